From an optimization exercise on the open Yosys and OpenROAD flow, aimed at small area; shortcuts taken in it are not production practice.
In this exercise RTL edits were held to simulation tests only and were not proved equivalent to the original.
Order is by start time. A run may have started before the one above it ended, and the first run may already hold edits.
The series may have gaps, and a smaller design here may also do less where the tests do not look.
No driver is modelled on the clock port, so clock power and skew are understated where the tree is cut down; a real chip needs a root buffer or a tree.
Power is estimated from default activity; no workload was simulated.

`flow/run.sh`:
```
#!/bin/bash
# synth_recipe.tcl (not shown) runs the flow's synth.tcl, then flattens the netlist and writes it again
# the make line also repeats each setting of config.mk as NAME=value (left out here)
make -C /OpenROAD-flow-scripts/flow DESIGN_CONFIG=/design/flow/config.mk WORK_HOME=/design/flow/orfs CLKGATE_MAP_FILE= SYNTH_SCRIPT=/design/flow/synth_recipe.tcl finish
```
`flow/config.mk`:
```
export PLATFORM = sky130hd
export DESIGN_NAME = stopWatch
export DESIGN_NICKNAME = stopWatch
export VERILOG_FILES = /design/flow/design.v
export SDC_FILE = /design/flow/constraint.sdc
export NUM_CORES = 4
export LEC_CHECK = 0
export CAP_MARGIN = 20
export CORE_MARGIN = 2
export CORE_UTILIZATION = 40
export SLEW_MARGIN = 20
```
`flow/constraint.sdc`:
```
create_clock -name core_clock -period 10.0 [get_ports {clk}]
set_input_delay 2.0000 -clock core_clock [delete_from_list [all_inputs] [get_ports {clk}]]
set_output_delay 2.0000 -clock core_clock [all_outputs]
set_load 0.01 [all_outputs]
```
`flow/design.v`:
```
`timescale 1ns / 1ps
module SetClk(
    sys_clk, rst,
    onehz_clk, twohz_clk, fast_clk, blink_clk,
    onehz_rise, twohz_rise, fast_rise
    );
input sys_clk;
input rst;
output wire onehz_clk;
reg onehz_clk_temp;
output wire twohz_clk;
reg twohz_clk_temp;
output wire fast_clk;
reg fast_clk_temp;
output wire blink_clk;
reg blink_clk_temp;
reg [31:0] onehz_count;
reg [31:0] twohz_count;
reg [31:0] fasthz_count;
reg [31:0] blinkhz_count;
    always @ (posedge sys_clk or posedge rst) begin
        if (rst == 1'b1) begin
            onehz_count <= 32'b0;
            onehz_clk_temp <= 1'b0;
        end
        else if (onehz_count == 32'd4000 - 32'b1) begin
            onehz_count <= 32'b0;
            onehz_clk_temp <= ~onehz_clk;
        end
        else begin
            onehz_count <= onehz_count + 32'b1;
            onehz_clk_temp <= onehz_clk;
        end
    end
    always @ (posedge sys_clk or posedge rst) begin
        if (rst == 1'b1) begin
            twohz_count <= 32'b0;
            twohz_clk_temp <= 1'b0;
        end
        else if (twohz_count == 32'd2000 - 32'b1) begin
            twohz_count <= 32'b0;
            twohz_clk_temp <= ~twohz_clk;
        end
        else begin
            twohz_count <= twohz_count + 32'b1;
            twohz_clk_temp <= twohz_clk;
        end
    end
    always @ (posedge sys_clk or posedge rst) begin
        if (rst == 1'b1) begin
            fasthz_count <= 32'b0;
            fast_clk_temp <= 1'b0;
        end
        else if (fasthz_count == 32'd10 - 32'b1) begin
            fasthz_count <= 32'b0;
            fast_clk_temp <= ~fast_clk;
        end
        else begin
            fasthz_count <= fasthz_count + 32'b1;
            fast_clk_temp <= fast_clk;
        end
    end
    always @ (posedge sys_clk or posedge rst) begin
        if (rst == 1'b1) begin
            blinkhz_count <= 32'b0;
            blink_clk_temp <= 1'b0;
        end
        else if (blinkhz_count == 32'd1000 - 32'b1) begin
            blinkhz_count <= 32'b0;
            blink_clk_temp <= ~blink_clk;
        end
        else begin
            blinkhz_count <= blinkhz_count + 32'b1;
            blink_clk_temp <= blink_clk;
        end
    end
	 assign onehz_clk = onehz_clk_temp;
	 assign twohz_clk = twohz_clk_temp;
	 assign fast_clk = fast_clk_temp;
	 assign blink_clk = blink_clk_temp;
output wire onehz_rise;
output wire twohz_rise;
output wire fast_rise;
	 assign onehz_rise = (onehz_count == 32'd4000 - 32'b1) && !onehz_clk_temp;
	 assign twohz_rise = (twohz_count == 32'd2000 - 32'b1) && !twohz_clk_temp;
	 assign fast_rise = (fasthz_count == 32'd10 - 32'b1) && !fast_clk_temp;
endmodule
`timescale 1ns / 1ps
module chose_clk(
onehz_clk,
twohz_clk,
adj,
sel_clk
    );
input onehz_clk;
input twohz_clk;
input adj;
output sel_clk;
reg clk_temp;
always @ (*) begin
    if (adj)
        clk_temp = twohz_clk;
    else
        clk_temp = onehz_clk;
end
assign sel_clk = clk_temp;
endmodule
`timescale 1ns / 1ps
module counter(
clk,
onehz_clk,
twohz_clk,
rst,
pause,
adj,
sel,
seconds,
minutes 
    );
input clk;
input onehz_clk;
input twohz_clk;
input adj;
input rst;
input sel;
input pause;
output [5:0] seconds;
output [5:0] minutes;
reg [5:0] minutes_temp;
reg [5:0] seconds_temp;
wire used_en;
chose_clk choose(.onehz_clk(onehz_clk), .twohz_clk(twohz_clk), .adj(adj), .sel_clk(used_en));
always @ (posedge clk or posedge rst) begin
    if (rst) begin
        minutes_temp <= 5'b0;
        seconds_temp <= 5'b0;
    end
    else begin
        if (used_en && !pause) begin
            minutes_temp <= minutes;
            seconds_temp <= seconds;
            if (adj) begin
                if (sel) begin
                    if (seconds_temp == 59) begin
                        seconds_temp <= 5'b0;
                    end
                    else begin
                        seconds_temp <= seconds_temp + 5'b1;
                    end
                end
                else begin
                    if (minutes_temp == 59) begin
                        minutes_temp <= 5'b0;
                    end
                    else begin
                        minutes_temp <= minutes_temp + 5'b1;
                    end
                end
            end
            else begin
                if (minutes_temp == 59 && seconds_temp == 59) begin
                    minutes_temp <= 5'b0;
                    seconds_temp <= 5'b0;
                end
                else if (seconds_temp == 59) begin
                    minutes_temp <= minutes_temp + 5'b1;
                    seconds_temp <= 5'b0;
                end
                else begin
                    seconds_temp <= seconds_temp + 5'b1;
                end
            end
        end
    end
end
	assign minutes = minutes_temp;
	assign seconds = seconds_temp;
endmodule
`timescale 1ns / 1ps
module seperate_digit(
left, middle_left, middle_right, right,
minute, second
    );
    input [5:0] minute;
    input [5:0] second;
    output [3:0] left;
    output [3:0] middle_left;
    output [3:0] middle_right;
    output [3:0] right;
    assign left = minute/10;
    assign middle_left = minute - (10*left);
    assign middle_right = second/10;
    assign right = second- 10*middle_right;
endmodule
`timescale 1ns / 1ps
module digit_to_segment(
num,
segment
    );
    input [3:0] num;
    output [6:0] segment;
    reg [6:0] segment_temp;
    always @ (num) begin
        case (num) 
            0: segment_temp = 7'b1000000; 
            1: segment_temp = 7'b1111001; 
            2: segment_temp = 7'b0100100; 
            3: segment_temp = 7'b0110000; 
            4: segment_temp = 7'b0011001; 
            5: segment_temp = 7'b0010010; 
            6: segment_temp = 7'b0000010; 
            7: segment_temp = 7'b1111000; 
            8: segment_temp = 7'b0000000; 
            9: segment_temp = 7'b0010000; 
            default: segment_temp = 7'b1111111;
        endcase
    end
    assign segment = segment_temp;
endmodule
`timescale 1ns / 1ps
module seven_segment(
seg, an,
clk, rst, display_clk, blink_clk, sel, adj, left, middle_left, middle_right, right);
    output [6:0] seg;
    output [3:0] an;
    input clk;
    input rst;
    input display_clk;
    input blink_clk;
    input sel;
    input adj;
    input [6:0] left;
    input [6:0] middle_left;
    input [6:0] middle_right;
    input [6:0] right;
    reg [1:0] cur_seg;
    reg [3:0] an_temp;
    reg [6:0] seg_temp;
    always @ (posedge clk or posedge rst) begin
        if (rst) begin
            cur_seg <= 2'b0;
            an_temp <= 4'b1111;
            seg_temp <= 7'b1111111;
        end
        else if (!display_clk) begin
        end
        else if (cur_seg == 0)begin
            cur_seg <= cur_seg+1;
            an_temp <= 4'b0111;
            if (adj && !sel)begin
                if (blink_clk)
                    seg_temp <= left;
                else
                    seg_temp <= 7'b1111111;
            end
            else
                seg_temp <= left;
        end
        else if (cur_seg == 1)begin
            cur_seg <= cur_seg+1;
            an_temp <= 4'b1011;
            if (adj && !sel)begin
                if (blink_clk)
                    seg_temp <= middle_left;
                else
                    seg_temp <= 7'b1111111;
            end
            else
                seg_temp <= middle_left;
        end
        else if (cur_seg == 2)begin
            cur_seg <= cur_seg+1;
            an_temp <= 4'b1101;
            if (adj && sel)begin
                if (blink_clk)
                    seg_temp <= middle_right;
                else
                    seg_temp <= 7'b1111111;
            end
            else
                seg_temp <= middle_right;
        end
        else if (cur_seg == 3)begin
            cur_seg <= 0;
            an_temp <= 4'b1110;
            if (adj && sel)begin
                if (blink_clk)
                    seg_temp <= right;
                else
                    seg_temp <= 7'b1111111;
            end
            else
                seg_temp <= right;
        end
    end  
    assign seg = seg_temp;
    assign an = an_temp;
endmodule
`timescale 1ns / 1ps
module stopWatch(
seg, an,
sel, adj, rst, pause, clk
    );
    input sel;
    input adj;
    input rst;
    input pause;
    input clk;
    output [6:0] seg;
    output [3:0] an;
    wire onehz_clk;
    wire tick_clk;
    wire blink_clk;
    wire display_clk;
    wire onehz_rise;
    wire tick_rise;
    wire display_rise;
    SetClk setClk(.sys_clk(clk), .rst(rst), .onehz_clk(onehz_clk), .twohz_clk(tick_clk), .blink_clk(blink_clk), .fast_clk(display_clk), .onehz_rise(onehz_rise), .twohz_rise(tick_rise), .fast_rise(display_rise));
    wire [5:0] second;
    wire [5:0] minute;
    counter counter(.clk(clk), .onehz_clk(onehz_rise), .twohz_clk(tick_rise), .rst(rst), .pause(pause), .adj(adj), .sel(sel), .seconds(second), .minutes(minute));
    wire [3:0] minute_10;
    wire [3:0] minute_1;
    wire [3:0] second_10;
    wire [3:0] second_1;
    seperate_digit digits(.minute(minute), .second(second), .left(minute_10), .middle_left(minute_1), .middle_right(second_10), .right(second_1));
    wire [6:0] left_num;
    wire [6:0] middle_left_num;
    wire [6:0] middle_right_num;
    wire [6:0] right_num;
    digit_to_segment tens_minute(.num(minute_10), .segment(left_num));
    digit_to_segment ones_minute(.num(minute_1), .segment(middle_left_num));
    digit_to_segment tens_second(.num(second_10), .segment(middle_right_num));
    digit_to_segment ones_second(.num(second_1), .segment(right_num));
    seven_segment display(.seg(seg), .an(an), .clk(clk), .rst(rst), .display_clk(display_rise), .blink_clk(blink_clk), .sel(sel), .adj(adj), .left(left_num), .middle_left(middle_left_num), .middle_right(middle_right_num), .right(right_num));
endmodule
```
==> results of run 1 <==
-- how the worst max path moves through the flow --
stage                                              startpoint                             endpoint  slack [ns]  cells past startpoint
after floorplan                                           rst  counter.minutes_temp[0]$_DFFE_PP0P_        3.78                      1
after global placement    counter.minutes_temp[3]$_DFFE_PP0P_      display.seg_temp[4]$_DFFE_PP1P_        4.52                     21
after detailed placement  counter.minutes_temp[3]$_DFFE_PP0P_      display.seg_temp[4]$_DFFE_PP1P_        4.37                     21
after CTS                 counter.minutes_temp[3]$_DFFE_PP0P_      display.seg_temp[4]$_DFFE_PP1P_        4.35                     21
after global routing      counter.minutes_temp[3]$_DFFE_PP0P_      display.seg_temp[4]$_DFFE_PP1P_        3.82                     21
final                     counter.minutes_temp[3]$_DFFE_PP0P_      display.seg_temp[4]$_DFFE_PP1P_        4.33                     21
-- cell usage after synthesis, types with 3 or more instances --
library cell	number	area, µm²
buf_2	6	30.0
ha_1	47	588
o211ai_1	3	22.5
nand4_1	22	138
a21oi_1	19	95.1
mux2i_1	4	40.0
xor2_1	44	385
nand2_1	97	364
and2_1	9	56.3
nand3_1	53	265
nand2b_1	11	68.8
xnor2_1	78	683
mux2_2	4	45.0
nor4_1	25	156
a31oi_1	7	43.8
nor3_1	12	60.1
a21o_1	3	22.5
or2_2	3	18.8
nor4bb_1	4	40.0
inv_1	30	113
and4_1	10	87.6
o31ai_1	6	45.0
clkbuf_1	9	33.8
a311o_1	4	40.0
nor2b_1	10	62.6
or3_1	9	56.3
o21ai_0	42	210
buf_6	4	45.0
and3_1	23	144
or4_1	3	22.5
nor2_1	85	319
dfstp_2	11	289
a22o_1	3	26.3
nand3b_1	4	30.0
dfrtp_1	146	3650
-- state kept, by name (all words and copies together) (netlist names) --
| register | flops |
|---|---|
| counter.minutes_temp | 6 |
| counter.seconds_temp | 6 |
| display.an_temp | 4 |
| display.cur_seg | 2 |
| display.seg_temp | 7 |
| setClk.blink_clk_temp | 1 |
| setClk.blinkhz_count | 32 |
| setClk.fast_clk_temp | 1 |
| setClk.fasthz_count | 32 |
| setClk.onehz_clk_temp | 1 |
| setClk.onehz_count | 32 |
| setClk.twohz_clk_temp | 1 |
| setClk.twohz_count | 32 |
-- kinds of logic after synthesis --
family / count (synthesis) / share of synthesized area (%)
simple gates: 393 / 22.7
flops: 157 / 44.7
xor+xnor: 125 / 12.9
compound gates: 116 / 8.76
buf+inv: 52 / 2.91
fa+ha+maj: 49 / 7.12
mux: 8 / 0.964
-- routing by layer --
layer	share of wire [%]	routed length, µm	GRT usage, %	vias up
met3	2.6	432	3.38	20
met4	1.9	306	5.25	0
met2	43	7080	21.7	79
met1	53	8650	21.5	2961
li1	-	-	-	3175
met5	0	0	0	-
-- layout make-up --
cell class | instances | area (µm²)
fillers | 2043 | 11900
multi-input cells | 691 | 4630
flip-flops and latches | 157 | 3940
clock buffers | 17 | 425
well taps | 280 | 350
clock inverters | 15 | 193
repair buffers | 18 | 173
inverters | 30 | 118
-- power breakdown --
group | leakage (µW) | internal [µW] | switching (µW)
combinational | 0.00201 | 15.9 | 27.1
clock | 0.000295 | 362 | 308
sequential | 0.00210 | 641 | 2.88
total | 0.00440 | 1020 | 338
-- through the flow --
stage               util, %  area, µm²  worst slack, ns  std cells  power [µW]
floorplan                 -       8820             3.78        900         683
global placement       42.3       9210             4.52       1176         700
detailed placement     42.4       9210             4.37       1176         700
CTS                    45.2       9830             4.35       1208        1370
global route           45.2       9830             3.82       1208        1410
finish                 45.2       9830             4.33       1208        1360
-- worst reg2reg max path, delay by kind of cell (launching register included) --
kind                     cells  cell delay [ns]
AO/OA/AOI/OAI                5             1.34
XOR/XNOR                     2             0.59
adder cells (fa/ha/maj)      5             1.22
buffers and inverters        4             0.56
flip-flops                   1             0.59
AND/OR/NAND/NOR              5             1.29
==> metrics.cfg, run 1 <==
[run_status]
status = complete, no violations

[route]
drt_iter0_markers = 336
final_antenna_net_count = 0
via_count = 6235
drt_first_pass_iters = 4
drc_errors = 0
viasPerCell = 5.16
totalWireLength_um = 16500
wire_per_inst_um = 13.6

[place]
hpwl_um = 11300
place.gp.congestion = 0.783
port_buffers = 15

[die]
rows = 54
fp.dieH_um = 153
fp.dieW_um = 153
io_pins = 16
dieArea_mm2 = 0.0233
start_util_pct = 40.6
core_area_mm2 = 0.0218

[worst_setup_path]
worstRegToRegCells = 21
cp_max_fo = 13
r2r_start = counter.minutes_temp[3]$_DFFE_PP0P_
criticalPathCategory = reg2reg
crit_slowest_cell = a211oi_4
critPathBufInv = 4
path_cells = inv_1 -> ha_1 -> inv_1 -> ha_1 -> nand2b_1 -> or4_1 -> o21ai_0 -> a21oi_1 -> inv_1 -> ha_1 -> nor3b_1 -> nor2_1 -> a211oi_4 -> inv_1 -> ha_1 -> fa_1 -> xor2_2 -> xor2_4 -> and3b_2 -> a311o_1 -> a31oi_1
rrSetupSlack_ns = 4.33
crit_path_end_kind = flop
worst_r2r_endpoint = display.seg_temp[4]$_DFFE_PP1P_
startpoint_type = flop
cp.arrival_ns = 6.02
cp.required_ns = 10.35
crit_family = compound AO/OA/AOI/OAI gates
critPathMaxStageDelay_ns = 0.60

[sta]
setup_viol = 0
grt_setup_unrepaired = false
min_period_ns = 5.67
hold_violations = 0
fin_tns_setup_ns = 0
period_share_pct = 56.7
hold_ws_ns = 0.474
maxSlewHeadroom_pct = 39.3
fmax_mhz = 176
worstMarginPinSlew_ns = 0.911
maxSlewViolCount = 0
finClkSkew_ns = 0.0136

[global_routing]
overflow = 0
grt_pass1_wl_um = 28900
grt_pass1_vias = 5896
grt_start_max_net_pins = 86
track_usage_pct = 14.8
antenna_found_initial = 0

[synth]
ys.warnings.count = 5
syn_area_mm2 = 0.00882
synthFlopType = dfrtp_1
avgSynthCellArea_um2 = 9.81
async_flop_share_pct = 100
synth_nets = 954
ys_ff_latch = 157
synth_cell_types = 76
yosysSeqAreaShare_pct = 44.7
synth_edf_count = 0
synth_cells = 900

[final_layout]
nets = 969
diodes = 0
final_common_cell = dfrtp_1
layout_common_cells = dfrtp_1 (146), nand2_1 (97), nor2_1 (85), xnor2_1 (78), nand3_1 (53)
layout-drive-gt1-share_pct = 7.00
area_growth_syn_to_layout_pct = 11.4

[clock_network]
worstSkewPairLatency_ns = 0.43
htree_levels = 4
cts-resized-gates = 0
cts_made_buffers = 17
cts_tree = built
cts_root_buf = clkbuf_16
cts_sinks = 157
path_clk_slew_ns = 0.07
hold_buffers = 0
clock_path_buffers = 2
postCtsSetupBuffers = 0

[pwr]
p_leak_uw = 0.00440
power_density_mw_per_mm2 = 138
vdd_drop_max_mv = 0.128

[min_path]
min_path_cells = 1
holdPathEnd = setClk.twohz_count[31]$_DFF_PP0_
hold_class = reg2reg
hold_start = setClk.twohz_count[31]$_DFF_PP0_

[job]
max_cap_viol_count = 0

==> inputs of run 2 (changes only) <==
==> flow/design.v (replaced) <==
`timescale 1ns / 1ps
module stopWatch(
seg, an,
sel, adj, rst, pause, clk
    );
    input sel;
    input adj;
    input rst;
    input pause;
    input clk;
    output [6:0] seg;
    output [3:0] an;
    reg [4:0] r;
    reg [8:0] q;
    reg       started;
    reg       blank;
    reg       pend;
    reg [3:0] so;
    reg [2:0] st;
    reg [3:0] mo;
    reg [2:0] mt;
    wire scan   = (r == 5'd19);
    wire tick_r = (r == 5'd9);
    wire q199   = (q == 9'd199);
    wire qT     = q199 | (q == 9'd99) | (q == 9'd299);
    wire ev     = tick_r & qT & ~pause & (adj ? ~q199 : q199);
    wire sec_f  = ~adj | sel;
    wire so9    = (so == 4'd9);
    wire carry_s = ev & so9 & sec_f;
    wire min_inc = ev & (adj ? ~sel : (so9 & st == 3'd5));
    wire [1:0] npos = q[1:0] + 2'd1;
    wire blink = ((q >= 9'd49) && (q < 9'd99)) || ((q >= 9'd149) && (q < 9'd199)) ||
                 ((q >= 9'd249) && (q < 9'd299)) || ((q >= 9'd349) && (q < 9'd399));
    always @(posedge clk or posedge rst) begin
        if (rst) begin
            r <= 5'd10;
            q <= 9'd399;
            started <= 1'b0;
            blank <= 1'b1;
            pend <= 1'b0;
            so <= 4'd0;
            st <= 3'd0;
            mo <= 4'd0;
            mt <= 3'd0;
        end else begin
            r <= scan ? 5'd0 : r + 5'd1;
            if (scan) begin
                q <= (q == 9'd399) ? 9'd0 : q + 9'd1;
                started <= 1'b1;
                blank <= adj & (sel == npos[1]) & ~blink;
                if (pend)
                    so <= so9 ? 4'd0 : so + 4'd1;
            end
            if (tick_r)
                pend <= ev & sec_f;
            if (carry_s)
                st <= (st == 3'd5) ? 3'd0 : st + 3'd1;
            if (min_inc) begin
                mo <= (mo == 4'd9) ? 4'd0 : mo + 4'd1;
                if (mo == 4'd9)
                    mt <= (mt == 3'd5) ? 3'd0 : mt + 3'd1;
            end
        end
    end
    reg [3:0] digit;
    always @(*) begin
        case (q[1:0])
            2'd0: digit = {1'b0, mt};
            2'd1: digit = mo;
            2'd2: digit = {1'b0, st};
            default: digit = so;
        endcase
    end
    reg [6:0] dec;
    always @(*) begin
        case (digit)
            4'd0: dec = 7'b1000000;
            4'd1: dec = 7'b1111001;
            4'd2: dec = 7'b0100100;
            4'd3: dec = 7'b0110000;
            4'd4: dec = 7'b0011001;
            4'd5: dec = 7'b0010010;
            4'd6: dec = 7'b0000010;
            4'd7: dec = 7'b1111000;
            4'd8: dec = 7'b0000000;
            default: dec = 7'b0010000;
        endcase
    end
    assign seg = blank ? 7'b1111111 : dec;
    assign an = started ? ~(4'b1000 >> q[1:0]) : 4'b1111;
endmodule
==> run 2 against run 1 <==
Compared with the run above: synthesized cell count shrank 74%; still clean; sequential power is about 80% lower; utilization increased by 2.7 points; largest power group is now registers; power decreased by 82%; first-iteration DRC count shrank 56%; via count is 72% lower.
==> metrics.cfg, run 2 <==
[min_path]
hold_start = r[0]$_DFF_PP0_  ; was setClk.twohz_count[31]$_DFF_PP0_
min_path_cells = 1  ; unchanged
hold_class = reg2reg  ; unchanged
holdPathEnd = r[0]$_DFF_PP0_  ; was setClk.twohz_count[31]$_DFF_PP0_

[worst_setup_path]
path_cells = inv_1 -> ha_1 -> a222oi_1 -> nand2_1 -> o21ai_0 -> inv_1 -> ha_1 -> inv_1 -> nor3_1 -> a21oi_1 -> clkdlybuf4s50_1  ; was inv_1 -> ha_1 -> inv_1 -> ha_1 -> nand2b_1 -> or4_1 -> o21ai_0 -> a21oi_1 -> inv_1 -> ha_1 -> nor3b_1 -> nor2_1 -> a211oi_4 -> inv_1 -> ha_1 -> fa_1 -> xor2_2 -> xor2_4 -> and3b_2 -> a311o_1 -> a31oi_1
criticalPathCategory = reg2out  ; was reg2reg
worst_r2r_endpoint = mt[1]$_DFFE_PP0P_  ; was display.seg_temp[4]$_DFFE_PP1P_
critPathMaxStageDelay_ns = 0.60  ; about the same
cp.arrival_ns = 3.19  ; was 6.02 ns
crit_path_frequent_cell = inv_1
r2r_start = q[7]$_DFFE_PP1N_  ; was counter.minutes_temp[3]$_DFFE_PP0P_
startpoint_type = flop  ; unchanged
worstRegToRegCells = 5  ; was 21
cp.required_ns = 8.00  ; was 10.35 ns
crit_path_end_kind = primary output  ; was flop
cp_max_fo = 9  ; was 13
crit_slowest_cell = dfstp_2  ; was a211oi_4
rrSetupSlack_ns = 7.48  ; was 4.33 ns

[clock_network]
postCtsSetupBuffers = 0  ; unchanged
htree_levels = 2  ; was 4
hold_buffers = 0  ; unchanged
worstSkewPairLatency_ns = 0.28  ; was 0.43 ns
cts_root_buf = clkbuf_8  ; was clkbuf_16
cts_sinks = 31  ; was 157
cts_made_buffers = 5  ; was 17
path_clk_slew_ns = 0.07  ; about the same
clock_path_buffers = 2  ; unchanged
cts-resized-gates = 0  ; unchanged
cts_tree = built  ; unchanged

[global_routing]
grt_pass1_wl_um = 7580  ; was 28900 µm
overflow = 0  ; unchanged
antenna_found_initial = 0  ; unchanged
track_usage_pct = 15.9  ; was 14.8%
grt_start_max_net_pins = 32  ; was 86
grt_pass1_vias = 1581  ; was 5896

[sta]
worstMarginPinSlew_ns = 0.772  ; was 0.911 ns
period_share_pct = 51.9  ; was 56.7%
finClkSkew_ns = 0.00643  ; was 0.0136 ns
hold_violations = 0  ; unchanged
min_period_ns = 5.19  ; was 5.67 ns
fin_tns_setup_ns = 0  ; unchanged
fmax_mhz = 193  ; was 176 MHz
setup_viol = 0  ; unchanged
hold_ws_ns = 0.501  ; was 0.474 ns
maxSlewViolCount = 0  ; unchanged
grt_setup_unrepaired = false  ; unchanged
maxSlewHeadroom_pct = 47.1  ; was 39.3%

[synth]
async_flop_share_pct = 100  ; unchanged
avgSynthCellArea_um2 = 9.00  ; was 9.81 µm²
synth_nets = 255  ; was 954
synth_edf_count = 0  ; unchanged
synth.most_common_cell = nand2_1  ; was dfrtp_1
ys_ff_latch = 31  ; was 157
ys_top_cells_by_area = dfrtp_1 (26%), dfstp_2 (11%), ha_1 (7.0%)  ; was dfrtp_1 (41%), xnor2_1 (7.7%), ha_1 (6.7%)
synth_cells = 238  ; was 900
yosysSeqAreaShare_pct = 36.7  ; was 44.7%
ys_top_cells_by_count = nand2_1 (33), dfrtp_1 (22), nor2_1 (18), o21ai_0 (18), inv_1 (14)  ; was dfrtp_1 (146), nand2_1 (97), nor2_1 (85), xnor2_1 (78), nand3_1 (53)
syn_area_mm2 = 0.00214  ; was 0.00882 mm²
yosys.area.top_type = dfrtp_1  ; unchanged
synth_cell_types = 55  ; was 76
ys.warnings.count = 1  ; was 5
synth_top_cell_area_share_pct = 25.7  ; was 41.4%
synthFlopType = dfrtp_1  ; unchanged

[run_status]
status = complete, no violations  ; unchanged

[place]
port_buffers = 15  ; unchanged
hpwl_um = 3230  ; was 11300 µm
place.gp.congestion = 0.857  ; was 0.783

[final_layout]
diodes = 0  ; unchanged
largest_register_ffs = 9
top_regs = q (9), r (5)
multi_input_area_mm2 = 0.00127  ; was 0.00463 mm²
largest-register = q
layout_common_cells = nand2_1 (33), dfrtp_1 (22), nor2_1 (18), o21ai_0 (18), clkdlybuf4s50_1 (15)  ; was dfrtp_1 (146), nand2_1 (97), nor2_1 (85), xnor2_1 (78), nand3_1 (53)
fillers = 505  ; was 2043
nets = 269  ; was 969
final_common_cell = nand2_1  ; was dfrtp_1
area_growth_syn_to_layout_pct = 15.0  ; was 11.4%
layout-drive-gt1-share_pct = 11.9  ; was 7.00%
regArea_um2 = 787  ; was 0.00394 mm²

[die]
core_area_mm2 = 0.00514  ; was 0.0218 mm²
io_pins = 16  ; unchanged
dieArea_mm2 = 0.00596  ; was 0.0233 mm²
start_util_pct = 41.7  ; was 40.6%
fp.dieW_um = 77.2  ; was 153 µm
fp.dieH_um = 77.2  ; was 153 µm
rows = 26  ; was 54

[route]
via_count = 1731  ; was 6235
drt_iter0_markers = 148  ; was 336
final_antenna_net_count = 0  ; unchanged
drt_first_pass_iters = 4  ; unchanged
drc_errors = 0  ; unchanged
viasPerCell = 5.36  ; was 5.16
totalWireLength_um = 4470  ; was 16500 µm
wire_per_inst_um = 13.8  ; was 13.6 µm

[pwr]
p_leak_uw = 0.00102  ; was 0.00440 µW
vdd_drop_max_mv = 0.0559  ; was 0.128 mV
swShare_pct = 21.4  ; was 24.9%
power_density_mw_per_mm2 = 100  ; was 138 mW/mm²
comb_power_share_pct = 4.4  ; was 3.2%
power_uw = 247  ; was 1360 µW
power.switching_uw = 52.9  ; was 338 µW
pwr-share-clk_pct = 44.3  ; was 49.4%
p_int_uw = 194  ; was 1020 µW
seq_power_share_pct = 51.3  ; was 47.4%

[job]
max_cap_viol_count = 0  ; unchanged

[run 2: changes by cell type after synthesis, moves of 16 or more]
| cell | previous run | this run |
|---|---|---|
| o21ai_0 | 42 | 18 |
| nand2_1 | 97 | 33 |
| xnor2_1 | 78 | 8 |
| nand3_1 | 53 | 5 |
| and3_1 | 23 | 4 |
| xor2_1 | 44 | 3 |
| dfrtp_1 | 146 | 22 |
| nand4_1 | 22 | 2 |
| nor2_1 | 85 | 18 |
| ha_1 | 47 | 12 |
| nor4_1 | 25 | 1 |
| inv_1 | 30 | 14 |
[run 2: stage by stage]
step                      util (%)  instances  instance area (µm²)  setup slack, ns
after CTS                     47.9        323                 2460             4.80
after detailed placement      46.0        315                 2360             5.11
after floorplan                  -        238                 2140             5.86
after global placement        46.0        315                 2360             5.25
final                         47.9        323                 2460             4.81
after global routing          47.9        323                 2460             4.57
[run 2: kinds of logic after synthesis]
group / share of synthesized area [%]
AO/OA/AOI/OAI: 16.4
XOR/XNOR: 4.50
flip-flops: 36.7
AND/OR/NAND/NOR: 24.8
buffers and inverters: 4.26
multiplexers: 6.37
adder cells (fa/ha/maj): 7.01
[run 2: worst max-delay path by stage]
stage	startpoint	endpoint	slack, ns	cells after the start
after floorplan	q[1]$_DFFE_PP1N_	seg[3]	5.86	8
final	q[1]$_DFFE_PP1N_	seg[4]	4.81	11
after CTS	q[1]$_DFFE_PP1N_	seg[4]	4.80	11
after global routing	q[1]$_DFFE_PP1N_	seg[4]	4.57	11
after detailed placement	q[1]$_DFFE_PP1N_	seg[4]	5.11	11
after global placement	q[1]$_DFFE_PP1N_	seg[4]	5.25	11
[run 2: worst max-delay path, delay by kind of cell, from the launching register on]
family                   cells  cell delay, ns
AO/OA/AOI/OAI                3            0.83
adder cells (fa/ha/maj)      2            0.50
buffers and inverters        4            0.84
flip-flops                   1            0.60
AND/OR/NAND/NOR              2            0.14
[run 2: per-layer routing]
layer / routed length, µm / track usage [%] / vias to the layer above / part of all wire, %
met5: 0 / 0 / - / 0
met4: 58 / 5.36 / 0 / 1.3
met3: 188 / 3.53 / 5 / 4.2
met2: 1950 / 23.5 / 41 / 44
met1: 2270 / 23.1 / 807 / 51
li1: - / - / 878 / -
[run 2: power by group through the flow]
stage | clock network, µW | registers [µW] | logic (µW)
global placement | 0 | 129 | 11.2
global route | 118 | 126 | 12.0
CTS | 113 | 126 | 11.2
finish | 109 | 126 | 10.9
floorplan | 0 | 129 | 5.10
detailed placement | 0 | 129 | 11.2
[run 2: layout make-up]
cell class	instances	share of cell area (%)
timing repair buffer	17	6.71
clock buffer	8	4.07
inverter	14	2.13
sequential	31	32.0
multi-input combinational	183	51.6
tap	70	3.56
==> inputs of run 3 (changes only) <==
--- a/flow/design.v
+++ b/flow/design.v
@@ -10,8 +10,11 @@
     input clk;
     output [6:0] seg;
     output [3:0] an;
-    reg [4:0] r;
-    reg [8:0] q;
+    reg [1:0] a;    
+    reg [2:0] b;    
+    reg [1:0] p;
+    reg [4:0] g;
+    reg [1:0] H;
     reg       started;
     reg       blank;
     reg       pend;
@@ -19,22 +22,28 @@
     reg [2:0] st;
     reg [3:0] mo;
     reg [2:0] mt;
-    wire scan   = (r == 5'd19);
-    wire tick_r = (r == 5'd9);
-    wire q199   = (q == 9'd199);
-    wire qT     = q199 | (q == 9'd99) | (q == 9'd299);
+    wire b4     = b[2] & ~b[1];
+    wire scan   = a[1] & ~a[0] & b4;       
+    wire tick_r = ~a[1] & a[0] & b4;       
+    wire p3     = (p == 2'd3);
+    wire g24    = (g == 5'd24);
+    wire q99    = g24 & p3;                
+    wire qT     = q99 & (H != 2'd3);
+    wire q199   = (H == 2'd1);
     wire ev     = tick_r & qT & ~pause & (adj ? ~q199 : q199);
     wire sec_f  = ~adj | sel;
     wire so9    = (so == 4'd9);
     wire carry_s = ev & so9 & sec_f;
     wire min_inc = ev & (adj ? ~sel : (so9 & st == 3'd5));
-    wire [1:0] npos = q[1:0] + 2'd1;
-    wire blink = ((q >= 9'd49) && (q < 9'd99)) || ((q >= 9'd149) && (q < 9'd199)) ||
-                 ((q >= 9'd249) && (q < 9'd299)) || ((q >= 9'd349) && (q < 9'd399));
-    always @(posedge clk or posedge rst) begin
+    wire [1:0] npos = p + 2'd1;
+    wire blink = ((g > 5'd12) | (g == 5'd12 & p != 2'd0)) & ~q99;
+    always @(posedge clk) begin
         if (rst) begin
-            r <= 5'd10;
-            q <= 9'd399;
+            a <= 2'b11;
+            b <= 3'b000;
+            p <= 2'd3;
+            g <= 5'd24;
+            H <= 2'd3;
             started <= 1'b0;
             blank <= 1'b1;
             pend <= 1'b0;
@@ -43,9 +52,15 @@
             mo <= 4'd0;
             mt <= 3'd0;
         end else begin
-            r <= scan ? 5'd0 : r + 5'd1;
+            a <= {a[0], ~a[1]};
+            b <= {b[1:0], ~b[2] & ~b[1]};
             if (scan) begin
-                q <= (q == 9'd399) ? 9'd0 : q + 9'd1;
+                p <= npos;
+                if (p3) begin
+                    g <= g24 ? 5'd0 : g + 5'd1;
+                    if (g24)
+                        H <= H + 2'd1;
+                end
                 started <= 1'b1;
                 blank <= adj & (sel == npos[1]) & ~blink;
                 if (pend)
@@ -64,7 +79,7 @@
     end
     reg [3:0] digit;
     always @(*) begin
-        case (q[1:0])
+        case (p)
             2'd0: digit = {1'b0, mt};
             2'd1: digit = mo;
             2'd2: digit = {1'b0, st};
@@ -87,5 +102,5 @@
         endcase
     end
     assign seg = blank ? 7'b1111111 : dec;
-    assign an = started ? ~(4'b1000 >> q[1:0]) : 4'b1111;
+    assign an = started ? ~(4'b1000 >> p) : 4'b1111;
 endmodule
==> flow/flow/run.sh (new file) <==
#!/bin/bash
# Standard ORFS layout with area-oriented choices:
#  - synthesis: the standard flow's script unchanged except that ABC maps with an area
#    script (flow/area.abc) and Yosys's adder extraction is off;
#  - port buffers: the smallest buffer (buf_1);
#  - CTS: small clock buffers, no dummy loads.
set -euo pipefail
W=$PWD
sed "s#log_cmd abc {\*}\$abc_args#log_cmd abc -script $W/flow/area.abc {*}[lrange \$abc_args 2 end]#" \
    $FLOW_HOME/scripts/synth.tcl > $W/synth_area.tcl
grep -q "flow/area.abc" $W/synth_area.tcl
sed "s#\$::env(SCRIPTS_DIR)/synth.tcl#$W/synth_area.tcl#" synth_recipe.tcl > $W/synth_recipe_area.tcl
grep -q "synth_area.tcl" $W/synth_recipe_area.tcl
sed "s#SYNTH_SCRIPT=[^ ]*#SYNTH_SCRIPT=$W/synth_recipe_area.tcl#" standard.sh > $W/standard_area.sh
grep -q "synth_recipe_area.tcl" $W/standard_area.sh
bash $W/standard_area.sh ADDER_MAP_FILE= \
    "BUFFER_PORTS_ARGS=-buffer_cell sky130_fd_sc_hd__buf_1" \
    "CTS_ARGS=-sink_clustering_enable -repair_clock_nets -dont_use_dummy_load -buf_list sky130_fd_sc_hd__clkbuf_4 sky130_fd_sc_hd__clkbuf_8 -root_buf sky130_fd_sc_hd__clkbuf_8" \
    finish > $W/flow_make.log 2>&1
==> flow/flow/area.abc (new file) <==
strash
dch -f
amap
strash
dch -f
amap
==> flow/standard.sh (new file) <==
#!/bin/bash
# synth_recipe.tcl (not shown) runs the flow's synth.tcl, then flattens the netlist and writes it again
# the make line also repeats each setting of config.mk as NAME=value (left out here)
make -C /OpenROAD-flow-scripts/flow DESIGN_CONFIG=/design/flow/config.mk WORK_HOME=/design/flow/orfs CLKGATE_MAP_FILE= SYNTH_SCRIPT=/design/flow/synth_recipe.tcl "${@:-finish}"
removed: flow/run.sh
==> run 3 against run 2 <==
Compared with the run above: synthesized cell count decreased by 18%; the run now fails in clock tree synthesis (4_1_cts); synthesized area decreased by 33%.
==> metrics.cfg, run 3 <==
[synth]
syn_area_mm2 = 0.00143  ; was 0.00214 mm²
synth_cells = 195  ; was 238
synth_nets = 200  ; was 255
synth.most_common_cell = nor2_1  ; was nand2_1
yosys.area.top_type = dfxtp_1  ; was dfrtp_1
yosysSeqAreaShare_pct = 43.4  ; was 36.7%
ys.warnings.count = 1  ; unchanged
synth_top_cell_area_share_pct = 43.4  ; was 25.7%
ys_ff_latch = 31  ; unchanged
async_flop_share_pct = 0  ; was 100%
ys_top_cells_by_count = nor2_1 (38), dfxtp_1 (31), clkinv_1 (30), o21ai_0 (20), nand2_1 (18)  ; was nand2_1 (33), dfrtp_1 (22), nor2_1 (18), o21ai_0 (18), inv_1 (14)
synth_cell_types = 27  ; was 55
synth_edf_count = 0  ; unchanged
synthFlopType = dfxtp_1  ; was dfrtp_1
ys_top_cells_by_area = dfxtp_1 (43%), nor2_1 (10%), clkinv_1 (7.9%)  ; was dfrtp_1 (26%), dfstp_2 (11%), ha_1 (7.0%)
avgSynthCellArea_um2 = 7.33  ; was 9.00 µm²

[die]
io_pins = 16  ; unchanged
rows = 21  ; was 26
fp.dieW_um = 63.8  ; was 77.2 µm
start_util_pct = 42.2  ; was 41.7%
fp.dieH_um = 63.8  ; was 77.2 µm

[run_status]
status = aborted with a tool error  ; was complete, no violations
error = [ERROR STA-0564] clock_tree_synthesis positional arguments not supported.
haltStage = clock tree synthesis (4_1_cts)

[place]
dp_cells = 256  ; was 315
port_buffers = 15  ; unchanged
place.gp.congestion = 0.747  ; was 0.857
hpwl_um = 2480  ; was 3230 µm
place_area_mm2 = 0.00154  ; was 0.00236 mm²
dp_slack_ns = 5.97  ; was 5.11 ns

run 3: changes by cell type after synthesis, moves of 12 or more:
cell | before | now
clkinv_1 | 0 | 30
dfrtp_1 | 22 | 0
dfxtp_1 | 0 | 31
ha_1 | 12 | 0
inv_1 | 14 | 0
nand2_1 | 33 | 18
nor2_1 | 18 | 38
run 3: cells by family after synthesis:
family / count (synthesis) / synth area share (%)
buffers and inverters: 30 / 7.87
AO/OA/AOI/OAI: 52 / 23.4
flip-flops: 31 / 43.4
AND/OR/NAND/NOR: 82 / 25.3
run 3: how the worst max path moves through the flow:
stage / slack, ns / end / start / cells past startpoint
after floorplan: 6.23 / seg[0] / p[0]$_SDFFE_PP1P_ / 7
after detailed placement: 5.97 / seg[3] / p[0]$_SDFFE_PP1P_ / 8
after global placement: 6.14 / seg[0] / p[0]$_SDFFE_PP1P_ / 8
run 3: per-stage QoR:
stage | power (µW) | util, %
after floorplan | 136 | -
after detailed placement | 140 | 45.6
after global placement | 140 | 45.6
run 3: power by group through the flow:
stage / clock, µW / sequential, µW / combinational (µW)
floorplan: 0 / 130 / 6.40
global placement: 0 / 130 / 10.2
detailed placement: 0 / 130 / 10.3
==> inputs of run 4 (changes only) <==
--- a/flow/flow/run.sh
+++ b/flow/flow/run.sh
@@ -15,5 +15,5 @@
 grep -q "synth_recipe_area.tcl" $W/standard_area.sh
 bash $W/standard_area.sh ADDER_MAP_FILE= \
     "BUFFER_PORTS_ARGS=-buffer_cell sky130_fd_sc_hd__buf_1" \
-    "CTS_ARGS=-sink_clustering_enable -repair_clock_nets -dont_use_dummy_load -buf_list sky130_fd_sc_hd__clkbuf_4 sky130_fd_sc_hd__clkbuf_8 -root_buf sky130_fd_sc_hd__clkbuf_8" \
+    "CTS_ARGS=-sink_clustering_enable -repair_clock_nets -dont_use_dummy_load -buf_list sky130_fd_sc_hd__clkbuf_4 -root_buf sky130_fd_sc_hd__clkbuf_4" \
     finish > $W/flow_make.log 2>&1
==> run 4 against run 3 <==
Compared with the run above: now clean on timing, DRC and antenna; synthesized area did not move; synthesized cell count did not move.
==> metrics.cfg, run 4 <==
[route]
dr_wl_met2_um = 1510
routed.top_layer = met4
wire_per_inst_um = 12.7
viasPerCell = 5.36
drt_first_pass_iters = 4
drt_iter0_markers = 83
totalWireLength_um = 3310
via_count = 1399
drc_errors = 0
wl_met1_um = 1600
dr_wl_met3_um = 144
final_antenna_net_count = 0

[synth]
synthSimpleGateAreaFrac_pct = 25.3  ; unchanged
avgSynthCellArea_um2 = 7.33  ; unchanged
async_flop_share_pct = 0  ; unchanged
yosys.area.top_type = dfxtp_1  ; unchanged
synth_nets = 200  ; unchanged
synthAdderAreaFrac_pct = 0  ; unchanged
ys_top_cells_by_count = nor2_1 (38), dfxtp_1 (31), clkinv_1 (30), o21ai_0 (20), nand2_1 (18)  ; unchanged
synth_cells = 195  ; unchanged
yosysSeqAreaShare_pct = 43.4  ; unchanged
ys_ff_latch = 31  ; unchanged
ys.warnings.count = 1  ; unchanged
synthFlopType = dfxtp_1  ; unchanged
synth_xor_xnor_area_share_pct = 0  ; unchanged
synth_cell_types = 27  ; unchanged
synth_compound_area_share_pct = 23.4  ; unchanged
synth_edf_count = 0  ; unchanged
synth_top_family_by_area = simple AND/OR/NAND/NOR gates  ; unchanged
syn_area_mm2 = 0.00143  ; unchanged
synth.most_common_cell = nor2_1  ; unchanged
synth_top_cell_area_share_pct = 43.4  ; unchanged
synth.area.mux_share_pct = 0  ; unchanged
ys_top_cells_by_area = dfxtp_1 (43%), nor2_1 (10%), clkinv_1 (7.9%)  ; unchanged

[job]
max_cap_viol_count = 0

[final_layout]
regArea_um2 = 621
fillers = 345
diodes = 0
layout_common_cells = nor2_1 (38), dfxtp_1 (31), clkinv_1 (30), o21ai_0 (20), nand2_1 (18)
layout-drive-gt1-share_pct = 2.33
final_common_cell = nor2_1
area_growth_syn_to_layout_pct = 10.6
largest-register = g
postLayoutCellArea_mm2 = 0.00158
fin_cells = 261
multi_input_area_um2 = 697
nets = 222
largest_register_ffs = 5
top_regs = g (5), mo (4), so (4)

[clock_network]
clock_path_buffers = 2
path_clk_slew_ns = 0.09
cts_root_buf = clkbuf_4
cts-resized-gates = 0
cts_tree = built
cts_made_buffers = 5
hold_buffers = 0
htree_levels = 2
worstSkewPairLatency_ns = 0.34
cts_sinks = 31
postCtsSetupBuffers = 0

[global_routing]
track_usage_pct = 18.4
grt_pass1_vias = 1318
overflow = 0
grt_pass1_wl_um = 5840
antenna_found_initial = 0
grt_start_max_net_pins = 22

[die]
fp.dieH_um = 63.8  ; unchanged
core_area_mm2 = 0.00339
io_pins = 16  ; unchanged
start_util_pct = 42.2  ; unchanged
fp.dieW_um = 63.8  ; unchanged
dieArea_mm2 = 0.00407
rows = 21  ; unchanged

[worst_setup_path]
cp.arrival_ns = 2.41
cp_max_fo = 5
path_cells = clkinv_1 -> nand2_1 -> o22ai_1 -> a221oi_1 -> nor2_1 -> or3_1 -> o21ai_0 -> buf_1
startpoint_type = flop
criticalPathCategory = reg2out
crit_slowest_cell = a221oi_1
crit_path_end_kind = primary output
cp.required_ns = 8.00
critPathMaxStageDelay_ns = 0.44

[sta]
maxSlewViolCount = 0
fmax_mhz = 227
maxSlewHeadroom_pct = 36.9
min_period_ns = 4.41
timing.final.ws_setup_ns = 5.59
period_share_pct = 44.1
hold_ws_ns = 0.393
fin_tns_setup_ns = 0
setup_viol = 0
worstMarginPinSlew_ns = 0.946
hold_violations = 0
grt_setup_unrepaired = false
finClkSkew_ns = 0.0199

[min_path]
hold_class = reg2reg

[pwr]
power_density_mw_per_mm2 = 126
vdd_drop_max_mv = 0.0684
p_leak_uw = 0.000523

[place]
port_buffers = 15  ; unchanged
dp_cells = 256  ; unchanged
place_area_mm2 = 0.00154  ; unchanged
place.gp.congestion = 0.747  ; unchanged
dp_slack_ns = 5.97  ; unchanged
hpwl_um = 2480  ; unchanged

[run_status]
status = complete, no violations  ; was aborted with a tool error

==> run 4: layer usage <==
| layer | up-vias | global-route usage, % |
|---|---|---|
| li1 | 724 | - |
| met1 | 642 | 24.2 |
| met2 | 27 | 28.4 |
| met3 | 6 | 5.81 |
| met4 | 0 | 6.52 |
| met5 | - | 0 |
==> run 4: kinds of logic (layout without fill, tap and decap cells) <==
kind of cell	after synthesis	after routing
AND/OR/NAND/NOR	82	82
AO/OA/AOI/OAI	52	52
flip-flops	31	31
buffers and inverters	30	50
==> run 4: through the flow <==
stage	utilization, %	total power [µW]
floorplan	-	136
global placement	45.6	140
detailed placement	45.6	140
CTS	46.7	202
global route	46.7	211
finish	46.7	199
==> run 4: area by class of cell <==
class / count / area share (%)
tap: 46 / 3.64
inverter: 30 / 7.12
clock buffer: 5 / 2.37
timing repair buffer: 15 / 3.56
sequential: 31 / 39.2
multi-input combinational: 134 / 44.1
==> run 4: worst max-delay path: cells and delay by family, from the launching register on <==
kind                   cells  cell delay [ns]
AND/OR/NAND/NOR            3             0.67
AO/OA/AOI/OAI              3             0.69
buffers and inverters      2             0.31
flip-flops                 1             0.41
==> run 4: final timing paths <==
check | from | end | slack [ns] | cells past startpoint
worst max register to register | p[0]$_SDFFE_PP1P_ | mt[1]$_SDFFE_PP0P_ | 7.57 | 9
worst min register to register | a[1]$_SDFF_PP1_ | a[0]$_SDFF_PP1_ | 0.39 | 1
worst max-delay path | p[0]$_SDFFE_PP1P_ | seg[3] | 5.59 | 8
worst min-delay path | a[1]$_SDFF_PP1_ | a[0]$_SDFF_PP1_ | 0.39 | 1
==> run 4: where the power goes <==
group	internal, µW	switching, µW	leakage [µW]
combinational	3.17	7.29	0.000248
clock	23.4	38.0	0.0000230
sequential	126	1.35	0.000252
total	152	46.7	0.000523
==> inputs of run 5 (changes only) <==
==> flow/design.v (replaced) <==
`timescale 1ns / 1ps
module stopWatch(
seg, an,
sel, adj, rst, pause, clk
    );
    input sel;
    input adj;
    input rst;
    input pause;
    input clk;
    output [6:0] seg;
    output [3:0] an;
    reg [1:0] a;    
    reg [2:0] b;    
    reg [1:0] p;
    reg [4:0] g;
    reg [1:0] H;
    reg       blank;
    reg       pend;
    reg [3:0] so;
    reg [2:0] st;
    reg [3:0] mo;
    reg [2:0] mt;
    wire b4     = b[2] & ~b[1];
    wire scan   = a[1] & ~a[0] & b4;       
    wire tick_r = ~a[1] & a[0] & b4;       
    wire p3     = p[1] & p[0];
    wire g24    = g[4] & g[3];             
    wire ns     = g24 & g[0];              
    wire q99    = g24 & p3;                
    wire qT     = q99 & ~(H[1] & H[0]);
    wire q199   = ~H[1] & H[0];
    wire ev     = tick_r & qT & ~pause & (adj ? ~q199 : q199);
    wire sec_f  = ~adj | sel;
    wire so9    = so[3] & so[0];
    wire st5    = st[2] & st[0];
    wire mo9    = mo[3] & mo[0];
    wire e_so   = scan & pend;
    wire e_st   = ev & so9 & sec_f;
    wire e_mo   = ev & (adj ? ~sel : (so9 & st5));
    wire e_mt   = e_mo & mo9;
    wire [1:0] npos = {p[1] ^ p[0], ~p[0]};
    wire g_ge13 = g[4] | (g[3] & g[2] & (g[1] | g[0]));
    wire g12    = ~g[4] & g[3] & g[2] & ~g[1] & ~g[0];
    wire blink  = (g_ge13 | (g12 & (p[1] | p[0]))) & ~q99;
    always @(posedge clk) begin
        if (rst) begin
            a <= 2'b11;
            b <= 3'b000;
            p <= 2'd3;
            g <= 5'd31;
            H <= 2'd3;
            blank <= 1'b1;
            pend <= 1'b0;
            so <= 4'd0;
            st <= 3'd0;
            mo <= 4'd0;
            mt <= 3'd0;
        end else begin
            a <= {a[0], ~a[1]};
            b <= {b[1:0], ~b[2] & ~b[1]};
            if (scan) begin
                p <= npos;
                if (p3) begin
                    g[0] <= ~g24 & ~g[0];
                    g[1] <= ~g24 & (g[1] ^ g[0]);
                    g[2] <= ~g24 & (g[2] ^ (g[1] & g[0]));
                    g[3] <= ~g24 & (g[3] ^ (g[2] & g[1] & g[0]));
                    g[4] <= ~g24 & (g[4] | (g[3] & g[2] & g[1] & g[0]));
                    if (g24)
                        H <= {H[1] ^ H[0], ~H[0]};
                end
                blank <= adj & (sel == npos[1]) & ~blink;
            end
            if (tick_r)
                pend <= ev & sec_f;
            so[0] <= so[0] ^ e_so;
            so[1] <= so[1] ^ (e_so & so[0] & ~so[3]);
            so[2] <= so[2] ^ (e_so & so[0] & so[1]);
            so[3] <= (so[3] & ~(e_so & so[0])) | (e_so & so[0] & so[1] & so[2]);
            st[0] <= st[0] ^ e_st;
            st[1] <= st[1] ^ (e_st & st[0] & ~st[2]);
            st[2] <= st[2] ^ (e_st & st[0] & (st[1] | st[2]));
            mo[0] <= mo[0] ^ e_mo;
            mo[1] <= mo[1] ^ (e_mo & mo[0] & ~mo[3]);
            mo[2] <= mo[2] ^ (e_mo & mo[0] & mo[1]);
            mo[3] <= (mo[3] & ~(e_mo & mo[0])) | (e_mo & mo[0] & mo[1] & mo[2]);
            mt[0] <= mt[0] ^ e_mt;
            mt[1] <= mt[1] ^ (e_mt & mt[0] & ~mt[2]);
            mt[2] <= mt[2] ^ (e_mt & mt[0] & (mt[1] | mt[2]));
        end
    end
    wire s0 = ~p[1] & ~p[0];
    wire s1 = ~p[1] &  p[0];
    wire s2 =  p[1] & ~p[0];
    wire s3 =  p[1] &  p[0];
    wire d0 = (s0 & mt[0]) | (s1 & mo[0]) | (s2 & st[0]) | (s3 & so[0]);
    wire d1 = (s0 & mt[1]) | (s1 & mo[1]) | (s2 & st[1]) | (s3 & so[1]);
    wire d2 = (s0 & mt[2]) | (s1 & mo[2]) | (s2 & st[2]) | (s3 & so[2]);
    wire d3 = (s1 & mo[3]) | (s3 & so[3]);
    wire t1 = ~d3 & ~d2 & ~d1 & d0;        
    wire t4 = d2 & ~d1 & ~d0;              
    wire t7 = d2 & d1 & d0;                
    wire a_off = t1 | t4;                  
    wire b_off = d2 & (d1 ^ d0);           
    wire c_off = ~d2 & d1 & ~d0;           
    wire d_off = t1 | t4 | t7;             
    wire e_off = d0 | (d2 & ~d1);          
    wire f_off = (~d3 & ~d2 & (d1 | d0)) | (d1 & d0);   
    wire g_off = (~d3 & ~d2 & ~d1) | t7;   
    assign seg = {7{blank}} | {g_off, f_off, e_off, d_off, c_off, b_off, a_off};
    assign an = ~({s0, s1, s2, s3} & {4{~ns}});
endmodule
==> flow/flow/run.sh (replaced) <==
#!/bin/bash
# Layout flow: the standard ORFS flow (standard.sh) with area-oriented choices.
#  - Synthesis is the standard flow's synthesis script unchanged except for the ABC step: the
#    combinational logic is mapped with an area-oriented ABC script, and Yosys's
#    adder extraction (ADDER_MAP_FILE) is off. The registers come out of the
#    steps before ABC, so they are the standard synthesis's registers. Several
#    ABC scripts (flow/abc*.abc) are tried; the one giving the least cell area
#    is used for the layout.
#  - Port buffers use the smallest buffer (buf_1).
#  - CTS uses small clock buffers and no dummy loads.
# Each tool's output goes to a log file in this folder.
set -euo pipefail
W=$PWD

make_scripts() {  # $1 = tag, $2 = abc script, $3 = work home
  sed "s#log_cmd abc {\*}\$abc_args#log_cmd abc -script $2 {*}[lrange \$abc_args 2 end]#" \
      $FLOW_HOME/scripts/synth.tcl > $W/synth_$1.tcl
  grep -q "$2" $W/synth_$1.tcl
  sed "s#\$::env(SCRIPTS_DIR)/synth.tcl#$W/synth_$1.tcl#" $W/synth_recipe.tcl > $W/synth_recipe_$1.tcl
  grep -q "synth_$1.tcl" $W/synth_recipe_$1.tcl
  sed -e "s#SYNTH_SCRIPT=[^ ]*#SYNTH_SCRIPT=$W/synth_recipe_$1.tcl#" \
      -e "s#WORK_HOME=[^ ]*#WORK_HOME=$3#" $W/standard.sh > $W/standard_$1.sh
  grep -q "synth_recipe_$1.tcl" $W/standard_$1.sh
}

# 1. try the ABC scripts
tags=()
for f in $W/flow/abc*.abc; do
  t=$(basename $f .abc)
  tags+=($t)
  make_scripts $t $f $W/try_$t
  (bash $W/standard_$t.sh ADDER_MAP_FILE= synth > $W/synth_try_$t.log 2>&1 || true) &
done
wait
best=""; best_area=""
for t in "${tags[@]}"; do
  stat=$W/try_$t/reports/$FLOW_PLATFORM/stopWatch/base/synth_stat.txt
  net=$W/try_$t/results/$FLOW_PLATFORM/stopWatch/base/1_2_yosys.v
  [[ -f $stat && -f $net ]] || continue
  a=$(awk '/Chip area/ {print $NF}' $stat | tail -1)
  # every register must carry its RTL name (as the standard synthesis names it)
  anon=$(grep -o 'sky130_fd_sc_hd__df[a-z]*_[0-9]* [^ ]*' $net | grep -vc '\$_' || true)
  echo "abc script $t: area $a, unnamed registers $anon" | tee -a $W/choice.log
  [[ "$anon" == "0" ]] || continue
  if [[ -z "$best" ]] || awk "BEGIN{exit !($a < $best_area)}"; then best=$t; best_area=$a; fi
done
[[ -n "$best" ]]
echo "chosen: $best ($best_area)" | tee -a $W/choice.log

# 2. the layout, with the chosen script
make_scripts main $W/flow/$best.abc $W/orfs
bash $W/standard_main.sh ADDER_MAP_FILE= \
    "BUFFER_PORTS_ARGS=-buffer_cell sky130_fd_sc_hd__buf_1" \
    "CTS_ARGS=-sink_clustering_enable -repair_clock_nets -dont_use_dummy_load -buf_list sky130_fd_sc_hd__clkbuf_4 -root_buf sky130_fd_sc_hd__clkbuf_4" \
    finish > $W/flow_make.log 2>&1
rm -rf $W/try_*
==> flow/flow/abc1.abc (new file) <==
strash; dc2; amap
==> flow/flow/abc2.abc (new file) <==
strash; dc2; dch -f; amap -m
==> flow/flow/abc3.abc (new file) <==
strash; dc2; dch; amap
==> flow/flow/abc4.abc (new file) <==
strash; dch -f; amap
==> flow/flow/abc5.abc (new file) <==
strash; dch -f; amap; strash; dch -f; amap
==> flow/flow/abc6.abc (new file) <==
strash; &get -n; &st; &dch -f; &nf -a; &put; strash; dch -f; amap
removed: flow/flow/area.abc
==> run 5 against run 4 <==
Compared with the run above: still clean on timing, DRC and antenna; die area down 7.9%; synthesized cell count decreased by 12%; sequential share of layout area increased by 1.9 points; via count fell by 11%; fmax up 4.5%; cell count down 9.6%; synthesized area decreased by 8.4%; register-to-register slack hardly changed; sequential cell count decreased by 1; highest routed layer unchanged.
==> metrics.cfg, run 5 <==
[synth]
yosys.area.top_type = dfxtp_1  ; unchanged
yosysSeqAreaShare_pct = 45.8  ; was 43.4%
synth_top_cell_area_share_pct = 45.8  ; was 43.4%
syn_area_mm2 = 0.00131  ; was 0.00143 mm²
ys_top_cells_by_count = dfxtp_1 (30), o21ai_0 (27), nor2_1 (25), nand2_1 (24), clkinv_1 (18)  ; was nor2_1 (38), dfxtp_1 (31), clkinv_1 (30), o21ai_0 (20), nand2_1 (18)
synth_nets = 177  ; was 200
async_flop_share_pct = 0  ; unchanged
synth.most_common_cell = dfxtp_1  ; was nor2_1
ys_ff_latch = 30  ; was 31
synth_cells = 172  ; was 195
ys_top_cells_by_area = dfxtp_1 (46%), o21ai_0 (10%), nor2_1 (7.2%)  ; was dfxtp_1 (43%), nor2_1 (10%), clkinv_1 (7.9%)
synth_cell_types = 21  ; was 27
ys.warnings.count = 1  ; unchanged
avgSynthCellArea_um2 = 7.62  ; was 7.33 µm²
synthFlopType = dfxtp_1  ; unchanged
synth_edf_count = 0  ; unchanged

[sta]
fmax_mhz = 237  ; was 227 MHz
min_period_ns = 4.21  ; was 4.41 ns
maxSlewViolCount = 0  ; unchanged
fin_tns_setup_ns = 0  ; unchanged
hold_violations = 0  ; unchanged
maxSlewHeadroom_pct = 49.2  ; was 36.9%
worstMarginPinSlew_ns = 0.755  ; was 0.946 ns
setup_viol = 0  ; unchanged
grt_setup_unrepaired = false  ; unchanged
period_share_pct = 42.1  ; was 44.1%
finClkSkew_ns = 0.0138  ; was 0.0199 ns
timing.final.ws_setup_ns = 5.79  ; was 5.59 ns

[global_routing]
grt_use_met1_pct = 23.7  ; was 24.2%
grt_pass1_vias = 1121  ; was 1318
grtUsageMet2_pct = 26.7  ; was 28.4%
overflow = 0  ; unchanged
busiest_layer = met2  ; unchanged
grt_start_max_net_pins = 21  ; was 22
antenna_found_initial = 0  ; unchanged
grt_pass1_wl_um = 4860  ; was 5840 µm
track_usage_pct = 18.0  ; was 18.4%
use_met3_pct = 5.67  ; was 5.81%

[job]
max_cap_viol_count = 0  ; unchanged

[die]
dieArea_mm2 = 0.00375  ; was 0.00407 mm²
start_util_pct = 42.6  ; was 42.2%
rows = 20  ; was 21
fp.dieH_um = 61.2  ; was 63.8 µm
core_area_mm2 = 0.00308  ; was 0.00339 mm²
io_pins = 16  ; unchanged
fp.dieW_um = 61.2  ; was 63.8 µm

[final_layout]
layout_common_cells = dfxtp_1 (30), o21ai_0 (27), nor2_1 (25), nand2_1 (24), clkinv_1 (18)  ; was nor2_1 (38), dfxtp_1 (31), clkinv_1 (30), o21ai_0 (20), nand2_1 (18)
top_regs = g (5), mo (4), so (4)  ; unchanged
largest_register_ffs = 5  ; unchanged
final_common_cell = dfxtp_1  ; was nor2_1
layout-drive-gt1-share_pct = 2.60  ; was 2.33%
diodes = 0  ; unchanged
regArea_um2 = 601  ; was 621 µm²
fillers = 328  ; was 345
area_growth_syn_to_layout_pct = 11.4  ; was 10.6%
nets = 199  ; was 222
multi_input_area_um2 = 642  ; was 697 µm²
largest-register = g  ; unchanged

[route]
drt_first_pass_iters = 4  ; unchanged
drc_errors = 0  ; unchanged
viasPerCell = 5.27  ; was 5.36
final_antenna_net_count = 0  ; unchanged
drt_iter0_markers = 72  ; was 83
via_count = 1244  ; was 1399
totalWireLength_um = 2790  ; was 3310 µm
wire_per_inst_um = 11.8  ; was 12.7 µm

[run_status]
status = complete, no violations  ; unchanged

[clock_network]
hold_buffers = 0  ; unchanged
cts_root_buf = clkbuf_4  ; unchanged
path_clk_slew_ns = 0.09  ; about the same
cts_made_buffers = 5  ; unchanged
cts_tree = built  ; unchanged
cts-resized-gates = 0  ; unchanged
postCtsSetupBuffers = 0  ; unchanged
cts_sinks = 30  ; was 31
worstSkewPairLatency_ns = 0.32  ; was 0.34 ns
htree_levels = 2  ; unchanged
clock_path_buffers = 2  ; unchanged

[pwr]
vdd_drop_max_mv = 0.0706  ; was 0.0684 mV
power_density_mw_per_mm2 = 132  ; was 126 mW/mm²
p_leak_uw = 0.000537  ; was 0.000523 µW

[place]
place.gp.congestion = 0.810  ; was 0.747
dp_slack_ns = 6.15  ; was 5.97 ns
hpwl_um = 2110  ; was 2480 µm
port_buffers = 15  ; unchanged

[worst_setup_path]
startpoint_type = flop  ; unchanged
path_cells = nor2_1 -> a222oi_1 -> nand2_1 -> a221o_1 -> o21ai_0 -> o21a_1 -> or2_0 -> buf_1  ; was clkinv_1 -> nand2_1 -> o22ai_1 -> a221oi_1 -> nor2_1 -> or3_1 -> o21ai_0 -> buf_1
crit_slowest_cell = dfxtp_1  ; was a221oi_1
criticalPathCategory = reg2out  ; unchanged
cp_max_fo = 5  ; unchanged
crit_path_end_kind = primary output  ; unchanged
cp.arrival_ns = 2.21  ; was 2.41 ns
critPathMaxStageDelay_ns = 0.40  ; was 0.44 ns
cp.required_ns = 8.00  ; about the same

[min_path]
hold_class = reg2reg  ; unchanged

run 5: cell count changes after synthesis, moves of 6 or more:
cell      delta
nor2_1      -13
a21oi_1      +6
clkinv_1    -12
o21ai_0      +7
nand2_1      +6
run 5: final timing paths:
check	cells after the start	end	slack (ns)	startpoint
max	8	seg[3]	5.79	p[0]$_SDFFE_PP1N_
min	1	a[0]$_SDFF_PP1_	0.38	a[1]$_SDFF_PP1_
max reg2reg	10	mt[1]$_SDFF_PP0_	7.58	p[1]$_SDFFE_PP1N_
min reg2reg	1	a[0]$_SDFF_PP1_	0.38	a[1]$_SDFF_PP1_
run 5: layout make-up:
type,instances,share of cell area [%]
repair buffers,15,3.86
flip-flops and latches,30,41.2
multi-input cells,124,44.0
clock buffers,5,2.57
inverters,18,4.63
well taps,44,3.77
run 5: routing by layer:
layer / part of all wire (%) / wire, µm
met5: 0 / 0
met4: 1.4 / 40
met3: 9.2 / 256
met2: 43 / 1190
met1: 47 / 1310
run 5: stage by stage:
step | total power, µW | instance area [µm²] | utilization [%] | hold WS, ns | std cells
2_1_floorplan | 133 | 1310 | - | 0.362 | 172
4_1_cts | 196 | 1460 | 47.4 | 0.390 | 236
3_5_place_dp | 137 | 1420 | 46.2 | 0.372 | 231
3_3_place_gp | 137 | 1420 | 46.2 | 0.370 | 231
5_1_grt | 203 | 1460 | 47.4 | 0.421 | 236
6_report | 193 | 1460 | 47.4 | 0.384 | 236
run 5: logic make-up after synthesis:
logic type | share of synthesized area (%)
AND/OR/NAND/NOR | 21.6
flip-flops | 45.8
buffers and inverters | 5.16
AO/OA/AOI/OAI | 27.4
run 5: power by group:
group,internal [µW],total [µW],switching [µW]
Combinational,3.38,10.6,7.20
Clock,23.4,58.9,35.4
Sequential,122,123,1.63
Total,148,193,44.3
run 5: worst max-delay path, delay by kind of cell, from the launching register on:
kind                   cells  cell delay (ns)
buffers and inverters      1             0.15
AO/OA/AOI/OAI              4             0.99
AND/OR/NAND/NOR            3             0.34
flip-flops                 1             0.40
==> inputs of run 6 (changes only) <==
--- a/flow/config.mk
+++ b/flow/config.mk
@@ -7,5 +7,5 @@
 export LEC_CHECK = 0
 export CAP_MARGIN = 20
 export CORE_MARGIN = 2
-export CORE_UTILIZATION = 40
+export CORE_UTILIZATION = 70
 export SLEW_MARGIN = 20
==> run 6 against run 5 <==
Compared with the run above: synthesized area is the same; cell count shrank 8.1%; count of clock-buffer cells in the layout is the same; critical path depth is the same; highest routed layer unchanged; critical path type unchanged; combinational power is essentially flat.
==> metrics.cfg, run 6 <==
[pwr]
p_leak_uw = 0.000537  ; unchanged
power_density_mw_per_mm2 = 135  ; was 132 mW/mm²
vdd_drop_max_mv = 0.113  ; was 0.0706 mV

[synth]
synth_nets = 177  ; unchanged
yosys.area.top_type = dfxtp_1  ; unchanged
ys_top_cells_by_area = dfxtp_1 (46%), o21ai_0 (10%), nor2_1 (7.2%)  ; unchanged
syn_area_mm2 = 0.00131  ; unchanged
synth_edf_count = 0  ; unchanged
synth_top_cell_area_share_pct = 45.8  ; unchanged
synth_cell_types = 21  ; unchanged
synth_cells = 172  ; unchanged
async_flop_share_pct = 0  ; unchanged
ys.warnings.count = 1  ; unchanged
avgSynthCellArea_um2 = 7.62  ; unchanged
ys_top_cells_by_count = dfxtp_1 (30), o21ai_0 (27), nor2_1 (25), nand2_1 (24), clkinv_1 (18)  ; unchanged
synthFlopType = dfxtp_1  ; unchanged
ys_ff_latch = 30  ; unchanged
yosysSeqAreaShare_pct = 45.8  ; unchanged
synth.most_common_cell = dfxtp_1  ; unchanged

[clock_network]
cts_made_buffers = 5  ; unchanged
hold_buffers = 0  ; unchanged
clock_path_buffers = 2  ; unchanged
cts_sinks = 30  ; unchanged
path_clk_slew_ns = 0.08  ; was 0.09 ns
postCtsSetupBuffers = 0  ; unchanged
worstSkewPairLatency_ns = 0.32  ; about the same
cts-resized-gates = 0  ; unchanged
htree_levels = 2  ; unchanged
cts_tree = built  ; unchanged
cts_root_buf = clkbuf_4  ; unchanged

[sta]
finClkSkew_ns = 0.0144  ; was 0.0138 ns
period_share_pct = 42.4  ; was 42.1%
setup_viol = 0  ; unchanged
worstMarginPinSlew_ns = 0.879  ; was 0.755 ns
fin_tns_setup_ns = 0  ; unchanged
maxSlewHeadroom_pct = 40.9  ; was 49.2%
hold_violations = 0  ; unchanged
min_period_ns = 4.24  ; was 4.21 ns
grt_setup_unrepaired = false  ; unchanged
fmax_mhz = 236  ; was 237 MHz
maxSlewViolCount = 0  ; unchanged

[route]
via_count = 1274  ; was 1244
wire_per_inst_um = 12.9  ; was 11.8 µm
drt_first_pass_iters = 7  ; was 4
final_antenna_net_count = 0  ; unchanged
drt_iter0_markers = 63  ; was 72
totalWireLength_um = 2810  ; was 2790 µm
drc_errors = 0  ; unchanged
viasPerCell = 5.87  ; was 5.27

[global_routing]
track_usage_pct = 30.2  ; was 18.0%
overflow = 0  ; unchanged
antenna_found_initial = 0  ; unchanged
grtUsageMet2_pct = 52.2  ; was 26.7%
grt_start_max_net_pins = 21  ; unchanged
grt_pass1_vias = 1090  ; was 1121
use_met3_pct = 9.23  ; was 5.67%
busiest_layer = met2  ; unchanged
grt_pass1_wl_um = 4550  ; was 4860 µm
grt_use_met1_pct = 34.7  ; was 23.7%

[final_layout]
largest-register = g  ; unchanged
area_growth_syn_to_layout_pct = 9.55  ; was 11.4%
final_common_cell = dfxtp_1  ; unchanged
fin_cells = 217  ; was 236
layout_common_cells = dfxtp_1 (30), o21ai_0 (27), nor2_1 (25), nand2_1 (24), clkinv_1 (18)  ; unchanged
top_regs = g (5), mo (4), so (4)  ; unchanged
nets = 199  ; unchanged
diodes = 0  ; unchanged
fillers = 119  ; was 328
postLayoutCellArea_mm2 = 0.00144  ; was 0.00146 mm²
layout-drive-gt1-share_pct = 2.60  ; unchanged
largest_register_ffs = 5  ; unchanged

[worst_setup_path]
cp.required_ns = 8.00  ; about the same
worst_r2r_endpoint = H[1]$_SDFFE_PP1P_  ; was mt[1]$_SDFF_PP0_
worstRegToRegCells = 9  ; was 10
startpoint_type = flop  ; unchanged
r2r_start = b[2]$_SDFF_PP0_  ; was p[1]$_SDFFE_PP1N_
rrSetupSlack_ns = 7.51  ; was 7.58 ns
criticalPathCategory = reg2out  ; unchanged
cp_max_fo = 5  ; unchanged
crit_path_end_kind = primary output  ; unchanged
cp.arrival_ns = 2.24  ; was 2.21 ns

[die]
rows = 15  ; was 20
dieArea_mm2 = 0.00223  ; was 0.00375 mm²
io_pins = 16  ; unchanged
fp.dieH_um = 47.3  ; was 61.2 µm
fp.dieW_um = 47.3  ; was 61.2 µm
core_area_mm2 = 0.00175  ; was 0.00308 mm²
start_util_pct = 75.1  ; was 42.6%

[place]
place_area_mm2 = 0.00140  ; was 0.00142 mm²
dp_cells = 212  ; was 231
place.gp.congestion = 0.890  ; was 0.810
hpwl_um = 2100  ; was 2110 µm
port_buffers = 15  ; unchanged

[min_path]
holdPathEnd = a[0]$_SDFF_PP1_  ; unchanged
hold_start = a[1]$_SDFF_PP1_  ; unchanged
min_path_cells = 1  ; unchanged
hold_class = reg2reg  ; unchanged

[run_status]
status = complete, no violations  ; unchanged

[job]
max_cap_viol_count = 0  ; unchanged

==> run 6: logic make-up after synthesis <==
group | share of synthesized area (%)
DFF | 45.8
and+or+nand+nor | 21.6
AOI/OAI and AO/OA | 27.4
buffers and inverters | 5.16
==> run 6: worst max-delay path: stages (launching register included) <==
cell      delay (ns)
dfxtp_1         0.41
nor2_1          0.12
a222oi_1        0.35
nand2_1         0.11
a221o_1         0.28
o21ai_0         0.21
o21a_1          0.17
or2_0           0.12
buf_1           0.15
==> run 6: area by class of cell <==
cell class,count,area [µm²],share of cell area [%]
inverter,18,67.6,4.71
clock buffer,5,37.5,2.62
sequential,30,601,41.8
multi-input combinational,124,642,44.7
timing repair buffer,15,56.3,3.92
tap,25,31.3,2.18
==> run 6: power breakdown <==
group          switching, µW  internal, µW  leakage, µW
clock                   36.3          23.4    0.0000230
sequential              1.62           122     0.000244
combinational           7.50          3.39     0.000270
total                   45.4           148     0.000537
==> run 6: stage by stage <==
| step | utilization [%] | worst slack [ns] | total power [µW] | hold slack [ns] |
|---|---|---|---|---|
| floorplan | - | 6.28 | 133 | 0.362 |
| global placement | 80.1 | 6.25 | 136 | 0.368 |
| detailed placement | 80.1 | 6.11 | 137 | 0.373 |
| CTS | 82.2 | 5.77 | 195 | 0.393 |
| global route | 82.2 | 5.55 | 201 | 0.403 |
| finish | 82.2 | 5.76 | 194 | 0.389 |
==> run 6: worst max-delay path by stage <==
stage	from	endpoint	slack, ns	cells past startpoint
6_report	p[0]$_SDFFE_PP1N_	seg[3]	5.76	8
5_1_grt	p[0]$_SDFFE_PP1N_	seg[3]	5.55	8
4_1_cts	p[0]$_SDFFE_PP1N_	seg[3]	5.77	8
3_5_place_dp	p[0]$_SDFFE_PP1N_	seg[3]	6.11	8
3_3_place_gp	p[0]$_SDFFE_PP1N_	seg[3]	6.25	8
2_1_floorplan	p[0]$_SDFFE_PP1N_	seg[3]	6.28	8
==> run 6: per-layer routing <==
metal	wire length [µm]	up-vias
li1	-	648
met1	1200	562
met2	1350	59
met3	209	5
met4	38	0
met5	0	-
==> inputs of run 7 (changes only) <==
--- a/flow/design.v
+++ b/flow/design.v
@@ -16,7 +16,6 @@
     reg [4:0] g;
     reg [1:0] H;
     reg       blank;
-    reg       pend;
     reg [3:0] so;
     reg [2:0] st;
     reg [3:0] mo;
@@ -26,7 +25,8 @@
     wire tick_r = ~a[1] & a[0] & b4;       
     wire p3     = p[1] & p[0];
     wire g24    = g[4] & g[3];             
-    wire ns     = g24 & g[0];              
+    wire ns     = g24 & g[1];              
+    wire pend   = g24 & ~g[1] & g[0];      
     wire q99    = g24 & p3;                
     wire qT     = q99 & ~(H[1] & H[0]);
     wire q199   = ~H[1] & H[0];
@@ -51,7 +51,6 @@
             g <= 5'd31;
             H <= 2'd3;
             blank <= 1'b1;
-            pend <= 1'b0;
             so <= 4'd0;
             st <= 3'd0;
             mo <= 4'd0;
@@ -72,8 +71,8 @@
                 end
                 blank <= adj & (sel == npos[1]) & ~blink;
             end
-            if (tick_r)
-                pend <= ev & sec_f;
+            if (ev & sec_f)
+                g[0] <= 1'b1;
             so[0] <= so[0] ^ e_so;
             so[1] <= so[1] ^ (e_so & so[0] & ~so[3]);
             so[2] <= so[2] ^ (e_so & so[0] & so[1]);
==> flow/flow/abc2.abc (replaced) <==
strash; rewrite; dc2; amap
==> flow/flow/abc3.abc (replaced) <==
strash; dc2; dc2; amap
==> flow/flow/abc4.abc (replaced) <==
strash; dc2; amap; strash; dc2; amap
==> flow/flow/abc5.abc (replaced) <==
strash; dc2; dch -f; amap; strash; dc2; amap
==> flow/flow/abc6.abc (replaced) <==
strash; dc2; rewrite -z; refactor -z; dc2; amap
==> flow/flow/abc7.abc (new file) <==
strash; dc2; amap -A 2
==> flow/flow/abc8.abc (new file) <==
strash; dch -f; amap; strash; dch -f; amap
--- a/flow/config.mk
+++ b/flow/config.mk
@@ -7,5 +7,5 @@
 export LEC_CHECK = 0
 export CAP_MARGIN = 20
 export CORE_MARGIN = 2
-export CORE_UTILIZATION = 70
+export CORE_UTILIZATION = 40
 export SLEW_MARGIN = 20
==> run 7 against run 6 <==
Compared with the run above: non-clock buffer count unchanged; global-route usage down 11 points; utilization down 35 points; final area down 0.96%; via count down 6.0%; first-iteration DRC count down 41%; routed wire length up 3.2%; synthesized area down 2.9%; die area up 63%; synthesized cell count down 3.5%; cell count up 6.0%; worst hold slack better by 0.0027 ns.
==> metrics.cfg, run 7 <==
[final_layout]
largest_register_ffs = 5  ; unchanged
final_util_pct = 46.9  ; was 82.2%
fillers = 328  ; was 119
layout_common_cells = dfxtp_1 (29), o21ai_0 (29), nor2_1 (27), clkinv_1 (22), buf_1 (15)  ; was dfxtp_1 (30), o21ai_0 (27), nor2_1 (25), nand2_1 (24), clkinv_1 (18)
diodes = 0  ; unchanged
layout-drive-gt1-share_pct = 2.69  ; was 2.60%
nets = 193  ; was 199
largest-register = g  ; unchanged
area_growth_syn_to_layout_pct = 11.7  ; was 9.55%
top_regs = g (5), mo (4), so (4)  ; unchanged

[die]
dieArea_mm2 = 0.00365  ; was 0.00223 mm²
rows = 20  ; was 15
fp.dieW_um = 60.4  ; was 47.3 µm
fp.dieH_um = 60.4  ; was 47.3 µm
core_area_mm2 = 0.00303  ; was 0.00175 mm²
start_util_pct = 42.0  ; was 75.1%
io_pins = 16  ; unchanged

[sta]
setup_viol = 0  ; unchanged
maxSlewViolCount = 0  ; unchanged
fin_tns_setup_ns = 0  ; unchanged
min_period_ns = 4.60  ; was 4.24 ns
finClkSkew_ns = 0.0291  ; was 0.0144 ns
period_share_pct = 46.0  ; was 42.4%
timing.final.ws_setup_ns = 5.40  ; was 5.76 ns
grt_setup_unrepaired = false  ; unchanged
maxSlewHeadroom_pct = 64.3  ; was 40.9%
fmax_mhz = 217  ; was 236 MHz
worstMarginPinSlew_ns = 0.530  ; was 0.879 ns
hold_violations = 0  ; unchanged

[clock_network]
hold_buffers = 0  ; unchanged
postCtsSetupBuffers = 0  ; unchanged
cts-resized-gates = 0  ; unchanged
htree_levels = 2  ; unchanged
worstSkewPairLatency_ns = 0.34  ; was 0.32 ns
cts_made_buffers = 5  ; unchanged
path_clk_slew_ns = 0.10  ; was 0.08 ns
cts_sinks = 29  ; was 30
cts_tree = built  ; unchanged
clock_path_buffers = 2  ; unchanged
cts_root_buf = clkbuf_4  ; unchanged

[synth]
yosys.area.top_type = dfxtp_1  ; unchanged
async_flop_share_pct = 0  ; unchanged
synth_edf_count = 0  ; unchanged
ys_ff_latch = 29  ; was 30
ys_top_cells_by_area = dfxtp_1 (46%), o21ai_0 (11%), nor2_1 (8.0%)  ; was dfxtp_1 (46%), o21ai_0 (10%), nor2_1 (7.2%)
avgSynthCellArea_um2 = 7.67  ; was 7.62 µm²
ys.warnings.count = 1  ; unchanged
synth_top_cell_area_share_pct = 45.6  ; was 45.8%
synth_cells = 166  ; was 172
synth_cell_types = 24  ; was 21
synthFlopType = dfxtp_1  ; unchanged
ys_top_cells_by_count = dfxtp_1 (29), o21ai_0 (29), nor2_1 (27), clkinv_1 (22), nand2_1 (13)  ; was dfxtp_1 (30), o21ai_0 (27), nor2_1 (25), nand2_1 (24), clkinv_1 (18)
yosysSeqAreaShare_pct = 45.6  ; was 45.8%
synth_nets = 171  ; was 177
syn_area_mm2 = 0.00127  ; was 0.00131 mm²

[pwr]
power_density_mw_per_mm2 = 133  ; was 135 mW/mm²
vdd_drop_max_mv = 0.0780  ; was 0.113 mV
p_leak_uw = 0.000482  ; was 0.000537 µW

[global_routing]
grt_pass1_wl_um = 5130  ; was 4550 µm
track_usage_pct = 19.2  ; was 30.2%
grt_pass1_vias = 1167  ; was 1090
overflow = 0  ; unchanged
grt_start_max_net_pins = 21  ; unchanged
antenna_found_initial = 0  ; unchanged

[job]
max_cap_viol_count = 0  ; unchanged

[worst_setup_path]
path_cells = nor2_1 -> a222oi_1 -> a21boi_0 -> o221ai_1 -> o21ai_0 -> o21a_1 -> or2_0 -> buf_1  ; was nor2_1 -> a222oi_1 -> nand2_1 -> a221o_1 -> o21ai_0 -> o21a_1 -> or2_0 -> buf_1
crit_family = compound AO/OA/AOI/OAI gates  ; unchanged
startpoint_type = flop  ; unchanged
critPathBufInv = 1  ; unchanged
critPathMaxStageDelay_ns = 0.50  ; was 0.41 ns
crit_path_end_kind = primary output  ; unchanged
crit_slowest_cell = a21boi_0  ; was dfxtp_1
criticalPathCategory = reg2out  ; unchanged
cp.arrival_ns = 2.60  ; was 2.24 ns
cp_max_fo = 5  ; unchanged
cp.required_ns = 8.00  ; about the same

[place]
place.gp.congestion = 0.900  ; was 0.890
dp_slack_ns = 5.78  ; was 6.11 ns
port_buffers = 15  ; unchanged
hpwl_um = 2240  ; was 2100 µm

[route]
final_antenna_net_count = 0  ; unchanged
via_count = 1198  ; was 1274
wire_per_inst_um = 12.6  ; was 12.9 µm
viasPerCell = 5.21  ; was 5.87
drc_errors = 0  ; unchanged
drt_first_pass_iters = 4  ; was 7
drt_iter0_markers = 37  ; was 63
totalWireLength_um = 2900  ; was 2810 µm

[min_path]
hold_class = reg2reg  ; unchanged

[run_status]
status = complete, no violations  ; unchanged

run 7: cell families after synthesis:
family,synth area share [%]
compound gates,29.4
simple gates,17.8
buf+inv,6.49
xor+xnor,0.688
flops,45.6
run 7: layout make-up:
cell class                 count  area (µm²)  share of cell area, %
tap                           44        55.1                   3.87
multi-input combinational    115         609                   42.9
timing repair buffer          15        56.3                   3.96
clock buffer                   5        37.5                   2.64
inverter                      22        82.6                   5.81
sequential                    29         581                   40.8
run 7: stage by stage:
stage	instances	power (µW)	hold slack [ns]	cell area, µm²
floorplan	166	129	0.362	1270
global placement	225	133	0.369	1380
detailed placement	225	133	0.373	1380
CTS	230	193	0.397	1420
global route	230	199	0.423	1420
finish	230	189	0.392	1420
run 7: metal layers:
layer / track usage (%) / up-vias / wire length [µm]
li1: - / 633 / -
met1: 22.5 / 538 / 1320
met2: 31.8 / 20 / 1380
met3: 5.54 / 7 / 110
met4: 10.5 / 0 / 82
met5: 0 / - / 0
run 7: final timing paths:
kind / from / to / slack, ns / cells past startpoint
max: p[0]$_SDFFE_PP1N_ / seg[3] / 5.40 / 8
min: a[1]$_SDFF_PP1_ / a[0]$_SDFF_PP1_ / 0.39 / 1
max reg2reg: p[0]$_SDFFE_PP1N_ / mt[1]$_SDFF_PP0_ / 7.42 / 12
min reg2reg: a[1]$_SDFF_PP1_ / a[0]$_SDFF_PP1_ / 0.39 / 1
run 7: report_power, final:
part / switching (µW) / internal [µW] / total, µW
Clock: 35.6 / 23.4 / 59.0
Sequential: 1.49 / 118 / 119
Combinational: 7.59 / 3.45 / 11.0
Total: 44.7 / 145 / 189
==> inputs of run 8 (changes only) <==
--- a/flow/flow/run.sh
+++ b/flow/flow/run.sh
@@ -52,5 +52,6 @@
 bash $W/standard_main.sh ADDER_MAP_FILE= \
     "BUFFER_PORTS_ARGS=-buffer_cell sky130_fd_sc_hd__buf_1" \
     "CTS_ARGS=-sink_clustering_enable -repair_clock_nets -dont_use_dummy_load -buf_list sky130_fd_sc_hd__clkbuf_4 -root_buf sky130_fd_sc_hd__clkbuf_4" \
+    "POST_CTS_TCL=$W/flow/one_clkbuf.tcl" \
     finish > $W/flow_make.log 2>&1
 rm -rf $W/try_*
==> flow/flow/one_clkbuf.tcl (new file) <==
# Post-CTS: replace the clock tree (a root buffer driving leaf buffers) by
# its root buffer alone, sized up, driving every clock sink.
set db [ord::get_db]
set block [ord::get_db_block]
set big [$db findMaster sky130_fd_sc_hd__clkbuf_16]
set root [$block findInst clkbuf_0_clk]
if { $root != "NULL" && $big != "NULL" } {
  set rootout [[$root findITerm X] getNet]
  set leaves {}
  foreach it [$rootout getITerms] {
    set inst [$it getInst]
    if { $inst == $root } { continue }
    if { [string match "sky130_fd_sc_hd__clkbuf_*" [[$inst getMaster] getName]] } {
      lappend leaves $inst
    }
  }
  foreach leaf $leaves {
    set lnet [[$leaf findITerm X] getNet]
    set sinks {}
    foreach it [$lnet getITerms] {
      if { [$it getInst] != $leaf } { lappend sinks $it }
    }
    foreach it $sinks {
      $it disconnect
      $it connect $rootout
    }
    [$leaf findITerm A] disconnect
    [$leaf findITerm X] disconnect
    odb::dbInst_destroy $leaf
    odb::dbNet_destroy $lnet
  }
  $root swapMaster $big
  puts "one_clkbuf: removed [llength $leaves] leaf buffers, root is now clkbuf_16"
  detailed_placement
  check_placement -verbose
  estimate_parasitics -placement
}
==> run 8 against run 7 <==
Compared with the run above: worst hold slack improved by 0.010 ns; clock power fell by about 20%; via count rose by 0.75%; sequential power barely moved; largest cell class unchanged; setup slack improved by 0.16 ns.
==> metrics.cfg, run 8 <==
[final_layout]
fillers = 330  ; was 328
postLayoutCellArea_mm2 = 0.00141  ; was 0.00142 mm²
fin_cells = 226  ; was 230
layout-drive-gt1-share_pct = 0.549  ; was 2.69%
area_growth_syn_to_layout_pct = 10.7  ; was 11.7%
diodes = 0  ; unchanged
nets = 189  ; was 193
multi_input_area_um2 = 609  ; unchanged
layout_common_cells = dfxtp_1 (29), o21ai_0 (29), nor2_1 (27), clkinv_1 (22), buf_1 (15)  ; unchanged
largest-register = g  ; unchanged
largest_register_ffs = 5  ; unchanged
regArea_um2 = 581  ; unchanged
top_regs = g (5), mo (4), so (4)  ; unchanged

[run_status]
status = complete, no violations  ; unchanged

[die]
rows = 20  ; unchanged
io_pins = 16  ; unchanged
dieArea_mm2 = 0.00365  ; unchanged
fp.dieH_um = 60.4  ; unchanged
fp.dieW_um = 60.4  ; unchanged
core_area_mm2 = 0.00303  ; unchanged
start_util_pct = 42.0  ; unchanged

[place]
dp_cells = 225  ; unchanged
place_area_mm2 = 0.00138  ; unchanged
port_buffers = 15  ; unchanged
hpwl_um = 2240  ; unchanged
place.gp.congestion = 0.900  ; unchanged

[worst_setup_path]
critPathBufInv = 1  ; unchanged
cp_max_fo = 5  ; unchanged
startpoint_type = flop  ; unchanged
path_cells = nor2_1 -> a222oi_1 -> a21boi_0 -> o221ai_1 -> o21ai_0 -> o21a_1 -> or2_0 -> buf_1  ; unchanged
worst_r2r_endpoint = mt[1]$_SDFF_PP0_  ; unchanged
criticalPathCategory = reg2out  ; unchanged
critPathMaxStageDelay_ns = 0.50  ; about the same
cp.arrival_ns = 2.44  ; was 2.60 ns
cp.required_ns = 8.00  ; about the same
crit_slowest_cell = a21boi_0  ; unchanged
r2r_start = p[0]$_SDFFE_PP1N_  ; unchanged
crit_family = compound AO/OA/AOI/OAI gates  ; unchanged
rrSetupSlack_ns = 7.42  ; about the same
worstRegToRegCells = 12  ; unchanged
crit_path_end_kind = primary output  ; unchanged

[synth]
synth_nets = 171  ; unchanged
synth_cell_types = 24  ; unchanged
synthFlopType = dfxtp_1  ; unchanged
ys_top_cells_by_area = dfxtp_1 (46%), o21ai_0 (11%), nor2_1 (8.0%)  ; unchanged
synth_edf_count = 0  ; unchanged
ys_top_cells_by_count = dfxtp_1 (29), o21ai_0 (29), nor2_1 (27), clkinv_1 (22), nand2_1 (13)  ; unchanged
ys_ff_latch = 29  ; unchanged
synth_top_cell_area_share_pct = 45.6  ; unchanged
yosys.area.top_type = dfxtp_1  ; unchanged
async_flop_share_pct = 0  ; unchanged
ys.warnings.count = 1  ; unchanged
yosysSeqAreaShare_pct = 45.6  ; unchanged
avgSynthCellArea_um2 = 7.67  ; unchanged
synth_cells = 166  ; unchanged
syn_area_mm2 = 0.00127  ; unchanged

[global_routing]
grt_start_max_net_pins = 30  ; was 21
track_usage_pct = 20.6  ; was 19.2%
antenna_found_initial = 0  ; unchanged
grt_pass1_vias = 1134  ; was 1167
grt_pass1_wl_um = 4970  ; was 5130 µm
overflow = 0  ; unchanged

[sta]
hold_violations = 0  ; unchanged
min_period_ns = 4.44  ; was 4.60 ns
maxSlewHeadroom_pct = 64.1  ; was 64.3%
fin_tns_setup_ns = 0  ; unchanged
grt_setup_unrepaired = false  ; unchanged
fmax_mhz = 225  ; was 217 MHz
maxSlewViolCount = 0  ; unchanged
setup_viol = 0  ; unchanged
period_share_pct = 44.4  ; was 46.0%
worstMarginPinSlew_ns = 0.534  ; was 0.530 ns
finClkSkew_ns = 0.0132  ; was 0.0291 ns

[clock_network]
worstSkewPairLatency_ns = 0.17  ; was 0.34 ns
cts_sinks = 29  ; unchanged
path_clk_slew_ns = 0.11  ; was 0.10 ns

[pwr]
p_leak_uw = 0.000472  ; was 0.000482 µW
power_uw = 178  ; was 189 µW
power_density_mw_per_mm2 = 126  ; was 133 mW/mm²
vdd_drop_max_mv = 0.0572  ; was 0.0780 mV

[job]
max_cap_viol_count = 0  ; unchanged

[route]
drc_errors = 0  ; unchanged
drt_first_pass_iters = 4  ; unchanged
wire_per_inst_um = 12.7  ; was 12.6 µm
drt_iter0_markers = 69  ; was 37
via_count = 1207  ; was 1198
totalWireLength_um = 2870  ; was 2900 µm
viasPerCell = 5.34  ; was 5.21
final_antenna_net_count = 0  ; unchanged

[min_path]
holdPathEnd = a[0]$_SDFF_PP1_  ; unchanged
hold_start = a[1]$_SDFF_PP1_  ; unchanged
min_path_cells = 1  ; unchanged
hold_class = reg2reg  ; unchanged

run 8: cell count changes in the layout (fill, tap and decap cells not counted):
cell | previous run | this run
clkbuf_16 | 0 | 1
clkbuf_4 | 5 | 0
run 8: how the worst max path moves through the flow:
stage	from	endpoint	slack [ns]	cells after the start
global placement	p[1]$_SDFFE_PP1N_	seg[3]	5.94	9
finish	p[0]$_SDFFE_PP1N_	seg[3]	5.56	8
detailed placement	p[0]$_SDFFE_PP1N_	seg[3]	5.78	8
floorplan	p[1]$_SDFFE_PP1N_	seg[3]	6.07	8
global route	p[0]$_SDFFE_PP1N_	seg[3]	5.23	8
run 8: cell families (layout without fill, tap and decap cells):
| logic type | count (synthesis) | count (layout) | synth area share, % |
|---|---|---|---|
| buffers and inverters | 22 | 38 | 6.49 |
| AND/OR/NAND/NOR | 52 | 52 | 17.8 |
| flip-flops | 29 | 29 | 45.6 |
| AO/OA/AOI/OAI | 62 | 62 | 29.4 |
| XOR/XNOR | 1 | 1 | 0.688 |
run 8: area by class of cell:
type / instances / share of cell area [%]
multi-input cells: 115 / 43.3
flip-flops and latches: 29 / 41.2
inverters: 22 / 5.86
repair buffers: 15 / 4.00
well taps: 44 / 3.91
clock buffers: 1 / 1.78
run 8: worst reg2reg max path: cells and delay by family (launching register included):
kind	cells	cell delay, ns
simple gates	7	1.34
buf+inv	2	0.32
compound gates	3	0.46
flops	1	0.39
run 8: where the power goes:
group / switching (µW) / internal, µW
Sequential: 1.49 / 118
Clock: 28.7 / 18.6
Combinational: 7.59 / 3.45
run 8: layer usage:
metal / routed length [µm] / track usage [%]
met5: 0 / 0
met3: 139 / 2.77
met1: 1290 / 26.6
met2: 1400 / 36.6
met4: 42 / 4.76
run 8: stage by stage:
step / utilization [%] / hold slack [ns] / setup slack, ns
after global routing: 46.5 / 0.429 / 5.23
final: 46.5 / 0.402 / 5.56
after global placement: 45.7 / 0.369 / 5.94
after detailed placement: 45.7 / 0.373 / 5.78
after floorplan: - / 0.362 / 6.07

## re-timing with driven ports
No port has a modelled driver above. Below, the same layouts with a new extraction and two added sets of constraints. Step 1, drivers: a clkbuf_16 drives clk and a buf_2 each remaining input, both assumed. Step 2, shift: input delay + t, output delay - t, t = (earliest + latest rising clock arrival at the registers) / 2. This alone moves slack from input paths to output paths. a / b / c = ideal / step 1 / step 2; a / b = the first two.
run | t (ns) | setup slack, ns | worst setup path after step 2
run 1 | 0.469 | 4.328 / 4.328 / 4.328 | register to register
run 2 | 0.302 | 4.806 / 4.779 / 5.081 | register to output
run 4 | 0.348 | 5.594 / 5.572 / 5.920 | register to output
run 5 | 0.336 | 5.785 / 5.763 / 6.099 | register to output
run 6 | 0.337 | 5.762 / 5.742 / 6.079 | register to output
run 7 | 0.345 | 5.400 / 5.378 / 5.723 | register to output
run 8 | 0.194 | 5.558 / 5.529 / 5.722 | register to output
After both steps every run listed still meets setup and hold.
